Background: an optimization exercise with open tools, aiming at small area and a short achievable clock period. Do not read the settings as production practice.
In this exercise RTL edits were held to simulation tests only and were not proved equivalent to the original.
Runs are listed by start time; runs that overlapped did not see each other's results, and the first one shown may already differ from the original design.
Not every run is shown, and edits may drop behaviour that the tests do not exercise.
No activity file was given, so power comes from the tool's default toggle rates.

$ cat design/flow/design.v
module acc_step_gen(
           input clk,
           input reset,
           input [31:0] dt_val,  
           input [31:0] steps_val,  
           input load,
           input set_steps_limit,
           input set_dt_limit,
           input reset_steps,
           input reset_dt,
           output reg [31:0] steps,
           output reg [31:0] dt,
           output reg abort,            
           output reg step_stb, 	 
           output reg done 		 
       );
localparam S_INIT = 0, S_WORKING = 1, S_WAIT = 2, S_ABORT = 3;
reg [31:0] next_dt;
reg [31:0] next_steps;
reg [31:0] steps_limit;
reg [31:0] next_steps_limit;
reg [31:0] dt_limit;
reg [31:0] next_dt_limit;
reg [2:0] state;
reg [2:0] next_state;
always @(*)
    begin
        next_state <= state;
        next_dt <= dt + 1;
        next_steps <= steps;
        next_steps_limit <= steps_limit;
        next_dt_limit <= dt_limit;
        abort <= 0;
        step_stb <= 0;
        done <= 0;
        if (reset)
            begin
                next_state <= S_INIT;
                next_dt <= 0;
                next_steps <= 0;
                next_steps_limit <= 0;
                next_dt_limit <= 0;
            end
        else
          begin
            if (load)
                begin
                    if (reset_dt)
                        next_dt <= 0;
                    if (reset_steps)
                        next_steps <= 0;
                    if (set_steps_limit)
                        next_steps_limit <= steps_val;
                    if (set_dt_limit)
                        next_dt_limit <= dt_val;
                end
            case (state)
                S_INIT:
                    begin
                        if (load)
                            next_state <= S_WORKING;
                    end
                S_WORKING:
                    begin
                        if (!load)
                            begin
                                if (dt + 1 >= dt_limit)
                                    begin
                                        next_dt <= 0;
                                        next_steps <= steps + 1;
                                        step_stb <= 1;
                                        if (steps + 1 >= steps_limit)
                                            begin
                                                done <= 1;
                                                next_state <= S_WAIT;
                                            end
                                    end
                            end
                    end
                S_WAIT:
                    begin
                        if (load)  
                            next_state <= S_WORKING;
                        else  
                            begin
                                if (dt + 1 >= dt_limit)
                                    begin
                                        next_dt <= 0;
                                        next_steps <= steps + 1;
                                        abort <= 1;
                                        step_stb <= 1;
                                        next_state <= S_ABORT;
                                    end
                            end
                    end
                S_ABORT:  
                    begin
                        if (load)  
                            next_state <= S_WORKING;
                        else
                            begin
                                abort <= 1;
                                if (dt + 1 >= dt_val)
                                    begin
                                        next_steps <= steps + 1;
                                        next_dt <= 0;
                                        step_stb <= 1;
                                    end
                            end
                    end
            endcase
          end
    end
always @(posedge clk)
    begin
        dt <= next_dt;
        dt_limit <= next_dt_limit;
        steps <= next_steps;
        steps_limit <= next_steps_limit;
        state <= next_state;
    end
endmodule
module acc_profile_gen(
           input clk,
           input reset,
           input acc_step,
           input load,
           input set_x,
           input set_v,
           input set_a,
           input set_j,
           input signed [63:0] x_val,
           input signed [31:0] v_val,
           input signed [31:0] a_val,
           input signed [31:0] j_val,
           input [5:0] step_bit,
           input abort,
           input signed [31:0] abort_a_val,
           output reg signed [63:0] x,
           output reg signed [31:0] v,
           output reg signed [31:0] a,
           output reg signed [31:0] j,
           output reg step,
           output reg dir,
           output reg stopped
       );
reg signed [31:0] next_v;
reg signed [31:0] next_a;
reg signed [31:0] next_j;
reg next_stopped;
always @(*)
    begin
        next_v <= v;
        next_a <= a;
        next_j <= j;
        next_stopped <= stopped;
        if (reset)
            begin
                next_v <= 0;
                next_a <= 0;
                next_j <= 0;
                next_stopped <= 0;
            end
        else if (load)
            begin
                if (set_v)
                    next_v <= v_val;
                if (set_a)
                    next_a <= a_val;
                if (set_j)
                    next_j <= j_val;
            end
        else if (acc_step)
            begin
                next_stopped <= 0;
                if (abort)
                    begin
                        next_j <= 0;
                        if (v != 0)
                            begin
                                if (v > abort_a_val)
                                    begin
                                        next_v <= v - abort_a_val;
                                        next_a <= -abort_a_val;
                                    end
                                else if (v >= -abort_a_val)
                                    begin
                                        next_v <= 0;
                                        next_a <= -v;
                                        next_stopped <= 1;
                                    end
                                else
                                    begin
                                        next_v <= v + abort_a_val;
                                        next_a <= abort_a_val;
                                    end
                            end
                        else
                            begin
                                next_v <= 0;
                                next_a <= 0;
                                next_stopped <= 1;
                            end
                    end
                else
                    begin
                        next_v <= v + a + (j>>>1);
                        next_a <= a + j;
                    end
            end
    end
reg next_dir;
reg next_step;
reg signed [63:0] next_x;
wire signed [63:0] x_acc;
assign x_acc = x + v + (a>>>1);
always @(*)
    begin
        next_x <= x;
        next_dir <= dir;
        next_step <= 0;
        if (reset)
            begin
                next_x <= 0;
                next_dir <= 0;
            end
        else if (load && set_x)
            begin
                next_x <= x_val;
                next_dir <= 0;
            end
        else
            begin
                next_x <= x_acc;
                if (x[step_bit] != x_acc[step_bit])
                    begin
                        if (v>0)
                            next_dir <= 1;
                        else
                            next_dir <= 0;
                        next_step <= 1;
                    end
            end
    end
always @(posedge clk)
    begin
        x <= next_x;
        v <= next_v;
        a <= next_a;
        j <= next_j;
        step <= next_step;
        dir <= next_dir;
        stopped <= next_stopped;
    end
endmodule
module motor_step_gen(
    input clk,
	 input reset,
    input [31:0] pre_n,
    input [31:0] pulse_n,
    input [31:0] post_n,
    input step_stb,
    input step_dir,
    output reg step,
    output reg dir,
    output reg missed
    );
reg [31:0] cnt;
reg [31:0] next_cnt;
reg next_dir;
reg next_step;
reg next_missed;
always @(*)
	begin
		next_cnt <= 0;
		next_dir <= dir;
		next_step <= 0;
		next_missed <= 0;
		if (reset)
			begin
				next_dir <= 0;
			end
		else if (cnt == 0)
			begin
				if (step_stb)
					begin
						next_dir <= step_dir;
						next_cnt <= 1;
					end
			end
		else
			begin
				if (step_stb)
					next_missed <= 1;
				next_cnt <= cnt + 1;
				if (cnt < pre_n)
					next_step <= 0;
				else if (cnt < pulse_n)
					next_step <= 1;
				else if (cnt < post_n)
					next_step <= 0;
				else
					next_cnt <= 0;
			end
	end
always @(posedge clk)
	begin
		cnt <= next_cnt;
		dir <= next_dir;
		step <= next_step;
		missed <= next_missed;
	end
endmodule
module motion_core(
           input clk,
           input rst,
           input reg_wr,
           input [5:0] reg_addr,
           input [31:0] reg_data,
           input load,
           output [31:0] dt,
           output [31:0] steps,
           output done,
           output motor_x_step,
           output motor_x_dir,
           output motor_x_enable,
           output motor_y_step,
           output motor_y_dir,
           output motor_y_enable,
           output motor_z_step,
           output motor_z_dir,
           output motor_z_enable,
           output motor_a_step,
           output motor_a_dir,
           output motor_a_enable
       );
reg [31:0] r0;
reg [31:0] r1;
reg [31:0] r2;
reg [31:0] r3;
reg [31:0] r4;
reg [31:0] r5;
reg [31:0] r6;
reg [31:0] r7;
reg [31:0] r8;
reg [31:0] r9;
reg [31:0] r10;
reg [31:0] r11;
reg [31:0] r12;
reg [31:0] r13;
reg [31:0] r14;
reg [31:0] r15;
reg [31:0] r16;
reg [31:0] r17;
reg [31:0] r18;
reg [31:0] r19;
reg [31:0] r20;
reg [31:0] r21;
reg [31:0] r22;
reg [31:0] r23;
reg [31:0] r24;
reg [31:0] r25;
reg [31:0] r26;
reg [31:0] r27;
reg [31:0] r28;
reg [31:0] r29;
always @(posedge clk)
    begin
        if (rst)
            begin
                r0 <= 0;
                r1 <= 0;
                r2 <= 0;
                r3 <= 0;
                r4 <= 0;
                r5 <= 0;
                r6 <= 0;
                r7 <= 0;
                r8 <= 0;
                r9 <= 0;
                r10 <= 0;
                r11 <= 0;
                r12 <= 0;
                r13 <= 0;
                r14 <= 0;
                r15 <= 0;
                r16 <= 0;
                r17 <= 0;
                r18 <= 0;
                r19 <= 0;
                r20 <= 0;
                r21 <= 0;
                r22 <= 0;
                r23 <= 0;
                r24 <= 0;
                r25 <= 0;
                r26 <= 0;
                r27 <= 0;
                r28 <= 0;
                r29 <= 0;
            end
        else if (reg_wr)
            case (reg_addr)
                0: r0 <= reg_data;
                1: r1 <= reg_data;
                2: r2 <= reg_data;
                3: r3 <= reg_data;
                4: r4 <= reg_data;
                5: r5 <= reg_data;
                6: r6 <= reg_data;
                7: r7 <= reg_data;
                8: r8 <= reg_data;
                9: r9 <= reg_data;
                10: r10 <= reg_data;
                11: r11 <= reg_data;
                12: r12 <= reg_data;
                13: r13 <= reg_data;
                14: r14 <= reg_data;
                15: r15 <= reg_data;
                16: r16 <= reg_data;
                17: r17 <= reg_data;
                18: r18 <= reg_data;
                19: r19 <= reg_data;
                20: r20 <= reg_data;
                21: r21 <= reg_data;
                22: r22 <= reg_data;
                23: r23 <= reg_data;
                24: r24 <= reg_data;
                25: r25 <= reg_data;
                26: r26 <= reg_data;
                27: r27 <= reg_data;
                28: r28 <= reg_data;
                29: r29 <= reg_data;
                default: ;
            endcase
    end
wire abort;
wire acc_step;
wire x_step;
wire x_dir;
wire y_step;
wire y_dir;
wire z_step;
wire z_dir;
wire a_step;
wire a_dir;
assign motor_x_enable = r0[26];
assign motor_y_enable = r0[27];
assign motor_z_enable = r0[28];
assign motor_a_enable = r0[29];
acc_step_gen acc_step1 (
             .clk(clk),
             .reset(rst),
             .dt_val(r1),
             .steps_val(r2),
             .load(load),
             .set_dt_limit(r0[0]),
             .set_steps_limit(r0[1]),
             .reset_dt(r0[2]),
             .reset_steps(r0[3]),
             .dt(dt),
             .steps(steps),
             .abort(abort),
             .step_stb(acc_step),
             .done(done)
);
acc_profile_gen acc_profile_x (
             .clk(clk),
             .reset(rst),
             .acc_step(acc_step),
             .abort(abort),
             .load(load),
             .set_x(r0[4]),
             .set_v(r0[5]),
             .set_a(r0[6]),
             .set_j(r0[7]),
             .step_bit(r0[25:20]),
             .x_val({r4, r3}),
             .v_val(r5),
             .a_val(r6),
             .j_val(r7),
             .abort_a_val(r8),
             .x(),
             .v(),
             .a(),
             .j(),
             .step(x_step),
             .dir(x_dir),
             .stopped()
);
acc_profile_gen acc_profile_y (
             .clk(clk),
             .reset(rst),
             .acc_step(acc_step),
             .abort(abort),
             .load(load),
             .set_x(r0[8]),
             .set_v(r0[9]),
             .set_a(r0[10]),
             .set_j(r0[11]),
             .step_bit(r0[25:20]),
             .x_val({r10, r9}),
             .v_val(r11),
             .a_val(r12),
             .j_val(r13),
             .abort_a_val(r14),
             .x(),
             .v(),
             .a(),
             .j(),
             .step(y_step),
             .dir(y_dir),
             .stopped()
);
acc_profile_gen acc_profile_z (
             .clk(clk),
             .reset(rst),
             .acc_step(acc_step),
             .abort(abort),
             .load(load),
             .set_x(r0[12]),
             .set_v(r0[13]),
             .set_a(r0[14]),
             .set_j(r0[15]),
             .step_bit(r0[25:20]),
             .x_val({r16, r15}),
             .v_val(r17),
             .a_val(r18),
             .j_val(r19),
             .abort_a_val(r20),
             .x(),
             .v(),
             .a(),
             .j(),
             .step(z_step),
             .dir(z_dir),
             .stopped()
);
acc_profile_gen acc_profile_a (
             .clk(clk),
             .reset(rst),
             .acc_step(acc_step),
             .abort(abort),
             .load(load),
             .set_x(r0[16]),
             .set_v(r0[17]),
             .set_a(r0[18]),
             .set_j(r0[19]),
             .step_bit(r0[25:20]),
             .x_val({r22, r21}),
             .v_val(r23),
             .a_val(r24),
             .j_val(r25),
             .abort_a_val(r26),
             .x(),
             .v(),
             .a(),
             .j(),
             .step(a_step),
             .dir(a_dir),
             .stopped()
);
motor_step_gen motor_x(
    .clk(clk),
    .reset(rst),
    .pre_n(r27),
    .pulse_n(r28),
    .post_n(r29),
    .step_stb(x_step),
    .step_dir(x_dir),
    .step(motor_x_step),
    .dir(motor_x_dir),
    .missed()
);
motor_step_gen motor_y(
    .clk(clk),
    .reset(rst),
    .pre_n(r27),
    .pulse_n(r28),
    .post_n(r29),
    .step_stb(y_step),
    .step_dir(y_dir),
    .step(motor_y_step),
    .dir(motor_y_dir),
    .missed()
);
motor_step_gen motor_z(
    .clk(clk),
    .reset(rst),
    .pre_n(r27),
    .pulse_n(r28),
    .post_n(r29),
    .step_stb(z_step),
    .step_dir(z_dir),
    .step(motor_z_step),
    .dir(motor_z_dir),
    .missed()
);
motor_step_gen motor_a(
    .clk(clk),
    .reset(rst),
    .pre_n(r27),
    .pulse_n(r28),
    .post_n(r29),
    .step_stb(a_step),
    .step_dir(a_dir),
    .step(motor_a_step),
    .dir(motor_a_dir),
    .missed()
);
endmodule
$ cat design/flow/config.mk
export PLATFORM = sky130hd
export DESIGN_NAME = motion_core
export DESIGN_NICKNAME = motion_core
export VERILOG_FILES = /design/flow/design.v
export SDC_FILE = /design/flow/constraint.sdc
export NUM_CORES = 4
export LEC_CHECK = 0
export CAP_MARGIN = 20
export CORE_MARGIN = 2
export CORE_UTILIZATION = 40
export PLACE_DENSITY = 0.6
export SLEW_MARGIN = 20
$ cat design/flow/constraint.sdc
create_clock -name core_clock -period 10.0 [get_ports {clk}]
set_input_delay 2.0000 -clock core_clock [delete_from_list [all_inputs] [get_ports {clk}]]
set_output_delay 2.0000 -clock core_clock [all_outputs]
set_load 0.01 [all_outputs]
$ cat design/flow/run.sh
#!/bin/bash
# synth_recipe.tcl (not shown) runs the flow's synth.tcl, then flattens the netlist and writes it again
# the make line also repeats each setting of config.mk as NAME=value (left out here)
make -C /OpenROAD-flow-scripts/flow DESIGN_CONFIG=/design/flow/config.mk WORK_HOME=/design/flow/orfs CLKGATE_MAP_FILE= SYNTH_SCRIPT=/design/flow/synth_recipe.tcl finish
==> run notes, run 1 <==
## Global route
- **residual overflow from global routing** 0
- **first-pass GRT wire length** 872 mm
- **antenna violations before repair** 43
- **total global routing track utilization** 31.2%
- **pin count of the biggest net entering global routing** 202
- **number of global-route vias before repair** 131,000

## Clock tree
- **setup repair bufs after CTS** 0
- **post-cts sizing count** 0
- **htree depth** 4
- **cts hold-fix bufs** 0
- **clock tree from TritonCTS** yes
- **deepest clock path buffer count** 4
- **Sinks on Clock Net** 1,872
- **Worst-Skew Late Latency** 0.97 ns
- **cell at the root of the clock tree** sky130_fd_sc_hd__clkbuf_16
- **CTS clock-pin slew for the worst setup and hold paths** 0.06 ns
- **cts bufs inserted** 221

## Timing
- **Post-Route Setup TNS** 0 ns
- **total count of max-transition violations in the final report** 0
- **fmax** 0.123 GHz
- **post-route fraction of the period consumed by the critical path** 81.3%
- **time the final worst path needs with I/O delays and setup** 8.13 ns
- **Post-Route Skew** 0.0684 ns
- **relative slew slack** 13.2%
- **final setup fails** 0
- **setup repair after global routing missed its margin** no
- **Worst Tran Pin Value** 1.27 ns
- **worst path setup slack after routing** 1.87 ns
- **Final Hold Viols** 0

## Worst setup path
- **cell-by-cell listing of the critical path** ha_1, and3_1, and4_1, and3_1, and3_1, and3_1, and3_1, nand3_1, nor2_1, xor2_1, ha_1, a21oi_1, nor2b_1, o21ai_0, nand2b_1, a21oi_1, nor2b_1, o21ai_0, nand3_1, o21bai_1, nor3b_1, clkdlybuf4s50_1
- **delay-heaviest family, CP** simple AND/OR/NAND/NOR gates
- **worst setup path class** register to output port
- **crit-path max cell delay** 0.53 ns
- **CP startpoint kind** register
- **crit path buf inv count** 1
- **launching instance or port of the critical path** acc_step1.steps[0]$_SDFF_PP0_
- **crit path max-delay cell type** sky130_fd_sc_hd__dfxtp_1
- **Critical Path End Type** output port
- **arrival time at the worst endpoint** 6.13 ns
- **Crit path top cell by count** sky130_fd_sc_hd__and3_1
- **reg-to-reg critical path startpoint** r26[2]$_SDFFE_PP0P_
- **largest driver fanout on the critical path** 10
- **required time reported for the critical path endpoint** 8.00 ns

## Floorplan
- **DIE HEIGHT** 605 microns
- **total number of placement rows** 220
- **chip width** 605 microns
- **starting density of the core** 40.2%
- **core area** 359,000 sq um
- **die footprint** 366,000 sq um
- **number of placed I/O pins** 119

## Logic synthesis
- **primary flip-flop cell chosen by synthesis mapping** sky130_fd_sc_hd__dfxtp_1
- **fraction of the mapped netlist area in adder cells** 17.3%
- **mean area per synthesized cell** 7.67 sq um
- **Post-Syn Instances** 18,800
- **most common cell in the netlist** sky130_fd_sc_hd__nand2_1
- **Netlist Area Pre-Place** 144,000 sq um
- **number of distinct library cells after synthesis** 109
- **share of the yosys chip area belonging to registers** 26.0%
- **commonest cells in the synthesized netlist** sky130_fd_sc_hd__nand2_1 (3,586), sky130_fd_sc_hd__a21oi_1 (2,519), sky130_fd_sc_hd__dfxtp_1 (1,872)
- **Simple-Gate Fraction of Synth Area** 20.9%
- **Post-Synthesis Net Count** 20,600
- **fraction of post-synthesis cell area in the top cell type by area** 26.0%
- **XOR/XNOR share of the synthesized area** 5.38%
- **number of flops mapped to enable cells by yosys** 0
- **dominant combinational cell family by area after synthesis** compound AO/OA/AOI/OAI gates
- **most area-hungry cell type in the Yosys netlist** sky130_fd_sc_hd__dfxtp_1
- **share of cell area taken by muxes after synthesis** 2.07%
- **total of warnings raised by yosys** 4
- **post-synthesis compound-gate area fraction** 23.7%
- **flip-flop and latch count after synthesis** 1,872
- **largest cells by area after synthesis** sky130_fd_sc_hd__dfxtp_1 (26%), sky130_fd_sc_hd__ha_1 (12%), sky130_fd_sc_hd__nand2_1 (9.3%)
- **fraction of registers with async set/reset** 0%

## Final layout
- **area added between synthesis and finish** 9.31%
- **number of nets in the final layout** 20,200
- **fraction of final layout cells sized beyond drive strength 1** 5.79%
- **utilization after layout** 43.9%

## Route
- **detail-routed net length per standard cell** 25.3 microns
- **Starting DRT DRC Count** 17,000
- **TritonRoute pass-1 iters** 8
- **Final ANT Viol Nets** 0
- **detailed-route via count** 141,000
- **remaining routing DRC violations** 0
- **detailed-route wire length** 590 mm
- **routed vias/inst** 6.06

## Pwr
- **maximum ir drop on the vdd rail** 0.648 mV
- **total power per unit cell area** 277 nW/um^2
- **leakage power total** 63.6 nW

## Run
- **MaxCap Viol Count** 0

## Placement
- **Port Buffer Count** 118
- **routability congestion estimate from global placement** 0.995
- **pre-CTS setup slack** 2.83 ns
- **detailed placer's ending HPWL** 419 mm

## Min path
- **Hold Path Class** register to register
- **hold path startpoint** r9[17]$_SDFFE_PP0P_

## Outcome
- **run status** finished clean

-- metal layers --
| metal | track usage (%) | up-vias | share of wire (%) |
|---|---|---|---|
| met4 | 14.5 | 10 | 5.4 |
| met5 | 0 | - | 0.074 |
| met2 | 48.5 | 6543 | 43 |
| li1 | - | 65800 | - |
| met1 | 42.3 | 67700 | 42 |
| met3 | 4.94 | 1321 | 9.0 |
-- cells by family after synthesis --
kind of cell,after synthesis
AOI/OAI and AO/OA,5491
DFF,1872
muxes,172
and+or+nand+nor,6849
buffers and inverters,1790
xor gates and xnor gates,886
adders and majority gates,1758
-- worst reg2reg max path, cell delays in order (launching register included) --
cell,delay (ns)
sky130_fd_sc_hd__dfxtp_1,0.38
sky130_fd_sc_hd__nor3_1,0.30
sky130_fd_sc_hd__nand3_1,0.22
sky130_fd_sc_hd__or4_1,0.54
sky130_fd_sc_hd__nor2_1,0.24
sky130_fd_sc_hd__nand3_1,0.24
sky130_fd_sc_hd__nor4_1,0.54
sky130_fd_sc_hd__nand2_1,0.29
sky130_fd_sc_hd__nor2_1,0.20
sky130_fd_sc_hd__xnor2_1,0.10
sky130_fd_sc_hd__ha_1,0.39
sky130_fd_sc_hd__nand2_1,0.07
sky130_fd_sc_hd__or3_1,0.41
sky130_fd_sc_hd__or4_1,0.54
sky130_fd_sc_hd__a31oi_1,0.19
sky130_fd_sc_hd__o31ai_1,0.13
sky130_fd_sc_hd__o21ai_4,0.08
sky130_fd_sc_hd__buf_4,0.54
sky130_fd_sc_hd__nand2_1,0.68
sky130_fd_sc_hd__o22ai_1,0.41
sky130_fd_sc_hd__a21oi_1,0.10
sky130_fd_sc_hd__or4_1,0.52
sky130_fd_sc_hd__a21oi_1,0.15
-- per-stage QoR --
| step | hold slack (ns) | cell area, sq um | total power, mW | cells |
|---|---|---|---|---|
| finish | 0.448 | 158000 | 43.8 | 23300 |
| global route | 0.459 | 158000 | 46.1 | 23300 |
| CTS | 0.431 | 158000 | 43.1 | 23300 |
| detailed placement | 0.442 | 150000 | 34.3 | 22900 |
| global placement | 0.437 | 150000 | 34.3 | 22900 |
| floorplan | 0.431 | 144000 | 26.3 | 18800 |
-- final cells by class --
class | count | area, sq um
sequential | 1872 | 37500
multi-input combinational | 15200 | 101000
timing repair buffer | 447 | 3670
fill | 36400 | 201000
antenna | 19 | 47.5
clock buffer | 299 | 6210
clock inverter | 110 | 1350
tap | 4773 | 5970
inverter | 662 | 2490
-- flip-flops by register name, indices dropped and copies added (netlist names), 64 cells and up --
register         count
acc_profile_a.x     64
acc_profile_x.x     64
acc_profile_z.x     64
acc_profile_y.x     64
-- layout by cell type, fill, tap and decap left out, types with 48 or more instances in the layout --
master / Yosys / routed
sky130_fd_sc_hd__a211oi_1: 226 / 224
sky130_fd_sc_hd__a21o_1: 519 / 514
sky130_fd_sc_hd__a21oi_1: 2519 / 2512
sky130_fd_sc_hd__a221o_1: 66 / 66
sky130_fd_sc_hd__a221oi_1: 144 / 144
sky130_fd_sc_hd__a311oi_1: 74 / 74
sky130_fd_sc_hd__a31oi_1: 125 / 125
sky130_fd_sc_hd__and2_1: 69 / 63
sky130_fd_sc_hd__and3_1: 139 / 139
sky130_fd_sc_hd__buf_4: 0 / 355
sky130_fd_sc_hd__clkbuf_16: 0 / 224
sky130_fd_sc_hd__clkdlybuf4s50_1: 0 / 84
sky130_fd_sc_hd__dfxtp_1: 1872 / 1861
sky130_fd_sc_hd__fa_1: 396 / 396
sky130_fd_sc_hd__ha_1: 1362 / 1362
sky130_fd_sc_hd__inv_1: 657 / 655
sky130_fd_sc_hd__mux2i_1: 67 / 67
sky130_fd_sc_hd__mux4_2: 101 / 101
sky130_fd_sc_hd__nand2_1: 3586 / 3571
sky130_fd_sc_hd__nand2b_1: 158 / 158
sky130_fd_sc_hd__nand3_1: 456 / 454
sky130_fd_sc_hd__nand4_1: 240 / 240
sky130_fd_sc_hd__nor2_1: 1212 / 1172
sky130_fd_sc_hd__nor2b_1: 176 / 176
sky130_fd_sc_hd__nor3_1: 365 / 352
sky130_fd_sc_hd__nor4_1: 119 / 118
sky130_fd_sc_hd__o211ai_1: 149 / 149
sky130_fd_sc_hd__o21a_1: 104 / 104
sky130_fd_sc_hd__o21ai_0: 691 / 691
sky130_fd_sc_hd__o21bai_1: 138 / 138
sky130_fd_sc_hd__o221ai_1: 64 / 64
sky130_fd_sc_hd__o22ai_1: 61 / 61
sky130_fd_sc_hd__o31ai_1: 64 / 64
sky130_fd_sc_hd__or2_2: 48 / 48
sky130_fd_sc_hd__or3_1: 125 / 124
sky130_fd_sc_hd__xnor2_1: 552 / 552
sky130_fd_sc_hd__xor2_1: 334 / 334
-- worst paths after layout --
check | slack (ns) | to | cells past startpoint
max | 1.87 | done | 22
min | 0.45 | acc_profile_y.x[17]$_SDFF_PP0_ | 2
max reg2reg | 2.63 | acc_profile_a.a[6]$_SDFFE_PP0P_ | 22
min reg2reg | 0.45 | acc_profile_y.x[17]$_SDFF_PP0_ | 2
-- where the power goes --
group,switching [mW],internal (mW)
sequential,0.930,8.15
combinational,17.4,8.65
clock,3.74,4.92
total,22.0,21.7
==> run 2: changes to the inputs <==
==> design/flow/design.v (replaced) <==
module acc_step_gen(
           input clk,
           input reset,
           input [31:0] dt_val,
           input [31:0] steps_val,
           input load,
           input set_steps_limit,
           input set_dt_limit,
           input reset_steps,
           input reset_dt,
           output reg [31:0] steps,
           output reg [31:0] dt,
           output abort,
           output step_stb,
           output done
       );
reg [1:0] state;
reg [31:0] steps_limit;
reg [31:0] dt_limit;
wire [31:0] dt_inc = dt + 32'd1;
wire [31:0] steps_inc = steps + 32'd1;
wire c_dt = dt_inc >= dt_limit;
wire c_dv = dt_inc >= dt_val;
wire c_st = steps_inc >= steps_limit;
wire go = ~reset & ~load;
wire s_work = state == 2'd1;
wire s_wait = state == 2'd2;
wire s_abort = state == 2'd3;
assign step_stb = go & (s_abort ? c_dv : (state[0] | state[1]) & c_dt);
assign abort = state[1];
assign done = go & s_work & c_dt & c_st;
always @(posedge clk)
    begin
        if (reset | step_stb | (load & reset_dt))
            dt <= 32'd0;
        else
            dt <= dt_inc;
        if (reset | (load & reset_steps))
            steps <= 32'd0;
        else if (step_stb)
            steps <= steps_inc;
        if (reset | (load & set_dt_limit))
            dt_limit <= reset ? 32'd0 : dt_val;
        if (reset | (load & set_steps_limit))
            steps_limit <= reset ? 32'd0 : steps_val;
        if (reset)
            state <= 2'd0;
        else if (load)
            state <= (state == 2'd0 && !load) ? 2'd0 : 2'd1;
        else if (s_work & c_dt & c_st)
            state <= 2'd2;
        else if (s_wait & c_dt)
            state <= 2'd3;
    end
endmodule
module acc_profile_gen(
           input clk,
           input reset,
           input acc_step,
           input load,
           input set_x,
           input set_v,
           input set_a,
           input set_j,
           input signed [63:0] x_val,
           input signed [31:0] v_val,
           input signed [31:0] a_val,
           input signed [31:0] j_val,
           input [5:0] step_bit,
           input abort,
           input signed [31:0] abort_a_val,
           output reg step,
           output reg dir
       );
reg [63:0] x;
reg signed [31:0] v;
reg signed [31:0] a;
reg signed [31:0] j;
wire [31:0] v_norm = v + a + {j[31], j[31:1]};
wire [31:0] a_norm = a + j;
wire [31:0] ab = abort_a_val;
wire [32:0] v_sub = {v[31], v} - {ab[31], ab};
wire [32:0] v_add = {v[31], v} + {ab[31], ab};
wire v_nz = |v;
wire ab_min = ab[31] & ~|ab[30:0];
wire gt = v_nz & ~v_sub[32] & (|v_sub[31:0]);     
wire ge = ~v_add[32] | ab_min | ~v_nz;             
wire [31:0] v_abort = gt ? v_sub[31:0] : ge ? 32'd0 : v_add[31:0];
wire [31:0] a_abort = gt ? -ab : ge ? -v : ab;
always @(posedge clk)
    begin
        if (reset)
            begin
                v <= 0;
                a <= 0;
                j <= 0;
            end
        else if (load)
            begin
                if (set_v)
                    v <= v_val;
                if (set_a)
                    a <= a_val;
                if (set_j)
                    j <= j_val;
            end
        else if (acc_step)
            begin
                if (abort)
                    begin
                        j <= 0;
                        v <= v_abort;
                        a <= a_abort;
                    end
                else
                    begin
                        v <= v_norm;
                        a <= a_norm;
                    end
            end
    end
wire [34:0] xs = {2'b00, x[32:0]} + {{3{v[31]}}, v} + {{4{a[31]}}, a[31:1]};
wire up = ~xs[34] & xs[33];
wire dn = xs[34];
wire [30:0] xh = x[63:33];
wire [30:0] ones, zeros;
assign ones[0] = 1'b1;
assign zeros[0] = 1'b1;
genvar k;
generate
    for (k = 1; k < 31; k = k + 1)
        begin : pfx
            assign ones[k] = ones[k-1] & xh[k-1];
            assign zeros[k] = zeros[k-1] & ~xh[k-1];
        end
endgenerate
wire [30:0] hflip = ({31{up}} & ones) | ({31{dn}} & zeros);
wire [63:0] flip = {hflip, xs[32:0] ^ x[32:0]};
wire [63:0] x_acc = x ^ flip;
always @(posedge clk)
    begin
        step <= 1'b0;
        if (reset)
            begin
                x <= 0;
                dir <= 0;
            end
        else if (load && set_x)
            begin
                x <= x_val;
                dir <= 0;
            end
        else
            begin
                x <= x_acc;
                if (flip[step_bit])
                    begin
                        dir <= ~v[31] & v_nz;
                        step <= 1'b1;
                    end
            end
    end
endmodule
module motor_step_gen(
    input clk,
    input reset,
    input [31:0] pre_n,
    input [31:0] pulse_n,
    input [31:0] post_n,
    input step_stb,
    input step_dir,
    output reg step,
    output reg dir
    );
reg [31:0] cnt;
wire act = |cnt;
wire lt_pre = cnt < pre_n;
wire lt_pulse = cnt < pulse_n;
wire lt_post = cnt < post_n;
wire run = act ? (lt_pre | lt_pulse | lt_post) : step_stb;
always @(posedge clk)
    begin
        cnt <= (run & ~reset) ? cnt + 32'd1 : 32'd0;
        step <= ~reset & act & ~lt_pre & lt_pulse;
        if (reset)
            dir <= 1'b0;
        else if (~act & step_stb)
            dir <= step_dir;
    end
endmodule
module motion_core(
           input clk,
           input rst,
           input reg_wr,
           input [5:0] reg_addr,
           input [31:0] reg_data,
           input load,
           output [31:0] dt,
           output [31:0] steps,
           output done,
           output motor_x_step,
           output motor_x_dir,
           output motor_x_enable,
           output motor_y_step,
           output motor_y_dir,
           output motor_y_enable,
           output motor_z_step,
           output motor_z_dir,
           output motor_z_enable,
           output motor_a_step,
           output motor_a_dir,
           output motor_a_enable
       );
wire [31:0] wd = rst ? 32'd0 : reg_data;
wire wsel = reg_wr | rst;
reg [29:0] r0;
reg [31:0] r1, r2, r3, r4, r5, r6, r7, r8, r9, r10, r11, r12, r13, r14, r15,
           r16, r17, r18, r19, r20, r21, r22, r23, r24, r25, r26, r27, r28, r29;
always @(posedge clk)
    begin
        if (rst | (reg_wr & (reg_addr == 6'd0))) r0 <= wd[29:0];
        if (rst | (reg_wr & (reg_addr == 6'd1))) r1 <= wd;
        if (rst | (reg_wr & (reg_addr == 6'd2))) r2 <= wd;
        if (rst | (reg_wr & (reg_addr == 6'd3))) r3 <= wd;
        if (rst | (reg_wr & (reg_addr == 6'd4))) r4 <= wd;
        if (rst | (reg_wr & (reg_addr == 6'd5))) r5 <= wd;
        if (rst | (reg_wr & (reg_addr == 6'd6))) r6 <= wd;
        if (rst | (reg_wr & (reg_addr == 6'd7))) r7 <= wd;
        if (rst | (reg_wr & (reg_addr == 6'd8))) r8 <= wd;
        if (rst | (reg_wr & (reg_addr == 6'd9))) r9 <= wd;
        if (rst | (reg_wr & (reg_addr == 6'd10))) r10 <= wd;
        if (rst | (reg_wr & (reg_addr == 6'd11))) r11 <= wd;
        if (rst | (reg_wr & (reg_addr == 6'd12))) r12 <= wd;
        if (rst | (reg_wr & (reg_addr == 6'd13))) r13 <= wd;
        if (rst | (reg_wr & (reg_addr == 6'd14))) r14 <= wd;
        if (rst | (reg_wr & (reg_addr == 6'd15))) r15 <= wd;
        if (rst | (reg_wr & (reg_addr == 6'd16))) r16 <= wd;
        if (rst | (reg_wr & (reg_addr == 6'd17))) r17 <= wd;
        if (rst | (reg_wr & (reg_addr == 6'd18))) r18 <= wd;
        if (rst | (reg_wr & (reg_addr == 6'd19))) r19 <= wd;
        if (rst | (reg_wr & (reg_addr == 6'd20))) r20 <= wd;
        if (rst | (reg_wr & (reg_addr == 6'd21))) r21 <= wd;
        if (rst | (reg_wr & (reg_addr == 6'd22))) r22 <= wd;
        if (rst | (reg_wr & (reg_addr == 6'd23))) r23 <= wd;
        if (rst | (reg_wr & (reg_addr == 6'd24))) r24 <= wd;
        if (rst | (reg_wr & (reg_addr == 6'd25))) r25 <= wd;
        if (rst | (reg_wr & (reg_addr == 6'd26))) r26 <= wd;
        if (rst | (reg_wr & (reg_addr == 6'd27))) r27 <= wd;
        if (rst | (reg_wr & (reg_addr == 6'd28))) r28 <= wd;
        if (rst | (reg_wr & (reg_addr == 6'd29))) r29 <= wd;
    end
wire abort;
wire acc_step;
wire x_step, x_dir, y_step, y_dir, z_step, z_dir, a_step, a_dir;
assign motor_x_enable = r0[26];
assign motor_y_enable = r0[27];
assign motor_z_enable = r0[28];
assign motor_a_enable = r0[29];
acc_step_gen acc_step1 (
             .clk(clk),
             .reset(rst),
             .dt_val(r1),
             .steps_val(r2),
             .load(load),
             .set_dt_limit(r0[0]),
             .set_steps_limit(r0[1]),
             .reset_dt(r0[2]),
             .reset_steps(r0[3]),
             .dt(dt),
             .steps(steps),
             .abort(abort),
             .step_stb(acc_step),
             .done(done)
);
acc_profile_gen acc_profile_x (
             .clk(clk), .reset(rst), .acc_step(acc_step), .abort(abort), .load(load),
             .set_x(r0[4]), .set_v(r0[5]), .set_a(r0[6]), .set_j(r0[7]),
             .step_bit(r0[25:20]),
             .x_val({r4, r3}), .v_val(r5), .a_val(r6), .j_val(r7), .abort_a_val(r8),
             .step(x_step), .dir(x_dir));
acc_profile_gen acc_profile_y (
             .clk(clk), .reset(rst), .acc_step(acc_step), .abort(abort), .load(load),
             .set_x(r0[8]), .set_v(r0[9]), .set_a(r0[10]), .set_j(r0[11]),
             .step_bit(r0[25:20]),
             .x_val({r10, r9}), .v_val(r11), .a_val(r12), .j_val(r13), .abort_a_val(r14),
             .step(y_step), .dir(y_dir));
acc_profile_gen acc_profile_z (
             .clk(clk), .reset(rst), .acc_step(acc_step), .abort(abort), .load(load),
             .set_x(r0[12]), .set_v(r0[13]), .set_a(r0[14]), .set_j(r0[15]),
             .step_bit(r0[25:20]),
             .x_val({r16, r15}), .v_val(r17), .a_val(r18), .j_val(r19), .abort_a_val(r20),
             .step(z_step), .dir(z_dir));
acc_profile_gen acc_profile_a (
             .clk(clk), .reset(rst), .acc_step(acc_step), .abort(abort), .load(load),
             .set_x(r0[16]), .set_v(r0[17]), .set_a(r0[18]), .set_j(r0[19]),
             .step_bit(r0[25:20]),
             .x_val({r22, r21}), .v_val(r23), .a_val(r24), .j_val(r25), .abort_a_val(r26),
             .step(a_step), .dir(a_dir));
motor_step_gen motor_x(
    .clk(clk), .reset(rst), .pre_n(r27), .pulse_n(r28), .post_n(r29),
    .step_stb(x_step), .step_dir(x_dir), .step(motor_x_step), .dir(motor_x_dir));
motor_step_gen motor_y(
    .clk(clk), .reset(rst), .pre_n(r27), .pulse_n(r28), .post_n(r29),
    .step_stb(y_step), .step_dir(y_dir), .step(motor_y_step), .dir(motor_y_dir));
motor_step_gen motor_z(
    .clk(clk), .reset(rst), .pre_n(r27), .pulse_n(r28), .post_n(r29),
    .step_stb(z_step), .step_dir(z_dir), .step(motor_z_step), .dir(motor_z_dir));
motor_step_gen motor_a(
    .clk(clk), .reset(rst), .pre_n(r27), .pulse_n(r28), .post_n(r29),
    .step_stb(a_step), .step_dir(a_dir), .step(motor_a_step), .dir(motor_a_dir));
endmodule
==> run 2 against run 1 <==
Compared with the run above:
- still clean
- global-route usage fell by 3.0 points
- final cell count is 20% lower
- wire length fell by 19%
- cell area is 9.0% lower
- combinational power shrank 73%
- count of clock-buffer cells in the layout is 5 higher
- fmax decreased by 7.2%
- largest power group is now registers
==> run notes, run 2 <==
## Global route
- **antenna violations before repair** 40, -7.0%
- **number of global-route vias before repair** 105,000, -20%
- **first-pass GRT wire length** 704 mm, -19%
- **pin count of the biggest net entering global routing** 94, -53%
- **residual overflow from global routing** 0, unchanged
- **total global routing track utilization** 28.2%, -3.0 points

## Worst setup path
- **crit path max-delay cell type** sky130_fd_sc_hd__clkdlybuf4s50_1
- **required time reported for the critical path endpoint** 8.00 ns, about the same
- **CP startpoint kind** register
- **crit-path max cell delay** 0.58 ns, +0.05 ns
- **worst setup path class** register to output port
- **arrival time at the worst endpoint** 6.76 ns, +0.63 ns
- **largest driver fanout on the critical path** 6, -4
- **cell-by-cell listing of the critical path** ha_1, nand3_1, nor3_1, nand4_1, nor2_1, and3_1, and3_1, and3_1, and3_1, and3_1, and3_1, and3_1, and3_1, xor2_1, ha_1, nand4_1, nor2_1, nor4b_1, o21ai_0, o21a_1, nor2_1, clkdlybuf4s50_1
- **Crit path top cell by count** sky130_fd_sc_hd__and3_1
- **FF-to-FF path depth** 19, -14%
- **Critical Path End Type** output port

## Placement
- **routability congestion estimate from global placement** 0.933, -6.3%
- **detailed placer's ending HPWL** 328 mm, -22%
- **pre-CTS setup slack** 2.18 ns, -0.654 ns
- **Port Buffer Count** 118, unchanged

## Timing
- **post-route fraction of the period consumed by the critical path** 87.6%, +6.3 points
- **total count of max-transition violations in the final report** 0, unchanged
- **worst hold slack** 0.454 ns, +0.00594 ns
- **time the final worst path needs with I/O delays and setup** 8.76 ns, +0.627 ns
- **Worst Tran Pin Value** 1.26 ns, -0.0100 ns
- **worst path setup slack after routing** 1.24 ns, -0.627 ns
- **setup repair after global routing missed its margin** no
- **Post-Route Skew** 0.0742 ns, +0.00578 ns
- **final setup fails** 0, unchanged
- **Post-Route Setup TNS** 0 ns, unchanged
- **fmax** 0.114 GHz, -7.2%
- **relative slew slack** 15.0%, +1.8 points
- **Final Hold Viols** 0, unchanged

## Logic synthesis
- **largest cells by area after synthesis** sky130_fd_sc_hd__edfxtp_1 (24%), sky130_fd_sc_hd__dfxtp_1 (13%), sky130_fd_sc_hd__ha_1 (11%)
- **share of the yosys chip area belonging to registers** 36.7%, +11 points
- **most common cell in the netlist** sky130_fd_sc_hd__nand2_1
- **flip-flop and latch count after synthesis** 1,864, -0.43%
- **primary flip-flop cell chosen by synthesis mapping** sky130_fd_sc_hd__edfxtp_1
- **mean area per synthesized cell** 9.13 sq um, +19%
- **fraction of post-synthesis cell area in the top cell type by area** 23.6%, -2.3 points
- **Post-Syn Instances** 14,200, -25%
- **Post-Synthesis Net Count** 15,600, -24%
- **fraction of registers with async set/reset** 0%, unchanged
- **most area-hungry cell type in the Yosys netlist** sky130_fd_sc_hd__edfxtp_1
- **total of warnings raised by yosys** 4, unchanged
- **commonest cells in the synthesized netlist** sky130_fd_sc_hd__nand2_1 (1,340), sky130_fd_sc_hd__a21oi_1 (1,208), sky130_fd_sc_hd__ha_1 (1,126)
- **number of distinct library cells after synthesis** 102, -6.4%
- **Netlist Area Pre-Place** 129,000 sq um, -10%
- **number of flops mapped to enable cells by yosys** 1,018, +1,018

## Min path
- **Hold Path Class** register to register
- **Hold Path Stages** 2, unchanged

## Clock tree
- **cts hold-fix bufs** 0, unchanged
- **Sinks on Clock Net** 1,864, -0.43%
- **clock tree from TritonCTS** yes
- **CTS clock-pin slew for the worst setup and hold paths** 0.06 ns, about the same
- **cts bufs inserted** 218, -1.4%
- **htree depth** 4, unchanged
- **setup repair bufs after CTS** 0, unchanged
- **Worst-Skew Late Latency** 0.96 ns, about the same
- **cell at the root of the clock tree** sky130_fd_sc_hd__clkbuf_16
- **deepest clock path buffer count** 4, unchanged
- **post-cts sizing count** 0, unchanged

## Floorplan
- **DIE HEIGHT** 573 microns, -5.3%
- **number of placed I/O pins** 119, unchanged
- **core area** 321,000 sq um, -11%
- **chip width** 573 microns, -5.3%
- **die footprint** 328,000 sq um, -10%
- **total number of placement rows** 208, -5.5%
- **starting density of the core** 40.3%, +0.084 points

## Pwr
- **post-layout power** 24.9 mW, -43%
- **switching portion of total power** 34.6%, -16 points
- **leakage power total** 59.3 nW, -6.8%
- **Clk pwr share** 34.2%, +14 points
- **Pint** 16.3 mW, -25%
- **total power per unit cell area** 174 nW/um^2, -37%
- **part of the total power dissipated in combinational logic** 27.9%, -32 points
- **Reg power frac** 37.9%, +17 points
- **net switching power of the design** 8.62 mW, -61%
- **maximum ir drop on the vdd rail** 0.151 mV, -77%

## Route
- **TritonRoute pass-1 iters** 6, -2
- **Final ANT Viol Nets** 0, unchanged
- **detail-routed net length per standard cell** 25.8 microns, +1.9%
- **Starting DRT DRC Count** 13,900, -19%
- **detailed-route via count** 113,000, -20%
- **remaining routing DRC violations** 0, unchanged
- **detailed-route wire length** 480 mm, -19%
- **routed vias/inst** 6.08, +0.33%

## Final layout
- **commonest non-fill, non-tap cell in the layout** sky130_fd_sc_hd__nand2_1
- **area added between synthesis and finish** 10.9%
- **top library cells by usage in the layout, fill and taps aside** sky130_fd_sc_hd__nand2_1 (1,326), sky130_fd_sc_hd__a21oi_1 (1,200), sky130_fd_sc_hd__ha_1 (1,126)
- **fraction of final layout cells sized beyond drive strength 1** 5.79%, about the same
- **utilization after layout** 44.6%, +0.73 points
- **number of nets in the final layout** 15,500, -23%
- **number of inserted filler cells in the final layout** 31,300, -14%

## Run
- **MaxCap Viol Count** 0, unchanged

## Outcome
- **run status** finished clean

==> run 2: power by group through the flow <==
stage | Combinational [mW] | Clock [mW] | Sequential [mW]
detailed placement | 6.77 | 0 | 9.60
CTS | 6.82 | 8.60 | 9.44
floorplan | 4.86 | 0 | 9.34
finish | 6.95 | 8.52 | 9.46
global placement | 6.75 | 0 | 9.59
global route | 7.55 | 8.86 | 9.54
==> run 2: cell type report <==
type	count	area, sq um	area share, %
clock inverter	106	1260	0.876
clock buffer	304	6200	4.32
sequential	1864	47500	33.1
inverter	641	2420	1.69
timing repair buffer	335	2890	2.02
multi-input combinational	11000	77700	54.2
tap	4305	5390	3.75
antenna	47	118	0.0820
==> run 2: critical path: cells and delay by family, from the launching register on <==
| kind | cells | cell delay (ns) |
|---|---|---|
| simple gates | 16 | 3.76 |
| buf+inv | 1 | 0.58 |
| fa+ha+maj | 2 | 0.53 |
| flops | 1 | 0.45 |
| compound gates | 2 | 0.44 |
| xor+xnor | 1 | 0.08 |
==> run 2: worst paths after layout <==
check                                  start                                to  slack [ns]
max          acc_step1.steps[0]$_SDFFE_PP0P_                              done        1.24
min                        r19[23]$_DFFE_PP_  acc_profile_z.j[23]$_SDFFE_PP0P_        0.45
max reg2reg  acc_profile_x.v[0]$_SDFFE_PP0P_  acc_profile_x.v[10]$_SDFFE_PP0P_        2.35
min reg2reg                r19[23]$_DFFE_PP_  acc_profile_z.j[23]$_SDFFE_PP0P_        0.45
==> run 2: metrics by stage <==
stage          area, sq um  instances
6_report            143000      18600
4_1_cts             143000      18600
2_1_floorplan       129000      14200
3_5_place_dp        136000      18200
5_1_grt             143000      18600
3_3_place_gp        136000      18200
==> run 2: logic make-up (layout without fill, tap and decap cells) <==
group / Yosys count / count (layout) / share of synthesized area (%)
simple gates: 4718 / 4718 / 17.5
compound gates: 3825 / 3825 / 19.3
flops: 1864 / 1864 / 36.7
fa+ha+maj: 1406 / 1406 / 15.2
buf+inv: 1282 / 1386 / 3.75
xor+xnor: 1014 / 1014 / 6.99
mux: 58 / 58 / 0.542
other cells: 0 / 47 / 0
==> run 2: routing by layer <==
layer	wire length, microns	global-route usage, %	vias to the layer above
met3	46900	4.67	846
li1	-	-	51900
met4	17800	10.8	4
met5	22	0	-
met2	211000	43.5	5585
met1	204000	39.3	54900
==> run 3: changes to the inputs <==
--- a/design/flow/design.v
+++ b/design/flow/design.v
@@ -4,2 +4,3 @@
            input [31:0] dt_val,
+           input [31:0] dt_val_next,      
            input [31:0] steps_val,
@@ -19,7 +20,5 @@
 reg [31:0] dt_limit;
-wire [31:0] dt_inc = dt + 32'd1;
-wire [31:0] steps_inc = steps + 32'd1;
-wire c_dt = dt_inc >= dt_limit;
-wire c_dv = dt_inc >= dt_val;
-wire c_st = steps_inc >= steps_limit;
+reg f_dt;    
+reg f_dv;    
+reg f_st;    
 wire go = ~reset & ~load;
@@ -28,19 +27,28 @@
 wire s_abort = state == 2'd3;
-assign step_stb = go & (s_abort ? c_dv : (state[0] | state[1]) & c_dt);
+assign step_stb = go & (s_abort ? f_dv : (state[0] | state[1]) & f_dt);
 assign abort = state[1];
-assign done = go & s_work & c_dt & c_st;
+assign done = go & s_work & f_dt & f_st;
+wire [30:0] dt_hi_inc = dt[31:1] + 31'd1;
+wire [31:0] dt_inc = dt[0] ? {dt_hi_inc, 1'b0} : {dt[31:1], 1'b1};
+wire [31:0] dt_inc2 = {dt_hi_inc, dt[0]};
+wire [30:0] steps_hi_inc = steps[31:1] + 31'd1;
+wire [31:0] steps_inc = steps[0] ? {steps_hi_inc, 1'b0} : {steps[31:1], 1'b1};
+wire [31:0] steps_inc2 = {steps_hi_inc, steps[0]};
+wire dt_zero = reset | step_stb | (load & reset_dt);
+wire steps_zero = reset | (load & reset_steps);
+wire [31:0] dt_next = dt_zero ? 32'd0 : dt_inc;
+wire [31:0] dt_next1 = dt_zero ? 32'd1 : dt_inc2;           
+wire [31:0] steps_next = steps_zero ? 32'd0 : step_stb ? steps_inc : steps;
+wire [31:0] steps_next1 = steps_zero ? 32'd1 : step_stb ? steps_inc2 : steps_inc;
+wire [31:0] dt_limit_next = reset ? 32'd0 : (load & set_dt_limit) ? dt_val : dt_limit;
+wire [31:0] steps_limit_next = reset ? 32'd0 : (load & set_steps_limit) ? steps_val : steps_limit;
 always @(posedge clk)
     begin
-        if (reset | step_stb | (load & reset_dt))
-            dt <= 32'd0;
-        else
-            dt <= dt_inc;
-        if (reset | (load & reset_steps))
-            steps <= 32'd0;
-        else if (step_stb)
-            steps <= steps_inc;
-        if (reset | (load & set_dt_limit))
-            dt_limit <= reset ? 32'd0 : dt_val;
-        if (reset | (load & set_steps_limit))
-            steps_limit <= reset ? 32'd0 : steps_val;
+        dt <= dt_next;
+        steps <= steps_next;
+        dt_limit <= dt_limit_next;
+        steps_limit <= steps_limit_next;
+        f_dt <= dt_next1 >= dt_limit_next;
+        f_dv <= dt_next1 >= dt_val_next;
+        f_st <= steps_next1 >= steps_limit_next;
         if (reset)
@@ -48,6 +56,6 @@
         else if (load)
-            state <= (state == 2'd0 && !load) ? 2'd0 : 2'd1;
-        else if (s_work & c_dt & c_st)
+            state <= 2'd1;
+        else if (s_work & f_dt & f_st)
             state <= 2'd2;
-        else if (s_wait & c_dt)
+        else if (s_wait & f_dt)
             state <= 2'd3;
@@ -69,3 +77,3 @@
            input [5:0] step_bit,
-           input abort,
+           input abort,                   
            input signed [31:0] abort_a_val,
@@ -78,13 +86,17 @@
 reg signed [31:0] j;
-wire [31:0] v_norm = v + a + {j[31], j[31:1]};
-wire [31:0] a_norm = a + j;
 wire [31:0] ab = abort_a_val;
-wire [32:0] v_sub = {v[31], v} - {ab[31], ab};
-wire [32:0] v_add = {v[31], v} + {ab[31], ab};
+wire [32:0] op1a = {v[31], v};
+wire [32:0] op1b = abort ? ~{ab[31], ab} : {a[31], a};
+wire [32:0] op1c = abort ? 33'd1 : {{2{j[31]}}, j[31:1]};
+wire [32:0] sum1 = op1a + op1b + op1c;
+wire [32:0] op2a = abort ? {v[31], v} : {a[31], a};
+wire [32:0] op2b = abort ? {ab[31], ab} : {j[31], j};
+wire [32:0] sum2 = op2a + op2b;
 wire v_nz = |v;
-wire ab_min = ab[31] & ~|ab[30:0];
-wire gt = v_nz & ~v_sub[32] & (|v_sub[31:0]);     
-wire ge = ~v_add[32] | ab_min | ~v_nz;             
-wire [31:0] v_abort = gt ? v_sub[31:0] : ge ? 32'd0 : v_add[31:0];
-wire [31:0] a_abort = gt ? -ab : ge ? -v : ab;
+wire gt = v_nz & ~sum1[32] & (|sum1[31:0]);      
+wire ge = ~sum2[32] | ~v_nz;                     
+wire [31:0] neg_ab = -ab;
+wire [31:0] neg_v = -v;
+wire [31:0] v_abort = gt ? sum1[31:0] : ge ? 32'd0 : sum2[31:0];
+wire [31:0] a_abort = gt ? neg_ab : ge ? neg_v : ab;
 always @(posedge clk)
@@ -116,4 +128,4 @@
                     begin
-                        v <= v_norm;
-                        a <= a_norm;
+                        v <= sum1[31:0];
+                        a <= sum2[31:0];
                     end
@@ -125,3 +137,3 @@
 wire [30:0] xh = x[63:33];
-wire [30:0] ones, zeros;
+wire [30:0] ones, zeros;       
 assign ones[0] = 1'b1;
@@ -132,4 +144,4 @@
         begin : pfx
-            assign ones[k] = ones[k-1] & xh[k-1];
-            assign zeros[k] = zeros[k-1] & ~xh[k-1];
+            assign ones[k] = &xh[k-1:0];
+            assign zeros[k] = ~|xh[k-1:0];
         end
@@ -215,3 +227,3 @@
 wire wsel = reg_wr | rst;
-reg [29:0] r0;
+reg [31:0] r0;
 reg [31:0] r1, r2, r3, r4, r5, r6, r7, r8, r9, r10, r11, r12, r13, r14, r15,
@@ -220,3 +232,3 @@
     begin
-        if (rst | (reg_wr & (reg_addr == 6'd0))) r0 <= wd[29:0];
+        if (rst | (reg_wr & (reg_addr == 6'd0))) r0 <= wd;
         if (rst | (reg_wr & (reg_addr == 6'd1))) r1 <= wd;
@@ -262,2 +274,3 @@
              .dt_val(r1),
+             .dt_val_next((rst | (reg_wr & (reg_addr == 6'd1))) ? wd : r1),
              .steps_val(r2),
--- a/design/flow/config.mk
+++ b/design/flow/config.mk
@@ -11,2 +11,3 @@
 export PLACE_DENSITY = 0.6
+export SETUP_SLACK_MARGIN = 5
 export SLEW_MARGIN = 20
==> run 3 against run 2 <==
Compared with the run above:
- synthesized cell count decreased by 2.3%
- critical path depth increased by 7
- sequential power about the same
- sequential share of layout area decreased by 2.3 points
- clock power increased by 2%
- final cell count decreased by 0.23%
- worst hold slack got worse by 0.057 ns
- count of clock-buffer cells in the layout decreased by 24
- first-iteration DRC count decreased by 1.1%
- register-to-register slack improved by 2.1 ns
- largest cell class unchanged
- largest power group is now combinational logic
==> run notes, run 3 <==
## Outcome
- **run status** finished clean

## Global route
- **Global Route met3 Usage** 6.23%, +1.6 points
- **first-pass GRT wire length** 711 mm, +1.0%
- **number of global-route vias before repair** 106,000, +0.52%
- **antenna violations before repair** 41, +2.5%
- **GR Layer Usage met1** 40.1%, +0.82 points
- **total global routing track utilization** 29.8%, +1.6 points
- **residual overflow from global routing** 0, unchanged
- **busiest grt layer** met2
- **met2 GRT Util** 45.1%, +1.6 points
- **pin count of the biggest net entering global routing** 125, +33%

## Floorplan
- **starting density of the core** 40.3%, about the same
- **core area** 309,000 sq um, -3.7%
- **number of placed I/O pins** 119, unchanged
- **DIE HEIGHT** 562 microns, -1.9%
- **chip width** 562 microns, -1.9%
- **total number of placement rows** 204, -1.9%
- **die footprint** 316,000 sq um, -3.7%

## Logic synthesis
- **Netlist Area Pre-Place** 125,000 sq um, -3.7%
- **primary flip-flop cell chosen by synthesis mapping** sky130_fd_sc_hd__dfxtp_1
- **number of flops mapped to enable cells by yosys** 922, -9.4%
- **mean area per synthesized cell** 9.00 sq um, -1.5%
- **fraction of registers with async set/reset** 0%, unchanged
- **Post-Syn Instances** 13,800, -2.3%
- **Post-Synthesis Net Count** 15,000, -3.7%
- **flip-flop and latch count after synthesis** 1,867, +0.16%
- **most common cell in the netlist** sky130_fd_sc_hd__nand2_1
- **largest cells by area after synthesis** sky130_fd_sc_hd__edfxtp_1 (22%), sky130_fd_sc_hd__dfxtp_1 (15%), sky130_fd_sc_hd__ha_1 (8.8%)
- **share of the yosys chip area belonging to registers** 37.4%, +0.70 points
- **total of warnings raised by yosys** 4, unchanged
- **commonest cells in the synthesized netlist** sky130_fd_sc_hd__nand2_1 (1,616), sky130_fd_sc_hd__a21oi_1 (1,152), sky130_fd_sc_hd__dfxtp_1 (945)
- **most area-hungry cell type in the Yosys netlist** sky130_fd_sc_hd__edfxtp_1
- **fraction of post-synthesis cell area in the top cell type by area** 22.2%, -1.4 points
- **number of distinct library cells after synthesis** 99, -2.9%

## Pwr
- **total power per unit cell area** 184 nW/um^2, +6.0%
- **maximum ir drop on the vdd rail** 0.150 mV, -0.19%
- **leakage power total** 62.0 nW, +4.6%

## Final layout
- **area added between synthesis and finish** 21.9%
- **number of inserted filler cells in the final layout** 28,700, -8.3%
- **top library cells by usage in the layout, fill and taps aside** sky130_fd_sc_hd__nand2_1 (1,535), sky130_fd_sc_hd__a21oi_1 (1,040), sky130_fd_sc_hd__edfxtp_1 (922)
- **commonest non-fill, non-tap cell in the layout** sky130_fd_sc_hd__nand2_1
- **storage element area** 46,700 sq um, -1.6%
- **fraction of final layout cells sized beyond drive strength 1** 17.7%, +12 points
- **number of nets in the final layout** 15,400, -0.66%
- **multi-input logic area** 79,600 sq um, +2.4%

## Clock tree
- **htree depth** 4, unchanged
- **cell at the root of the clock tree** sky130_fd_sc_hd__clkbuf_16
- **CTS clock-pin slew for the worst setup and hold paths** 0.07 ns, about the same
- **clock tree from TritonCTS** yes
- **deepest clock path buffer count** 4, unchanged
- **Sinks on Clock Net** 1,867, +0.16%
- **Worst-Skew Late Latency** 0.93 ns, -0.03 ns
- **cts bufs inserted** 219, +0.46%

## Timing
- **post-route fraction of the period consumed by the critical path** 56.0%, -32 points
- **fmax** 0.179 GHz, +56%
- **final setup fails** 0, unchanged
- **Post-Route Skew** 0.104 ns, +0.0299 ns
- **relative slew slack** 16.1%, +1.1 points
- **setup repair after global routing missed its margin** yes
- **worst hold slack** 0.397 ns, -0.0568 ns
- **Final Hold Viols** 0, unchanged
- **total count of max-transition violations in the final report** 0, unchanged
- **time the final worst path needs with I/O delays and setup** 5.60 ns, -3.16 ns
- **Post-Route Setup TNS** 0 ns, unchanged
- **Worst Tran Pin Value** 1.26 ns, -0.00331 ns

## Route
- **Final ANT Viol Nets** 0, unchanged
- **detailed-route wire length** 493 mm, +2.8%
- **routed vias/inst** 6.12, +0.61%
- **TritonRoute pass-1 iters** 7, +1
- **remaining routing DRC violations** 0, unchanged
- **Starting DRT DRC Count** 13,700, -1.1%
- **detailed-route via count** 114,000, +0.37%
- **detail-routed net length per standard cell** 26.6 microns, +3.0%

## Worst setup path
- **arrival time at the worst endpoint** 6.40 ns, -0.36 ns
- **crit-path max cell delay** 0.45 ns, -0.13 ns
- **Critical Path End Type** register
- **worst setup path class** register to register
- **required time reported for the critical path endpoint** 10.80 ns, +2.80 ns
- **CP startpoint kind** register
- **largest driver fanout on the critical path** 8, +2
- **Crit path top cell by count** sky130_fd_sc_hd__buf_4
- **crit path max-delay cell type** sky130_fd_sc_hd__fa_1

## Placement
- **Port Buffer Count** 118, unchanged
- **routability congestion estimate from global placement** 0.959, +2.8%
- **detailed placer's ending HPWL** 315 mm, -3.9%

## Run
- **MaxCap Viol Count** 0, unchanged

## Min path
- **Hold Path Class** register to register

## run 3: metal layers
metal,part of all wire [%],vias up
met5,0.013,-
met4,5.6,8
met3,11,1364
met2,43,6527
met1,41,54700
li1,-,51000
## run 3: timing repair
item / in CTS / in global routing
hold buffers: 0 / 0
endpoints found under the hold margin: 0 / 0
cloned: 91 / 11
gates resized for setup: 1140 / 642
pin swaps: 500 / 315
buffers inserted: 306 / 154
setup endpoints to repair: 323 / 268
## run 3: worst paths after layout
path / from / slack (ns) / cells after the start / end
min: r4[18]$_DFFE_PP_ / 0.40 / 2 / acc_profile_x.x[50]$_SDFF_PP0_
min reg2reg: r4[18]$_DFFE_PP_ / 0.40 / 2 / acc_profile_x.x[50]$_SDFF_PP0_
max: acc_step1.state[1]$_SDFFE_PN0P_ / 4.40 / 29 / acc_profile_a.a[10]$_SDFFE_PP0P_
max reg2reg: acc_step1.state[1]$_SDFFE_PN0P_ / 4.40 / 29 / acc_profile_a.a[10]$_SDFFE_PP0P_
## run 3: critical path: cells and delay by family, from the launching register on
family | cells | cell delay [ns]
buffers and inverters | 13 | 1.62
DFF | 1 | 0.36
adders and majority gates | 3 | 0.94
and+or+nand+nor | 7 | 1.64
AOI/OAI and AO/OA | 6 | 0.89
## run 3: final cells by class
| cell class | instances | area share (%) |
|---|---|---|
| Antenna cell | 45 | 0.0742 |
| Clock buffer | 280 | 3.99 |
| Clock inverter | 122 | 1.06 |
| Inverter | 680 | 1.71 |
| Multi-Input combinational cell | 10600 | 52.4 |
| Sequential cell | 1867 | 30.8 |
| Tap cell | 4120 | 3.40 |
| Timing Repair Buffer | 851 | 6.56 |
| Timing Repair inverter | 2 | 0.0206 |
## run 3: logic make-up after synthesis
logic type | synth area share, %
simple gates | 17.5
compound gates | 18.5
flops | 37.4
buf+inv | 4.27
fa+ha+maj | 13.2
xor+xnor | 6.45
mux | 2.64
## run 3: power by group
part	total [mW]	internal [mW]	switching [mW]
clock network	8.68	5.16	3.52
registers	9.49	8.75	0.745
logic	9.78	4.06	5.72
total	28.0	18.0	9.99
## run 3: through the flow
| stage | utilization [%] | cell area, sq um | setup slack (ns) | cells | power (mW) |
|---|---|---|---|---|---|
| 2_1_floorplan | - | 125000 | 4.59 | 13800 | 14.8 |
| 3_3_place_gp | 42.2 | 131000 | 2.74 | 17600 | 17.0 |
| 3_5_place_dp | 42.2 | 131000 | 2.75 | 17600 | 17.1 |
| 4_1_cts | 47.7 | 147000 | 4.55 | 18400 | 27.1 |
| 5_1_grt | 49.0 | 152000 | 4.34 | 18500 | 29.0 |
| 6_report | 49.1 | 152000 | 4.40 | 18600 | 28.0 |
==> run 4: changes to the inputs <==
--- a/design/flow/design.v
+++ b/design/flow/design.v
@@ -14,2 +14,3 @@
            output abort,
+           output to_wait,        
            output step_stb,
@@ -29,2 +30,3 @@
 assign abort = state[1];
+assign to_wait = s_work & f_dt & f_st;
 assign done = go & s_work & f_dt & f_st;
@@ -77,3 +79,3 @@
            input [5:0] step_bit,
-           input abort,                   
+           input to_wait,                 
            input signed [31:0] abort_a_val,
@@ -83,2 +85,5 @@
 reg [63:0] x;
+reg abort;
+always @(posedge clk)
+    abort <= ~reset & ~load & (abort | to_wait);
 reg signed [31:0] v;
@@ -95,3 +100,3 @@
 wire v_nz = |v;
-wire gt = v_nz & ~sum1[32] & (|sum1[31:0]);      
+wire gt = v_nz & ~sum1[32] & (v != ab);          
 wire ge = ~sum2[32] | ~v_nz;                     
@@ -181,2 +186,10 @@
     input [31:0] post_n,
+    input [31:0] wr_data,        
+    input wr_data_nz,            
+    input wr_pre,                
+    input wr_pulse,
+    input wr_post,
+    input pre_nz,                
+    input pulse_nz,
+    input post_nz,
     input step_stb,
@@ -187,7 +200,10 @@
 reg [31:0] cnt;
+reg le_pre, le_pulse, le_post;       
 wire act = |cnt;
-wire lt_pre = cnt < pre_n;
-wire lt_pulse = cnt < pulse_n;
-wire lt_post = cnt < post_n;
+wire lt_pre = le_pre & (cnt != pre_n);
+wire lt_pulse = le_pulse & (cnt != pulse_n);
+wire lt_post = le_post & (cnt != post_n);
 wire run = act ? (lt_pre | lt_pulse | lt_post) : step_stb;
+wire lt_wr = cnt < wr_data;
+wire idle_next = reset | ~run;       
 always @(posedge clk)
@@ -200,2 +216,5 @@
             dir <= step_dir;
+        le_pre <= idle_next | (act ? (wr_pre ? lt_wr : lt_pre) : (wr_pre ? wr_data_nz : pre_nz));
+        le_pulse <= idle_next | (act ? (wr_pulse ? lt_wr : lt_pulse) : (wr_pulse ? wr_data_nz : pulse_nz));
+        le_post <= idle_next | (act ? (wr_post ? lt_wr : lt_post) : (wr_post ? wr_data_nz : post_nz));
     end
@@ -264,2 +283,3 @@
 wire abort;
+wire to_wait;
 wire acc_step;
@@ -284,2 +304,3 @@
              .abort(abort),
+             .to_wait(to_wait),
              .step_stb(acc_step),
@@ -288,3 +309,3 @@
 acc_profile_gen acc_profile_x (
-             .clk(clk), .reset(rst), .acc_step(acc_step), .abort(abort), .load(load),
+             .clk(clk), .reset(rst), .acc_step(acc_step), .to_wait(to_wait), .load(load),
              .set_x(r0[4]), .set_v(r0[5]), .set_a(r0[6]), .set_j(r0[7]),
@@ -294,3 +315,3 @@
 acc_profile_gen acc_profile_y (
-             .clk(clk), .reset(rst), .acc_step(acc_step), .abort(abort), .load(load),
+             .clk(clk), .reset(rst), .acc_step(acc_step), .to_wait(to_wait), .load(load),
              .set_x(r0[8]), .set_v(r0[9]), .set_a(r0[10]), .set_j(r0[11]),
@@ -300,3 +321,3 @@
 acc_profile_gen acc_profile_z (
-             .clk(clk), .reset(rst), .acc_step(acc_step), .abort(abort), .load(load),
+             .clk(clk), .reset(rst), .acc_step(acc_step), .to_wait(to_wait), .load(load),
              .set_x(r0[12]), .set_v(r0[13]), .set_a(r0[14]), .set_j(r0[15]),
@@ -306,3 +327,3 @@
 acc_profile_gen acc_profile_a (
-             .clk(clk), .reset(rst), .acc_step(acc_step), .abort(abort), .load(load),
+             .clk(clk), .reset(rst), .acc_step(acc_step), .to_wait(to_wait), .load(load),
              .set_x(r0[16]), .set_v(r0[17]), .set_a(r0[18]), .set_j(r0[19]),
@@ -311,4 +332,13 @@
              .step(a_step), .dir(a_dir));
+wire wr27 = reg_wr & (reg_addr == 6'd27);
+wire wr28 = reg_wr & (reg_addr == 6'd28);
+wire wr29 = reg_wr & (reg_addr == 6'd29);
+wire wd_nz = |reg_data;
+wire r27_nz = |r27;
+wire r28_nz = |r28;
+wire r29_nz = |r29;
 motor_step_gen motor_x(
     .clk(clk), .reset(rst), .pre_n(r27), .pulse_n(r28), .post_n(r29),
+    .wr_data(reg_data), .wr_data_nz(wd_nz), .wr_pre(wr27), .wr_pulse(wr28), .wr_post(wr29),
+    .pre_nz(r27_nz), .pulse_nz(r28_nz), .post_nz(r29_nz),
     .step_stb(x_step), .step_dir(x_dir), .step(motor_x_step), .dir(motor_x_dir));
@@ -316,2 +346,4 @@
     .clk(clk), .reset(rst), .pre_n(r27), .pulse_n(r28), .post_n(r29),
+    .wr_data(reg_data), .wr_data_nz(wd_nz), .wr_pre(wr27), .wr_pulse(wr28), .wr_post(wr29),
+    .pre_nz(r27_nz), .pulse_nz(r28_nz), .post_nz(r29_nz),
     .step_stb(y_step), .step_dir(y_dir), .step(motor_y_step), .dir(motor_y_dir));
@@ -319,2 +351,4 @@
     .clk(clk), .reset(rst), .pre_n(r27), .pulse_n(r28), .post_n(r29),
+    .wr_data(reg_data), .wr_data_nz(wd_nz), .wr_pre(wr27), .wr_pulse(wr28), .wr_post(wr29),
+    .pre_nz(r27_nz), .pulse_nz(r28_nz), .post_nz(r29_nz),
     .step_stb(z_step), .step_dir(z_dir), .step(motor_z_step), .dir(motor_z_dir));
@@ -322,2 +356,4 @@
     .clk(clk), .reset(rst), .pre_n(r27), .pulse_n(r28), .post_n(r29),
+    .wr_data(reg_data), .wr_data_nz(wd_nz), .wr_pre(wr27), .wr_pulse(wr28), .wr_post(wr29),
+    .pre_nz(r27_nz), .pulse_nz(r28_nz), .post_nz(r29_nz),
     .step_stb(a_step), .step_dir(a_dir), .step(motor_a_step), .dir(motor_a_dir));
--- a/design/flow/config.mk
+++ b/design/flow/config.mk
@@ -9,4 +9,4 @@
 export CORE_MARGIN = 2
-export CORE_UTILIZATION = 40
-export PLACE_DENSITY = 0.6
+export CORE_UTILIZATION = 55
+export PLACE_DENSITY = 0.65
 export SETUP_SLACK_MARGIN = 5
==> run 4 against run 3 <==
Compared with the run above:
- total power down 0.34%
- worst hold slack improved by 0.071 ns
- die area down 28%
- sequential cell count is 16 higher
- largest cell class unchanged
- non-clock buffer count shrank 39
- critical endpoint is now acc_profile_a.a[12]$_SDFFE_PP0P_
- largest power group is now registers
- global-route usage up 14 points
- cell area is 3.3% lower
- combinational power shrank 4.3%
- critical path depth shrank 16
- area after synthesis is 1.3% lower
==> run notes, run 4 <==
## Outcome
- **run status** finished clean

## Placement
- **placed cells** 16,100, -8.2%
- **routability congestion estimate from global placement** 1.03, +7.8%
- **Port Buffer Count** 118, unchanged
- **detailed placer's ending HPWL** 333 mm, +5.7%
- **pre-CTS setup slack** 2.95 ns, +0.205 ns

## Timing
- **final setup fails** 0, unchanged
- **worst hold slack** 0.468 ns, +0.0707 ns
- **Worst Tran Pin Value** 1.29 ns, +0.0310 ns
- **Final Hold Viols** 0, unchanged
- **Post-Route Skew** 0.0711 ns, -0.0330 ns
- **post-route fraction of the period consumed by the critical path** 55.6%, -0.43 points
- **time the final worst path needs with I/O delays and setup** 5.56 ns, -0.0428 ns
- **relative slew slack** 14.2%, -1.9 points
- **fmax** 0.180 GHz, +0.77%
- **total count of max-transition violations in the final report** 0, unchanged
- **worst path setup slack after routing** 4.44 ns, +0.0428 ns
- **setup repair after global routing missed its margin** yes
- **Post-Route Setup TNS** 0 ns, unchanged

## Run
- **MaxCap Viol Count** 0, unchanged

## Route
- **detailed-route wire length** 528 mm, +7.0%
- **detail-routed net length per standard cell** 30.9 microns, +16%
- **remaining routing DRC violations** 0, unchanged
- **TritonRoute pass-1 iters** 14, +7
- **Starting DRT DRC Count** 17,100, +25%
- **routed vias/inst** 6.78, +11%
- **detailed-route via count** 116,000, +2.0%
- **Final ANT Viol Nets** 0, unchanged

## Floorplan
- **DIE HEIGHT** 477 microns, -15%
- **number of placed I/O pins** 119, unchanged
- **total number of placement rows** 173, -15%
- **die footprint** 227,000 sq um, -28%
- **core area** 222,000 sq um, -28%
- **starting density of the core** 55.3%, +15 points
- **chip width** 477 microns, -15%

## Clock tree
- **cell at the root of the clock tree** sky130_fd_sc_hd__clkbuf_16
- **deepest clock path buffer count** 3, -1
- **cts bufs inserted** 212, -3.2%
- **Worst-Skew Late Latency** 0.92 ns, about the same
- **CTS clock-pin slew for the worst setup and hold paths** 0.06 ns, about the same
- **htree depth** 4, unchanged
- **clock tree from TritonCTS** yes
- **cts hold-fix bufs** 0, unchanged
- **Sinks on Clock Net** 1,883, +0.86%

## Logic synthesis
- **share of the yosys chip area belonging to registers** 38.2%, +0.77 points
- **Post-Syn Instances** 13,700, -0.95%
- **most area-hungry cell type in the Yosys netlist** sky130_fd_sc_hd__edfxtp_1
- **total of warnings raised by yosys** 4, unchanged
- **flip-flop and latch count after synthesis** 1,883, +0.86%
- **mean area per synthesized cell** 8.96 sq um, -0.39%
- **fraction of post-synthesis cell area in the top cell type by area** 22.5%, +0.30 points
- **largest cells by area after synthesis** sky130_fd_sc_hd__edfxtp_1 (23%), sky130_fd_sc_hd__dfxtp_1 (16%), sky130_fd_sc_hd__ha_1 (6.4%)
- **number of distinct library cells after synthesis** 96, -3.0%
- **fraction of registers with async set/reset** 0%, unchanged
- **Post-Synthesis Net Count** 14,700, -2.5%
- **number of flops mapped to enable cells by yosys** 922, unchanged
- **primary flip-flop cell chosen by synthesis mapping** sky130_fd_sc_hd__dfxtp_1
- **Netlist Area Pre-Place** 123,000 sq um, -1.3%
- **most common cell in the netlist** sky130_fd_sc_hd__nand2_1
- **commonest cells in the synthesized netlist** sky130_fd_sc_hd__nand2_1 (1,571), sky130_fd_sc_hd__a21oi_1 (1,011), sky130_fd_sc_hd__dfxtp_1 (961)

## Final layout
- **number of standard cells in the final layout excluding fillers** 17,100, -8.0%
- **top library cells by usage in the layout, fill and taps aside** sky130_fd_sc_hd__nand2_1 (1,516), sky130_fd_sc_hd__edfxtp_1 (922), sky130_fd_sc_hd__a21oi_1 (909)
- **fraction of final layout cells sized beyond drive strength 1** 17.0%, -0.71 points
- **number of nets in the final layout** 14,800, -3.9%
- **area added between synthesis and finish** 19.4%
- **commonest non-fill, non-tap cell in the layout** sky130_fd_sc_hd__nand2_1

## Global route
- **residual overflow from global routing** 0, unchanged
- **Global Route met3 Usage** 13.1%, +6.9 points
- **first-pass GRT wire length** 745 mm, +4.7%
- **met2 GRT Util** 64.6%, +20 points
- **pin count of the biggest net entering global routing** 114, -8.8%
- **total global routing track utilization** 44.0%, +14 points
- **number of global-route vias before repair** 109,000, +3.3%
- **antenna violations before repair** 39, -4.9%
- **busiest grt layer** met2
- **GR Layer Usage met1** 56.3%, +16 points

## Worst setup path
- **CP startpoint kind** register
- **required time reported for the critical path endpoint** 10.75 ns, -0.05 ns
- **arrival time at the worst endpoint** 6.31 ns, -0.09 ns
- **reg-to-reg critical path startpoint** acc_profile_a.v[16]$_SDFFE_PP0P_
- **launching instance or port of the critical path** acc_profile_a.v[16]$_SDFFE_PP0P_
- **worst setup path class** register to register
- **Critical Path End Type** register
- **largest driver fanout on the critical path** 7, -1

## Min path
- **Hold Path Class** register to register
- **hold path startpoint** r10[14]$_DFFE_PP_

## Pwr
- **leakage power total** 59.7 nW, -3.6%
- **total power per unit cell area** 190 nW/um^2, +3.1%
- **post-layout power** 27.9 mW, -0.34%
- **maximum ir drop on the vdd rail** 0.180 mV, +20%

[run 4: changes by cell type after synthesis, sizes merged, moves of 92 or more]
cell and delta:
xor2 +333, ha -248, xnor2 +176, clkbuf +164
a21oi -140, nor4 +103, o21ai -103, nor2b -92
[run 4: final cells by class]
| type | instances | area, sq um |
|---|---|---|
| Timing Repair inverter | 2 | 17.5 |
| Sequential cell | 1883 | 47200 |
| Multi-Input combinational cell | 10300 | 76400 |
| Fill cell | 17800 | 75300 |
| Timing Repair Buffer | 812 | 8910 |
| Inverter | 689 | 2660 |
| Tap cell | 2975 | 3720 |
| Antenna cell | 62 | 155 |
| Clock buffer | 273 | 5840 |
| Clock inverter | 132 | 1920 |
[run 4: critical path, cell delays in order (launching register included)]
cell,delay [ns]
sky130_fd_sc_hd__dfxtp_1,0.47
sky130_fd_sc_hd__inv_1,0.24
sky130_fd_sc_hd__nand4_1,0.39
sky130_fd_sc_hd__nor4_1,1.08
sky130_fd_sc_hd__nand3_1,0.55
sky130_fd_sc_hd__or3_1,0.57
sky130_fd_sc_hd__o21ai_2,0.70
sky130_fd_sc_hd__or2_4,0.39
sky130_fd_sc_hd__buf_6,0.17
sky130_fd_sc_hd__buf_16,0.14
sky130_fd_sc_hd__o21ai_2,0.07
sky130_fd_sc_hd__a221o_1,0.35
sky130_fd_sc_hd__a21oi_2,0.19
sky130_fd_sc_hd__nor3_1,0.07
[run 4: path summary, 6_finish.rpt]
path	to	cells past startpoint	slack, ns
max	acc_profile_a.a[12]$_SDFFE_PP0P_	13	4.44
min	acc_profile_y.x[46]$_SDFF_PP0_	2	0.47
max reg2reg	acc_profile_a.a[12]$_SDFFE_PP0P_	13	4.44
min reg2reg	acc_profile_y.x[46]$_SDFF_PP0_	2	0.47
[run 4: where the power goes]
part / total, mW / switching, mW / internal [mW]
Combinational: 9.36 / 5.53 / 3.83
Sequential: 9.76 / 0.931 / 8.83
Clock: 8.73 / 3.67 / 5.06
[run 4: through the flow]
stage	area [sq um]	util (%)
after floorplan	123000	-
after global placement	127000	57.1
after detailed placement	127000	57.1
after CTS	142000	63.9
after global routing	147000	66.0
final	147000	66.1
[run 4: metal layers]
metal  wire length, microns  vias to the layer above  part of all wire (%)
met5                     75                        -                 0.014
met4                  40200                       10                   7.6
met3                  71800                     2255                    14
met2                 222000                     8793                    42
met1                 194000                    55600                    37
li1                       -                    49300                     -
[run 4: repair_timing]
| item | in CTS | in global routing |
|---|---|---|
| pin swaps | 295 | 378 |
| gates resized for setup | 903 | 776 |
| buffers inserted | 280 | 162 |
| endpoints found under the setup margin | 335 | 265 |
| hold endpoints to repair | 0 | 0 |
| gates cloned | 57 | 11 |
[run 4: cells by family (layout without fill, tap and decap cells)]
group,Yosys count,count (layout),share of synthesized area (%)
AO/OA/AOI/OAI,3200,3204,16.5
XOR/XNOR,1410,1411,10.2
adder cells (fa/ha/maj),903,903,10.9
buffers and inverters,1577,1908,4.83
flip-flops,1883,1883,38.2
multiplexers,235,235,2.11
other,0,62,0
AND/OR/NAND/NOR,4503,4520,17.3
==> run 5: changes to the inputs <==
--- a/design/flow/design.v
+++ b/design/flow/design.v
@@ -100,4 +100,4 @@
 wire v_nz = |v;
-wire gt = v_nz & ~sum1[32] & (v != ab);          
-wire ge = ~sum2[32] | ~v_nz;                     
+wire gt = ~sum1[32] & (v != ab);                 
+wire ge = ~sum2[32];                             
 wire [31:0] neg_ab = -ab;
@@ -128,4 +128,4 @@
                         j <= 0;
-                        v <= v_abort;
-                        a <= a_abort;
+                        v <= v_nz ? v_abort : 32'd0;
+                        a <= v_nz ? a_abort : 32'd0;
                     end
==> run 5 against run 4 <==
Compared with the run above:
- still clean
- first-iteration DRC count shrank 3.1%
- sequential share of layout area is 1.6 points higher
- core utilization decreased by 3.8 points
- count of clock-buffer cells in the layout unchanged
- clock power shrank 5.6%
- largest cell class unchanged
==> run notes, run 5 <==
## Pwr
- **post-layout power** 26.8 mW, -3.9%
- **switching portion of total power** 36.8%, +0.41 points
- **total power per unit cell area** 191 nW/um^2, +0.78%
- **Pint** 16.9 mW, -4.5%
- **maximum ir drop on the vdd rail** 0.159 mV, -11%
- **leakage power total** 57.1 nW, -4.4%
- **Reg power frac** 37.0%, +1.9 points
- **net switching power of the design** 9.85 mW, -2.8%
- **part of the total power dissipated in combinational logic** 32.2%, -1.4 points
- **Clk pwr share** 30.8%, -0.5 points

## Worst setup path
- **CP startpoint kind** primary input
- **required time reported for the critical path endpoint** 8.00 ns, -2.75 ns
- **largest driver fanout on the critical path** 5, -2
- **worst setup path class** primary input to output port
- **reg-to-reg critical path startpoint** acc_profile_y.v[4]$_SDFFE_PP0P_
- **flop-to-flop setup slack** 5.02 ns, +0.57 ns
- **launching instance or port of the critical path** rst
- **Critical Path End Type** output port
- **arrival time at the worst endpoint** 2.98 ns, -3.33 ns

## Clock tree
- **CTS clock-pin slew for the worst setup and hold paths** 0.06 ns, about the same
- **Sinks on Clock Net** 1,883, unchanged
- **htree depth** 4, unchanged
- **cell at the root of the clock tree** sky130_fd_sc_hd__clkbuf_16
- **deepest clock path buffer count** 3, unchanged
- **Worst-Skew Late Latency** 0.89 ns, -0.03 ns
- **clock tree from TritonCTS** yes
- **cts bufs inserted** 208, -1.9%

## Timing
- **Final Hold Viols** 0, unchanged
- **Worst Tran Pin Value** 1.26 ns, -0.0220 ns
- **total count of max-transition violations in the final report** 0, unchanged
- **Post-Route Setup TNS** 0 ns, unchanged
- **post-route fraction of the period consumed by the critical path** 49.8%, -5.7 points
- **relative slew slack** 15.7%, +1.5 points
- **Post-Route Skew** 0.0406 ns, -0.0305 ns
- **fmax** 0.201 GHz, +11%
- **setup repair after global routing missed its margin** yes
- **time the final worst path needs with I/O delays and setup** 4.98 ns, -0.571 ns
- **final setup fails** 0, unchanged

## Logic synthesis
- **flip-flop and latch count after synthesis** 1,883, unchanged
- **largest cells by area after synthesis** sky130_fd_sc_hd__edfxtp_1 (22%), sky130_fd_sc_hd__dfxtp_1 (15%), sky130_fd_sc_hd__ha_1 (6.3%)
- **share of the yosys chip area belonging to registers** 37.7%, -0.46 points
- **fraction of registers with async set/reset** 0%, unchanged
- **mean area per synthesized cell** 8.95 sq um, -0.11%
- **most common cell in the netlist** sky130_fd_sc_hd__nand2_1
- **Post-Synthesis Net Count** 14,800, +1.3%
- **most area-hungry cell type in the Yosys netlist** sky130_fd_sc_hd__edfxtp_1
- **Netlist Area Pre-Place** 124,000 sq um, +1.2%
- **Post-Syn Instances** 13,900, +1.3%
- **number of flops mapped to enable cells by yosys** 922, unchanged
- **primary flip-flop cell chosen by synthesis mapping** sky130_fd_sc_hd__dfxtp_1
- **commonest cells in the synthesized netlist** sky130_fd_sc_hd__nand2_1 (1,493), sky130_fd_sc_hd__nor2_1 (1,064), sky130_fd_sc_hd__a21oi_1 (1,019)
- **total of warnings raised by yosys** 4, unchanged
- **number of distinct library cells after synthesis** 100, +4.2%
- **fraction of post-synthesis cell area in the top cell type by area** 22.3%, -0.27 points

## Global route
- **total global routing track utilization** 42.8%, -1.3 points
- **number of global-route vias before repair** 108,000, -0.84%
- **pin count of the biggest net entering global routing** 123, +7.9%
- **first-pass GRT wire length** 733 mm, -1.6%
- **antenna violations before repair** 44, +13%
- **residual overflow from global routing** 0, unchanged

## Floorplan
- **core area** 225,000 sq um, +1.3%
- **chip width** 480 microns, +0.61%
- **total number of placement rows** 174, +0.58%
- **die footprint** 230,000 sq um, +1.2%
- **starting density of the core** 55.3%, about the same
- **DIE HEIGHT** 480 microns, +0.61%
- **number of placed I/O pins** 119, unchanged

## Route
- **Starting DRT DRC Count** 16,600, -3.1%
- **detailed-route wire length** 512 mm, -3.1%
- **routed vias/inst** 6.77, about the same
- **detail-routed net length per standard cell** 30.2 microns, -2.2%
- **Final ANT Viol Nets** 0, unchanged
- **remaining routing DRC violations** 0, unchanged
- **TritonRoute pass-1 iters** 9, -5
- **detailed-route via count** 115,000, -0.97%

## Final layout
- **commonest non-fill, non-tap cell in the layout** sky130_fd_sc_hd__nand2_1
- **storage element area** 47,100 sq um, about the same
- **number of nets in the final layout** 14,700, -0.99%
- **top library cells by usage in the layout, fill and taps aside** sky130_fd_sc_hd__nand2_1 (1,462), sky130_fd_sc_hd__nor2_1 (1,004), sky130_fd_sc_hd__a21oi_1 (969)
- **number of standard cells in the final layout excluding fillers** 17,000, -0.88%
- **fraction of final layout cells sized beyond drive strength 1** 11.5%, -5.5 points
- **multi-input logic area** 74,100 sq um, -3.1%
- **area added between synthesis and finish** 12.5%
- **number of inserted filler cells in the final layout** 19,000, +6.9%

## Placement
- **placed cells** 16,300, +1.3%
- **detailed placer's ending HPWL** 347 mm, +4.2%
- **Port Buffer Count** 118, unchanged
- **routability congestion estimate from global placement** 1.08, +4.8%

## Run
- **MaxCap Viol Count** 0, unchanged

## Min path
- **Hold Path Class** register to register
- **hold path startpoint** acc_profile_z.j[27]$_SDFFE_PP0P_

## Outcome
- **run status** finished clean

[run 5: cell count changes after synthesis, sizes merged, moves of 44 or more]
cell	delta
nor2	+111
a221oi	+86
a22oi	+97
nand2	-78
nand3	-58
or3	+44
[run 5: per-stage QoR]
step / area, sq um / utilization (%) / hold WS [ns] / setup WS (ns)
2_1_floorplan: 125000 / - / 0.429 / 4.53
3_3_place_gp: 128000 / 57.0 / 0.445 / 3.23
3_5_place_dp: 128000 / 57.1 / 0.448 / 3.14
4_1_cts: 138000 / 61.2 / 0.458 / 4.90
5_1_grt: 140000 / 62.2 / 0.477 / 4.88
6_report: 140000 / 62.2 / 0.456 / 5.02
[run 5: worst max-delay path: stages]
cell                      delay [ns]
sky130_fd_sc_hd__buf_16         0.13
sky130_fd_sc_hd__nor2_4         0.17
sky130_fd_sc_hd__buf_12         0.13
sky130_fd_sc_hd__nor4b_4        0.25
sky130_fd_sc_hd__buf_12         0.19
sky130_fd_sc_hd__buf_6          0.11
[run 5: layer usage]
metal / vias to the layer above / GRT usage, % / wire length, microns
li1: 49300 / - / -
met3: 1836 / 10.2 / 65600
met1: 55400 / 57.3 / 195000
met5: - / 0 / 148
met4: 18 / 24.1 / 33600
met2: 8216 / 63.4 / 218000
[run 5: worst paths after layout]
kind                                      end  cells past startpoint
max reg2reg    acc_profile_y.dir$_SDFFE_PP0P_                     17
min reg2reg  acc_profile_z.j[27]$_SDFFE_PP0P_                      2
min          acc_profile_z.j[27]$_SDFFE_PP0P_                      2
max                                      done                      6
[run 5: power groups by stage]
| stage | clock network [mW] | logic, mW | registers [mW] |
|---|---|---|---|
| floorplan | 0 | 5.91 | 9.41 |
| global placement | 0 | 7.74 | 9.98 |
| detailed placement | 0 | 7.86 | 9.99 |
| CTS | 8.25 | 8.14 | 9.84 |
| global route | 8.55 | 9.27 | 9.94 |
| finish | 8.24 | 8.62 | 9.91 |
[run 5: kinds of logic (layout without fill, tap and decap cells)]
group	after synthesis	after routing	share of synthesized area, %
AO/OA/AOI/OAI	3265	3265	16.7
other	0	45	0
adder cells (fa/ha/maj)	904	904	10.8
XOR/XNOR	1433	1433	10.2
flip-flops	1883	1883	37.7
AND/OR/NAND/NOR	4531	4533	17.3
multiplexers	270	272	2.41
buffers and inverters	1608	1623	4.87
[run 5: area by class of cell]
type / count / area share, %
clock buffer: 273 / 4.08
inverter: 710 / 1.93
timing repair buffer: 514 / 3.57
multi-input combinational: 10400 / 52.9
timing repair inverter: 1 / 0.00626
clock inverter: 125 / 1.08
sequential: 1883 / 33.7
antenna: 45 / 0.0804
tap: 2992 / 2.67
[run 5: timing repair]
item | in CTS | in global routing
hold buffers | 0 | 0
setup buffers | 62 | 102
gates cloned | 8 | 12
hold endpoints to repair | 0 | 0
pin swaps | 43 | 97
setup endpoints to repair | 328 | 239
resized for setup | 338 | 343
==> run 6: changes to the inputs <==
--- a/design/flow/config.mk
+++ b/design/flow/config.mk
@@ -10,2 +10,4 @@
 export CORE_UTILIZATION = 55
+export CTS_CLUSTER_DIAMETER = 80
+export CTS_CLUSTER_SIZE = 20
 export PLACE_DENSITY = 0.65
==> run 6 against run 5 <==
Compared with the run above:
- sequential share of layout area grew 0.57 points
- synthesized cell count unchanged
- count of clock-buffer cells in the layout shrank 91
- area after synthesis stayed put
- wire length shrank 0.36%
- non-clock buffer count is 3 lower
- sequential power is essentially flat
- highest routed layer unchanged
- setup slack worse by 0.033 ns
- largest power group unchanged
- clock power shrank 23%
==> run notes, run 6 <==
## Floorplan
- **number of placed I/O pins** 119, unchanged
- **DIE HEIGHT** 480 microns, unchanged
- **core area** 225,000 sq um, unchanged
- **starting density of the core** 55.3%, unchanged
- **total number of placement rows** 174, unchanged
- **die footprint** 230,000 sq um, unchanged
- **chip width** 480 microns, unchanged

## Route
- **Starting DRT DRC Count** 17,000, +2.3%
- **detail-routed net length per standard cell** 30.4 microns, +0.54%
- **detailed-route via count** 114,000, -0.76%
- **routed vias/inst** 6.78, +0.14%
- **Final ANT Viol Nets** 0, unchanged
- **detailed-route wire length** 510 mm, -0.36%
- **remaining routing DRC violations** 0, unchanged
- **TritonRoute pass-1 iters** 10, +1

## Final layout
- **top library cells by usage in the layout, fill and taps aside** sky130_fd_sc_hd__nand2_1 (1,458), sky130_fd_sc_hd__nor2_1 (1,004), sky130_fd_sc_hd__a21oi_1 (971)
- **number of inserted filler cells in the final layout** 19,200, +1.1%
- **number of standard cells in the final layout excluding fillers** 16,800, -0.90%
- **fraction of final layout cells sized beyond drive strength 1** 11.0%, -0.53 points
- **area added between synthesis and finish** 10.7%
- **commonest non-fill, non-tap cell in the layout** sky130_fd_sc_hd__nand2_1
- **utilization after layout** 61.2%, -1.0 points
- **number of nets in the final layout** 14,600, -0.46%

## Clock tree
- **cts bufs inserted** 142, -32%
- **htree depth** 4, unchanged
- **cell at the root of the clock tree** sky130_fd_sc_hd__clkbuf_16
- **cts hold-fix bufs** 0, unchanged
- **Worst-Skew Late Latency** 0.85 ns, -0.04 ns
- **CTS clock-pin slew for the worst setup and hold paths** 0.09 ns, +0.03 ns
- **Sinks on Clock Net** 1,883, unchanged
- **clock tree from TritonCTS** yes
- **deepest clock path buffer count** 3, unchanged

## Timing
- **total count of max-transition violations in the final report** 0, unchanged
- **Worst Tran Pin Value** 1.27 ns, +0.00682 ns
- **post-route fraction of the period consumed by the critical path** 50.2%, +0.33 points
- **Post-Route Setup TNS** 0 ns, unchanged
- **Final Hold Viols** 0, unchanged
- **final setup fails** 0, unchanged
- **relative slew slack** 14.6%, -1.1 points
- **fmax** 0.199 GHz, -0.66%
- **Post-Route Skew** 0.0355 ns, -0.00506 ns
- **worst path setup slack after routing** 4.98 ns, -0.0333 ns
- **setup repair after global routing missed its margin** yes
- **time the final worst path needs with I/O delays and setup** 5.02 ns, +0.0333 ns

## Worst setup path
- **required time reported for the critical path endpoint** 10.78 ns, +2.78 ns
- **crit path max-delay cell type** sky130_fd_sc_hd__fa_1
- **crit-path max cell delay** 0.50 ns, +0.25 ns
- **delay-heaviest family, CP** compound AO/OA/AOI/OAI gates
- **arrival time at the worst endpoint** 5.79 ns, +2.81 ns
- **worst setup path class** register to register
- **instance count on the critical path** 20, +14
- **cell-by-cell listing of the critical path** inv_8, buf_6, nand2_1, fa_1, inv_1, ha_1, a21o_1, a21o_1, a21oi_1, o21ai_1, nand2_1, o311ai_2, nor3_4, buf_6, nand2_4, nor2_2, buf_8, o21ai_0, a221o_1, a21oi_1
- **reg-to-reg critical path startpoint** acc_profile_y.abort$_DFF_P_
- **launching instance or port of the critical path** acc_profile_y.abort$_DFF_P_
- **flop-to-flop setup slack** 4.98 ns, -0.03 ns
- **CP startpoint kind** register
- **timing endpoint of the critical path** acc_profile_y.a[5]$_SDFFE_PP0P_
- **crit path buf inv count** 5, +1
- **Critical Path End Type** register
- **FF-to-FF path depth** 20, +3
- **largest driver fanout on the critical path** 30, +25
- **end of the worst register-to-register path** acc_profile_y.a[5]$_SDFFE_PP0P_

## Placement
- **detailed placer's ending HPWL** 347 mm, unchanged
- **placed cells** 16,300, unchanged
- **routability congestion estimate from global placement** 1.08, unchanged
- **Port Buffer Count** 118, unchanged
- **pre-CTS setup slack** 3.14 ns, unchanged

## Logic synthesis
- **mean area per synthesized cell** 8.95 sq um, unchanged
- **Netlist Area Pre-Place** 124,000 sq um, unchanged
- **number of distinct library cells after synthesis** 100, unchanged
- **share of the yosys chip area belonging to registers** 37.7%, unchanged
- **fraction of the mapped netlist area in adder cells** 10.8%, unchanged
- **Simple-Gate Fraction of Synth Area** 17.3%, unchanged
- **largest cells by area after synthesis** sky130_fd_sc_hd__edfxtp_1 (22%), sky130_fd_sc_hd__dfxtp_1 (15%), sky130_fd_sc_hd__ha_1 (6.3%)
- **fraction of post-synthesis cell area in the top cell type by area** 22.3%, unchanged
- **commonest cells in the synthesized netlist** sky130_fd_sc_hd__nand2_1 (1,493), sky130_fd_sc_hd__nor2_1 (1,064), sky130_fd_sc_hd__a21oi_1 (1,019)
- **dominant combinational cell family by area after synthesis** simple AND/OR/NAND/NOR gates
- **primary flip-flop cell chosen by synthesis mapping** sky130_fd_sc_hd__dfxtp_1
- **flip-flop and latch count after synthesis** 1,883, unchanged
- **most common cell in the netlist** sky130_fd_sc_hd__nand2_1
- **total of warnings raised by yosys** 4, unchanged
- **Post-Synthesis Net Count** 14,800, unchanged
- **most area-hungry cell type in the Yosys netlist** sky130_fd_sc_hd__edfxtp_1
- **post-synthesis compound-gate area fraction** 16.7%, unchanged
- **XOR/XNOR share of the synthesized area** 10.2%, unchanged
- **Post-Syn Instances** 13,900, unchanged
- **share of cell area taken by muxes after synthesis** 2.41%, unchanged
- **number of flops mapped to enable cells by yosys** 922, unchanged
- **fraction of registers with async set/reset** 0%, unchanged

## Global route
- **residual overflow from global routing** 0, unchanged
- **pin count of the biggest net entering global routing** 123, unchanged
- **met2 GRT Util** 63.2%, -0.25 points
- **busiest grt layer** met2
- **total global routing track utilization** 42.5%, -0.25 points
- **GR Layer Usage met1** 57.2%, -0.11 points
- **first-pass GRT wire length** 727 mm, -0.71%
- **antenna violations before repair** 39, -11%
- **number of global-route vias before repair** 107,000, -1.2%
- **Global Route met3 Usage** 9.74%, -0.43 points

## Run
- **MaxCap Viol Count** 0, unchanged

## Pwr
- **leakage power total** 55.9 nW, -2.1%
- **maximum ir drop on the vdd rail** 0.142 mV, -11%
- **post-layout power** 24.9 mW, -7.1%
- **total power per unit cell area** 181 nW/um^2, -5.5%

## Outcome
- **run status** finished clean

## Min path
- **Hold Path Class** register to register

[run 6: metal layers]
| metal | part of all wire, % | routed length, microns |
|---|---|---|
| met5 | 0.013 | 65 |
| met1 | 38 | 195000 |
| met2 | 42 | 216000 |
| met4 | 6.7 | 34300 |
| met3 | 13 | 64600 |
[run 6: cell type report]
| type | instances | area (sq um) | share of cell area [%] |
|---|---|---|---|
| Multi-Input combinational cell | 10400 | 74200 | 53.9 |
| Sequential cell | 1883 | 47100 | 34.3 |
| Timing Repair Buffer | 511 | 4940 | 3.59 |
| Clock buffer | 182 | 3920 | 2.84 |
| Tap cell | 2992 | 3740 | 2.72 |
| Inverter | 710 | 2710 | 1.97 |
| Clock inverter | 79 | 936 | 0.680 |
| Antenna cell | 32 | 80.1 | 0.0582 |
| Timing Repair inverter | 1 | 8.76 | 0.00636 |
[run 6: cells by family after synthesis]
logic type      Yosys count
compound gates         3265
xor+xnor               1433
fa+ha+maj               904
buf+inv                1608
flops                  1883
mux                     270
simple gates           4531
[run 6: where the power goes]
| part | internal [mW] | total, mW | switching (mW) |
|---|---|---|---|
| registers | 8.85 | 9.89 | 1.04 |
| logic | 3.36 | 8.66 | 5.29 |
| clock network | 3.08 | 6.33 | 3.25 |
[run 6: through the flow]
step / hold WS (ns) / instance area [sq um]
finish: 0.460 / 138000
global route: 0.480 / 138000
CTS: 0.460 / 135000
detailed placement: 0.448 / 128000
global placement: 0.445 / 128000
floorplan: 0.429 / 125000
[run 6: worst min path at each step]
stage                                                 from                               end  slack (ns)  cells past startpoint
after floorplan            acc_profile_z.j[0]$_SDFFE_PP0P_   acc_profile_z.j[0]$_SDFFE_PP0P_        0.43                      2
after global placement     acc_profile_z.j[1]$_SDFFE_PP0P_   acc_profile_z.j[1]$_SDFFE_PP0P_        0.45                      2
after detailed placement  acc_profile_z.j[30]$_SDFFE_PP0P_  acc_profile_z.j[30]$_SDFFE_PP0P_        0.45                      2
after CTS                 acc_profile_z.j[30]$_SDFFE_PP0P_  acc_profile_z.j[30]$_SDFFE_PP0P_        0.46                      2
after global routing              motor_z.dir$_SDFFE_PP0P_          motor_z.dir$_SDFFE_PP0P_        0.48                      2
final                     acc_profile_z.j[27]$_SDFFE_PP0P_  acc_profile_z.j[27]$_SDFFE_PP0P_        0.46                      2
[run 6: what timing repair did]
action,CTS,global route
gates cloned,6,15
pin swaps,43,113
gates resized for setup,326,386
setup endpoints to repair,327,238
buffers inserted,61,100
[run 6: worst min-delay path, delay by kind of cell (launching register included)]
| family | cells | cell delay (ns) |
|---|---|---|
| DFF | 1 | 0.32 |
| and+or+nand+nor | 1 | 0.05 |
| AOI/OAI and AO/OA | 1 | 0.05 |
==> run 7: changes to the inputs <==
==> design/flow/flow/run.sh (new file) <==
#!/bin/bash
set -o pipefail
export SETUP_SLACK_MARGIN=5.4
bash standard.sh 2>&1 | tee standard.log
==> design/flow/standard.sh (new file) <==
#!/bin/bash
# synth_recipe.tcl (not shown) runs the flow's synth.tcl, then flattens the netlist and writes it again
# the make line also repeats each setting of config.mk as NAME=value (left out here)
make -C /OpenROAD-flow-scripts/flow DESIGN_CONFIG=/design/flow/config.mk WORK_HOME=/design/flow/orfs CLKGATE_MAP_FILE= SYNTH_SCRIPT=/design/flow/synth_recipe.tcl "${@:-finish}"
--- a/design/flow/config.mk
+++ b/design/flow/config.mk
@@ -10,6 +10,3 @@
 export CORE_UTILIZATION = 55
-export CTS_CLUSTER_DIAMETER = 80
-export CTS_CLUSTER_SIZE = 20
 export PLACE_DENSITY = 0.65
-export SETUP_SLACK_MARGIN = 5
 export SLEW_MARGIN = 20
removed: design/flow/run.sh
==> run 7 against run 6 <==
Compared with the run above:
- sequential power is essentially flat
- core utilization grew 5.6 points
- fmax shrank 0.26%
- register-to-register slack is essentially flat
==> run notes, run 7 <==
## Pwr
- **Reg power frac** 34.9%, -4.9 points
- **switching portion of total power** 37.3%, -1.2 points
- **post-layout power** 28.3 mW, +14%
- **total power per unit cell area** 189 nW/um^2, +4.4%
- **leakage power total** 60.4 nW, +8.0%
- **Clk pwr share** 29.4%, +4.0 points
- **part of the total power dissipated in combinational logic** 35.7%, +0.9 points
- **net switching power of the design** 10.6 mW, +10%
- **maximum ir drop on the vdd rail** 0.177 mV, +25%
- **Pint** 17.8 mW, +16%

## Logic synthesis
- **Post-Syn Instances** 13,900, unchanged
- **number of distinct library cells after synthesis** 100, unchanged
- **primary flip-flop cell chosen by synthesis mapping** sky130_fd_sc_hd__dfxtp_1
- **share of the yosys chip area belonging to registers** 37.7%, unchanged
- **commonest cells in the synthesized netlist** sky130_fd_sc_hd__nand2_1 (1,493), sky130_fd_sc_hd__nor2_1 (1,064), sky130_fd_sc_hd__a21oi_1 (1,019)
- **fraction of registers with async set/reset** 0%, unchanged
- **fraction of post-synthesis cell area in the top cell type by area** 22.3%, unchanged
- **Netlist Area Pre-Place** 124,000 sq um, unchanged
- **mean area per synthesized cell** 8.95 sq um, unchanged
- **largest cells by area after synthesis** sky130_fd_sc_hd__edfxtp_1 (22%), sky130_fd_sc_hd__dfxtp_1 (15%), sky130_fd_sc_hd__ha_1 (6.3%)
- **most common cell in the netlist** sky130_fd_sc_hd__nand2_1
- **total of warnings raised by yosys** 4, unchanged
- **most area-hungry cell type in the Yosys netlist** sky130_fd_sc_hd__edfxtp_1
- **number of flops mapped to enable cells by yosys** 922, unchanged
- **Post-Synthesis Net Count** 14,800, unchanged
- **flip-flop and latch count after synthesis** 1,883, unchanged

## Outcome
- **run status** finished clean

## Placement
- **routability congestion estimate from global placement** 1.03, -5.2%
- **placed cells** 16,300, -0.061%
- **detailed placer's ending HPWL** 347 mm, about the same
- **Port Buffer Count** 118, unchanged
- **standard cell area after detailed placement** 128,000 sq um, about the same

## Floorplan
- **total number of placement rows** 174, unchanged
- **chip width** 480 microns, unchanged
- **DIE HEIGHT** 480 microns, unchanged
- **core area** 225,000 sq um, unchanged
- **die footprint** 230,000 sq um, unchanged
- **number of placed I/O pins** 119, unchanged
- **starting density of the core** 55.3%, unchanged

## Worst setup path
- **crit-path max cell delay** 0.52 ns, +0.02 ns
- **largest driver fanout on the critical path** 16, -47%
- **cell-by-cell listing of the critical path** buf_16, bufbuf_16, nand2_1, o21ai_1, fa_1, inv_1, ha_1, a21oi_2, o21bai_1, a21oi_2, a21oi_4, a21oi_4, o31a_1, mux2_8, nor2_4, buf_6, buf_6, nand2_8, o211ai_1, o2111ai_1, o31ai_1
- **worst setup path class** register to register
- **CP startpoint kind** register
- **arrival time at the worst endpoint** 5.83 ns, +0.04 ns
- **required time reported for the critical path endpoint** 10.80 ns, +0.02 ns
- **crit path buf inv count** 5, unchanged
- **crit path max-delay cell type** sky130_fd_sc_hd__fa_1
- **delay-heaviest family, CP** compound AO/OA/AOI/OAI gates
- **Critical Path End Type** register

## Global route
- **first-pass GRT wire length** 756 mm, +3.9%
- **pin count of the biggest net entering global routing** 121, -1.6%
- **residual overflow from global routing** 0, unchanged
- **total global routing track utilization** 44.2%, +1.7 points
- **antenna violations before repair** 53, +36%
- **number of global-route vias before repair** 112,000, +4.2%

## Timing
- **Post-Route Skew** 0.0640 ns, +0.0285 ns
- **Post-Route Setup TNS** 0 ns, unchanged
- **setup repair after global routing missed its margin** yes
- **Worst Tran Pin Value** 1.25 ns, -0.0202 ns
- **post-route fraction of the period consumed by the critical path** 50.3%, +0.13 points
- **final setup fails** 0, unchanged
- **fmax** 0.199 GHz, -0.26%
- **time the final worst path needs with I/O delays and setup** 5.03 ns, +0.0133 ns
- **total count of max-transition violations in the final report** 0, unchanged
- **Final Hold Viols** 0, unchanged
- **relative slew slack** 16.4%, +1.8 points

## Route
- **Starting DRT DRC Count** 18,000, +6.1%
- **detailed-route wire length** 543 mm, +6.4%
- **Final ANT Viol Nets** 0, unchanged
- **remaining routing DRC violations** 0, unchanged
- **detailed-route via count** 119,000, +4.7%
- **routed vias/inst** 6.87, +1.3%
- **detail-routed net length per standard cell** 31.3 microns, +3.0%
- **TritonRoute pass-1 iters** 9, -1

## Clock tree
- **clock tree from TritonCTS** yes
- **htree depth** 4, unchanged
- **deepest clock path buffer count** 3, unchanged
- **cell at the root of the clock tree** sky130_fd_sc_hd__clkbuf_16
- **cts hold-fix bufs** 0, unchanged
- **CTS clock-pin slew for the worst setup and hold paths** 0.07 ns, -0.02 ns
- **cts bufs inserted** 208, +46%
- **Worst-Skew Late Latency** 0.93 ns, +0.08 ns
- **Sinks on Clock Net** 1,883, unchanged

## Final layout
- **storage element area** 47,400 sq um, +0.51%
- **Finished Cell Area** 150,000 sq um, +9.1%
- **area added between synthesis and finish** 20.7%
- **commonest non-fill, non-tap cell in the layout** sky130_fd_sc_hd__nand2_1
- **number of inserted filler cells in the final layout** 17,600, -8.5%
- **fraction of final layout cells sized beyond drive strength 1** 19.4%, +8.4 points
- **top library cells by usage in the layout, fill and taps aside** sky130_fd_sc_hd__nand2_1 (1,411), sky130_fd_sc_hd__nor2_1 (962), sky130_fd_sc_hd__edfxtp_1 (922)
- **number of standard cells in the final layout excluding fillers** 17,400, +3.3%
- **multi-input logic area** 79,200 sq um, +6.8%
- **number of nets in the final layout** 15,100, +3.2%

## Min path
- **Hold Path Class** register to register

## Run
- **MaxCap Viol Count** 0, unchanged

==> run 7: cell counts after synthesis <==
No cell type changed its count.
==> run 7: metal layers <==
metal	wire length, microns	vias to the layer above	GRT usage (%)
li1	-	50200	-
met1	197000	57200	56.6
met2	232000	9344	66.9
met3	70200	2530	11.1
met4	43500	14	28.0
met5	83	-	0
==> run 7: worst reg2reg max path: cells and delay by family (launching register included) <==
kind | cells | cell delay [ns]
AND/OR/NAND/NOR | 3 | 0.51
buffers and inverters | 5 | 0.77
multiplexers | 1 | 0.45
adder cells (fa/ha/maj) | 2 | 0.86
AO/OA/AOI/OAI | 10 | 1.93
flip-flops | 1 | 0.37
==> run 7: through the flow <==
stage	util, %	worst slack, ns	hold slack (ns)
2_1_floorplan	-	4.53	0.429
3_3_place_gp	57.1	3.27	0.442
3_5_place_dp	57.1	3.23	0.450
4_1_cts	63.9	5.09	0.455
5_1_grt	66.7	4.95	0.480
6_report	66.8	4.97	0.449
==> run 7: power by group through the flow <==
stage	clock network (mW)	registers (mW)	logic, mW
2_1_floorplan	0	9.41	5.94
3_3_place_gp	0	9.93	7.76
3_5_place_dp	0	9.94	7.88
4_1_cts	8.29	9.80	8.88
5_1_grt	8.59	9.92	10.7
6_report	8.32	9.88	10.1
==> run 7: timing repair <==
action,4_1_cts,5_1_grt
setup buffers,294,228
gates cloned,46,23
resized for setup,1133,932
setup endpoints to repair,444,274
pin swaps,344,525
==> run 7: kinds of logic (layout without fill, tap and decap cells) <==
| family | Yosys count | count (layout) | synth area share [%] |
|---|---|---|---|
| simple gates | 4531 | 4544 | 17.3 |
| compound gates | 3265 | 3265 | 16.7 |
| flops | 1883 | 1883 | 37.7 |
| buf+inv | 1608 | 2004 | 4.87 |
| xor+xnor | 1433 | 1433 | 10.2 |
| fa+ha+maj | 904 | 904 | 10.8 |
| mux | 270 | 276 | 2.41 |
| other cells | 0 | 58 | 0 |
==> run 7: cell type report <==
class	instances	share of cell area (%)
multi-input cells	10400	52.7
flip-flops and latches	1883	31.6
repair buffers	896	6.43
clock buffers	278	3.90
well taps	2992	2.49
inverters	710	1.83
clock inverters	119	0.950
diodes	58	0.0966
repair inverters	1	0.00583
==> run 7: worst paths after layout <==
check	startpoint	slack [ns]	depth (start not counted)	end
max reg2reg	acc_profile_z.abort$_DFF_P_	4.97	21	acc_profile_z.v[11]$_SDFFE_PP0P_
min reg2reg	r3[29]$_DFFE_PP_	0.45	2	acc_profile_x.x[29]$_SDFF_PP0_
max	acc_profile_z.abort$_DFF_P_	4.97	21	acc_profile_z.v[11]$_SDFFE_PP0P_
min	r3[29]$_DFFE_PP_	0.45	2	acc_profile_x.x[29]$_SDFF_PP0_

## separate check: timing with driven ports
The flow's constraints put no driver on any port. The routed layouts listed below were extracted and timed again, unchanged, in two steps. Step 1, drivers: a clkbuf_16 drives clk and a buf_2 each remaining input, both assumed. Step 2 moves the port delays by t, midway between the first and last clock arrival at a register: inputs arrive t later, outputs are due t later. That takes back most of the time a late clock gives input paths. Three values: no drivers, after step 1, after step 2; two values: the first two.
run	t, ns	setup slack, ns	hold slack, ns
run 1	1.048	1.866 / 1.756 / 2.634	0.448 / 0.448 / 0.448
run 2	1.004	1.238 / 1.144 / 2.149	0.454 / 0.454 / 0.454
run 3	0.985	4.401 / 4.401 / 4.110	0.397 / 0.397 / 0.397
run 4	0.982	4.444 / 4.444 / 3.900	0.468 / 0.468 / 0.468
run 5	0.970	5.015 / 4.780 / 3.842	0.456 / 0.456 / 0.456
run 6	0.938	4.982 / 4.817 / 4.048	0.460 / 0.460 / 0.460
run 7	1.008	4.968 / 4.968 / 4.189	0.449 / 0.449 / 0.449
After both steps every run listed still meets setup and hold. The setup slack of run 5, which loses most, moves by -0.235 ns with the drivers and by -1.173 ns with both steps.
